What follows belongs to an exercise in optimizing a design on an open flow for small area and a short achievable clock period; a production flow would make more cautious choices. In this exercise RTL edits were held to simulation tests only and were not proved equivalent to the original. Runs are listed by start time; runs that overlapped did not see each other's results, and the first one shown may already differ from the original design. Not every run is shown, and edits may drop behaviour that the tests do not exercise.

## flow/design.v

```verilog
`timescale 1ns / 1ps
module Cordic_stage
#(parameter M=32,N=5)
(input signed [M-1:0] x_in,
 input signed [M-1:0] y_in,
 input signed [M-1:0] z_in,
 input [1:0] mode,
 input rst,
 input signed [M-1:0] atanj,
 input [31:0] j,
 input clk,
 output reg signed [M-1:0] x_out,
 output reg signed [M-1:0] y_out,
 output reg signed [M-1:0] z_out);
 always @(posedge clk)
 begin
     if(rst)
         begin
             x_out <= 32'b0;
             y_out <= 32'b0;
             z_out <= 32'b0;
         end
     else
         begin
             case(mode)
                2'b00:
                 begin
                     if(z_in[M-1])
                         begin
                             x_out <= x_in + (y_in >>>j);
                             y_out <= y_in - (x_in >>>j);
                             z_out <= z_in + atanj;
                         end
                     else
                         begin
                             x_out <= x_in - (y_in >>>j);
                             y_out <= y_in + (x_in >>>j);
                             z_out <= z_in - atanj;
                         end
                 end
                2'b01:
                 begin
                     if(y_in[M-1])
                         begin
                             x_out <= x_in - (y_in >>>j);
                             y_out <= y_in + (x_in >>>j);
                             z_out <= z_in - atanj;
                         end
                     else
                         begin
                             x_out <= x_in + (y_in >>>j);
                             y_out <= y_in - (x_in >>>j);
                             z_out <= z_in + atanj;
                         end
                 end
                 2'b10:
                 begin
                     if(z_in[M-1])
                         begin
                             x_out <= x_in - (y_in >>>(j+1));
                             y_out <= y_in - (x_in >>>(j+1));
                             z_out <= z_in + atanj;
                         end
                     else
                         begin
                             x_out <= x_in + (y_in >>>(j+1));
                             y_out <= y_in + (x_in >>>(j+1));
                             z_out <= z_in - atanj;
                         end
                 end
                2'b11:
                 begin
                     if(y_in[M-1])
                         begin
                             x_out <= x_in + (y_in >>>(j+1));
                             y_out <= y_in + (x_in >>>(j+1));
                             z_out <= z_in - atanj;
                         end
                     else
                         begin
                             x_out <= x_in - (y_in >>>(j+1));
                             y_out <= y_in - (x_in >>>(j+1));
                             z_out <= z_in + atanj;
                         end
                 end
             endcase    
         end
 end
endmodule
`timescale 1ns / 1ps
module pre_stage
#(parameter M=32,N=5)
(input signed [M-1:0] x_in,
 input signed [M-1:0] y_in,
 input signed [M-1:0] z_in,
 input [1:0] mode,
 input clk,
 output reg signed [M-1:0] x_0,
 output reg signed [M-1:0] y_0,
 output reg signed [M-1:0] z_0);
 localparam signed [M-1:0] pi_2       = 32'b00110010010000111111011010101001;
 localparam signed [M-1:0] minus_pi_2 = 32'b11001101101111000000100101010111;
 localparam signed [M-1:0] pi         = 32'b01100100100001111110110101010001;
 always @(posedge clk)
 begin
     case(mode)
        2'b00:
                begin
                x_0 <= (z_in>pi_2)?-y_in:(z_in<minus_pi_2)?y_in:x_in;
                y_0 <= (z_in>pi_2)?x_in:(z_in<minus_pi_2)?-x_in:y_in;
                z_0 <= (z_in>pi_2)?(z_in-pi_2):(z_in<minus_pi_2)?(z_in+pi_2):z_in;
                end
        2'b01:
                begin
                x_0 <= (x_in[M-1])? -x_in: x_in;
                y_0 <= (x_in[M-1])? -y_in: y_in;
                z_0 <= (x_in[M-1])? ((y_in[M-1])?(z_in-pi):(z_in+pi)): z_in;
                end
        2'b10:
                begin
                x_0 <= x_in;
                y_0 <= y_in;
                z_0 <= z_in;
                end
        2'b11:
                begin
                x_0 <= x_in;
                y_0 <= y_in;
                z_0 <= z_in;
                end               
     endcase
 end
endmodule
`timescale 1ns / 1ps
module ROT_Cordic
#(parameter M=32,N=5)
(input signed [M-1:0] x_in,
 input signed [M-1:0] y_in,
 input signed [M-1:0] z_in,
 input [1:0] mode,
 input clk,
 input rst,
 output signed [M-1:0] xf,
 output signed [M-1:0] yf,
 output signed [M-1:0] zf);
 genvar j;
 wire signed [M-1:0] x [0:M];
 wire signed [M-1:0] y [0:M];
 wire signed [M-1:0] z [0:M];
 wire signed [31:0] atanj [0:M-1];
assign atanj[0]  = (mode[1]) ? 32'b00010001100100111110101001111011 : 32'b00011001000111111011010101000100;
assign atanj[1]  = (mode[1]) ? 32'b00001000001011000101011101111101 : 32'b00001110110101100011100101111001;
assign atanj[2]  = (mode[1]) ? 32'b00000100000001010110001001000111 : 32'b00000111110101101101101110110011;
assign atanj[3]  = (mode[1]) ? 32'b00000010000000001010101100010001 : 32'b00000011111101011010111110011100;
assign atanj[4]  = (mode[1]) ? 32'b00000001000000000001010101011001 : 32'b00000001111111101010111001010010;
assign atanj[5]  = (mode[1]) ? 32'b00000000100000000000001010101011 : 32'b00000000111111111101010111011000;
assign atanj[6]  = (mode[1]) ? 32'b00000000010000000000000001010101 : 32'b00000000011111111111101010111011;
assign atanj[7]  = (mode[1]) ? 32'b00000000001000000000000000001011 : 32'b00000000001111111111111101010111;
assign atanj[8]  = (mode[1]) ? 32'b00000000000100000000000000000001 : 32'b00000000000111111111111111101011;
assign atanj[9]  = (mode[1]) ? 32'b00000000000010000000000000000000 : 32'b00000000000011111111111111111101;
assign atanj[10] = (mode[1]) ? 32'b00000000000001000000000000000000 : 32'b00000000000001111111111111111111;
assign atanj[11] = (mode[1]) ? 32'b00000000000000100000000000000000 : 32'b00000000000000111111111111111111;
assign atanj[12] = (mode[1]) ? 32'b00000000000000010000000000000000 : 32'b00000000000000011111111111111111;
assign atanj[13] = (mode[1]) ? 32'b00000000000000001000000000000000 : 32'b00000000000000001111111111111111;
assign atanj[14] = (mode[1]) ? 32'b00000000000000000100000000000000 : 32'b00000000000000000111111111111111;
assign atanj[15] = (mode[1]) ? 32'b00000000000000000010000000000000 : 32'b00000000000000000011111111111111;
assign atanj[16] = (mode[1]) ? 32'b00000000000000000001000000000000 : 32'b00000000000000000001111111111111;
assign atanj[17] = (mode[1]) ? 32'b00000000000000000000100000000000 : 32'b00000000000000000000111111111111;
assign atanj[18] = (mode[1]) ? 32'b00000000000000000000010000000000 : 32'b00000000000000000000011111111111;
assign atanj[19] = (mode[1]) ? 32'b00000000000000000000001000000000 : 32'b00000000000000000000001111111111;
assign atanj[20] = (mode[1]) ? 32'b00000000000000000000000100000000 : 32'b00000000000000000000000111111111;
assign atanj[21] = (mode[1]) ? 32'b00000000000000000000000010000000 : 32'b00000000000000000000000011111111;
assign atanj[22] = (mode[1]) ? 32'b00000000000000000000000001000000 : 32'b00000000000000000000000001111111;
assign atanj[23] = (mode[1]) ? 32'b00000000000000000000000000100000 : 32'b00000000000000000000000000111111;
assign atanj[24] = (mode[1]) ? 32'b00000000000000000000000000010000 : 32'b00000000000000000000000000011111;
assign atanj[25] = (mode[1]) ? 32'b00000000000000000000000000001000 : 32'b00000000000000000000000000001111;
assign atanj[26] = (mode[1]) ? 32'b00000000000000000000000000000100 : 32'b00000000000000000000000000000111;
assign atanj[27] = (mode[1]) ? 32'b00000000000000000000000000000010 : 32'b00000000000000000000000000000011;
assign atanj[28] = (mode[1]) ? 32'b00000000000000000000000000000001 : 32'b00000000000000000000000000000001;
assign atanj[29] = (mode[1]) ? 32'b00000000000000000000000000000000 : 32'b00000000000000000000000000000000;
assign atanj[30] = (mode[1]) ? 32'b00000000000000000000000000000000 : 32'b00000000000000000000000000000000;
assign atanj[31] = (mode[1]) ? 32'b00000000000000000000000000000000 : 32'b00000000000000000000000000000000;
pre_stage m1(x_in,y_in,z_in,mode,clk,x[0],y[0],z[0]);
assign xf = x[M];
assign yf = y[M];
assign zf = z[M];
 generate
 for( j=0; j<M; j=j+1)
 begin
 Cordic_stage c1 (x[j],y[j],z[j],mode,rst,atanj[j],j,clk,x[j+1],y[j+1],z[j+1]);
 end 
 endgenerate
endmodule
```

## flow/run.sh

```bash
#!/bin/bash
# synth_recipe.tcl (not shown) runs the flow's synth.tcl, then flattens the netlist and writes it again
# the make line also repeats each setting of config.mk as NAME=value (left out here)
make -C /OpenROAD-flow-scripts/flow DESIGN_CONFIG=/design/flow/config.mk WORK_HOME=/design/flow/orfs CLKGATE_MAP_FILE= SYNTH_SCRIPT=/design/flow/synth_recipe.tcl finish
```

## flow/config.mk

```make
export PLATFORM = sky130hd
export DESIGN_NAME = ROT_Cordic
export DESIGN_NICKNAME = ROT_Cordic
export VERILOG_FILES = /design/flow/design.v
export SDC_FILE = /design/flow/constraint.sdc
export NUM_CORES = 8
export LEC_CHECK = 0
export CAP_MARGIN = 20
export CORE_MARGIN = 2
export CORE_UTILIZATION = 40
export SLEW_MARGIN = 20
```

## flow/constraint.sdc

```tcl
create_clock -name core_clock -period 5.5 [get_ports {clk}]
set_input_delay 1.1000 -clock core_clock [delete_from_list [all_inputs] [get_ports {clk}]]
set_output_delay 1.1000 -clock core_clock [all_outputs]
set_load 0.01 [all_outputs]
```

==> results of run 1 <==
-- critical path, cell delays in order (launching register included) --
cell and delay (ns):
dfxtp_1 0.51, inv_1 0.11, ha_1 0.39, o21bai_1 0.09, a21oi_1 0.25, o21ai_0 0.19, a2111oi_0 0.69, o31ai_1 0.27
a41o_1 0.32, a2111oi_0 0.42, a2111oi_0 0.14, buf_4 0.18, a211oi_1 0.38, o31ai_1 0.12, a21o_1 0.20, xor2_1 0.13
a2111oi_0 0.45
-- cell type report --
| cell class | instances | area (um2) |
|---|---|---|
| Antenna cell | 55 | 138 |
| Clock buffer | 528 | 11700 |
| Clock inverter | 259 | 3230 |
| Fill cell | 126000 | 682000 |
| Inverter | 4454 | 16800 |
| Multi-Input combinational cell | 56800 | 391000 |
| Sequential cell | 3168 | 63400 |
| Tap cell | 16000 | 20000 |
| Timing Repair Buffer | 1690 | 15300 |
-- cells by family (layout without fill, tap and decap cells) --
| family | after synthesis | in the layout |
|---|---|---|
| fa+ha+maj | 7003 | 7003 |
| compound gates | 24400 | 24400 |
| flops | 3168 | 3168 |
| other cells | 0 | 55 |
| buf+inv | 7890 | 6931 |
| simple gates | 20300 | 20300 |
| mux | 986 | 986 |
| xor+xnor | 4196 | 4196 |
-- registers in the layout (all words and copies together) (netlist names) --
| name | flops |
|---|---|
| m1.y_0 | 32 |
| m1.x_0 | 32 |
| m1.z_0 | 32 |
| genblk1.c1.y_out | 1024 |
| genblk1.c1.z_out | 1024 |
| genblk1.c1.x_out | 1024 |
-- per-stage QoR --
step | util [%] | instances
after global placement | 42.1 | 82100
after floorplan | - | 67900
after CTS | 43.4 | 82900
final | 43.4 | 83000
after detailed placement | 42.1 | 82100
after global routing | 43.4 | 82900
-- cell usage after synthesis, drive strengths merged, types with 313 or more instances --
cell type,instances
a211oi,1564
a21o,1324
ha,6707
mux2i,477
a31oi,952
a21oi,8007
inv,4345
a21boi,313
or2,331
xnor2,3225
buf,491
and3,423
o31ai,867
dfxtp,3168
o21ai,4806
a221oi,317
nor2,8218
o211ai,608
nand4,627
nor3,1931
o22ai,314
or3,639
nor4,784
xor2,971
o21bai,1645
nand2,3787
o21a,681
clkbuf,2945
nand3,1009
nand2b,767
and2,372
mux4,402
nor2b,831
-- layer usage --
| layer | track usage [%] | wire length [um] | vias up |
|---|---|---|---|
| met5 | 0 | 253 | - |
| met4 | 20.0 | 152000 | 40 |
| met3 | 3.97 | 146000 | 4499 |
| met2 | 50.6 | 897000 | 22000 |
| met1 | 41.1 | 859000 | 243000 |
| li1 | - | - | 243000 |
-- cells in the final DEF, fill, tap and decap left out, types with 431 or more instances in the layout --
cell	count
dfxtp_1	3145
xnor2_1	3223
o31ai_1	866
a21o_1	1304
mux2i_1	473
nor4_1	781
nand4_1	627
xor2_1	971
o21bai_1	1645
a211oi_1	1554
inv_1	4329
nand3_1	1008
nor3_1	1925
o21ai_0	4758
nor2_1	8207
o21a_1	679
nand2b_1	767
nand2_1	3776
clkbuf_16	431
a21oi_1	7965
o211ai_1	608
nor2b_1	830
ha_1	6686
buf_4	1326
or3_1	636
a31oi_1	952
-- final timing paths --
path	depth (start not counted)	end	start
worst min-delay path	3	genblk1[7].c1.x_out[1]	mode[0]
worst max-delay path	16	genblk1[10].c1.y_out[30]	genblk1[9].c1.x_out[13]
worst min register to register	1	genblk1[31].c1.z_out[0]	genblk1[30].c1.z_out[0]
worst max register to register	16	genblk1[10].c1.y_out[30]	genblk1[9].c1.x_out[13]
==> reports/qor.yml, run 1 <==
status:
  status: "complete, no violations"
clock_network:
  cts_setup_buffers: 0
  cts.sinks: 3168
  root_buffer: "clkbuf_16"
  hold_buffers: 0
  cts_inserted_buffers: 427
  clkSlewWorstSetupHoldPaths_ns: 0.06
  clk_path_buf_depth: 5
  postCtsResizedCells: 0
  insertion_delay_ns: 1.25
  htree_levels: 5
  cts_tree: "yes"
timing:
  maxSlewViolCount: 0
  fin_crit_ns: 5.00
  fmax_mhz: 200
  post-route-period-util_pct: 90.9
  setup_ws_ns: 0.501
  setup_viol: 0
  finClkSkew_ns: 0.123
  hold_ws_ns: 0.426
  rsz0062_at_grt: "false"
  hold_viol: 0
  tns_ns: 0
  relSlewSlack_pct: 11.2
  tightest_slew_ns: 1.32
synth:
  synth_compound_area_share_pct: 31.9
  synth_adder_area_share_pct: 18.6
  synth.top_cell.area_share_pct: 17.4
  synth-seq-cells: 3168
  synth_xor_area_share_pct: 7.61
  synth_area_leaders: "ha_1, dfxtp_1, a21oi_1"
  syn_inst: 67900
  yosys_warnings: 3
  synth_edf_count: 0
  yosysTopAreaCell: "ha_1"
  synth_cell_types: 95
  synth-simple-area-share_pct: 19.5
  avgSynthCellArea_um2: 7.11
  synth_top_family_by_area: "compound AO/OA/AOI/OAI gates"
  muxShareOfSynthArea_pct: 3.11
  ys.flop_type: "dfxtp_1"
  ys_seq_area_share_pct: 13.1
  synth_nets: 75000
  netlist_area_um2: 483000
  synthArstFlopShare_pct: 0
die:
  io_pins: 196
  die_h_um: 1100
  initial_core_util_pct: 40.1
  die_x_um: 1100
  coreArea_um2: 1200000
  dieArea_um2: 1220000
  core.rowCount: 403
layout:
  fin_nets: 73700
  stdcell_area_um2: 522000
  drive_gt1_share_pct: 5.44
  syn_to_final_growth_pct: 8.11
min_path:
  hold_class: "input pin to flop"
placed_design:
  io_buffers: 195
  place_congestion: 1.02
  placed_cell_area_um2: 507000
  hpwl_um: 1630000
  place_ws_ns: -0.0136
setup_path:
  rrSetupSlack_ns: 0.50
  arrival_ns: 6.00
  cp_max_fo: 7
  crit_path_end_kind: "flop"
  path_class: "flop to flop"
  required_ns: 6.51
  critPathLaunchType: "flop"
grt:
  grt_pass1_vias: 478000
  antenna_found_initial: 84
  grt_pass1_wl_um: 3050000
  grt_use_total_pct: 31.9
  grt_max_degree: 204
  grt_overflow: 0
drt:
  firstDrtPassIters: 8
  drtIter0Drc: 52200
  routed_wl_um: 2060000
  drc: 0
  detail_route.wl_per_cell_um: 24.8
  vias: 513000
  viasPerCell: 6.18
  ant_nets: 0
job:
  drv_cap: 0
Power of run 1 is not shown: the default activity estimate is doubtful for this run.
==> run 2, diff against run 1 <==
==> flow/design.v (replaced) <==
`timescale 1ns / 1ps
module Cordic_stage
#(parameter J=0, parameter [31:0] AC=32'd0, parameter [31:0] AH=32'd0)
(input clk,
 input rst,
 input [1:0] mode,
 input f_in,
 input [31:0] x_in,
 input [31:0] y_in,
 input [31:0] z_in,
 output reg f_out,
 output reg [31:0] x_out,
 output reg [31:0] y_out,
 output reg [31:0] z_out);
 wire zadd = mode[0] ? ~y_in[31] : z_in[31];    
 wire xsub = ~(zadd ^ mode[1]);                 
 wire ysub = zadd;                              
 wire zsub = ~zadd;
 wire [63:0] yx = {{32{y_in[31]}}, y_in};
 wire [63:0] xx = {{32{x_in[31]}}, x_in};
 wire [31:0] ys = mode[1] ? yx[J+1 +: 32] : yx[J +: 32];
 wire [31:0] xs = mode[1] ? xx[J+1 +: 32] : xx[J +: 32];
 wire [31:0] a  = mode[1] ? AH : AC;
 wire [31:0] xn = x_in + (ys ^ {32{xsub}}) + {31'd0, xsub};
 wire [31:0] yn = y_in + (xs ^ {32{ysub}}) + {31'd0, ysub};
 wire [31:0] zn = z_in + (a  ^ {32{zsub}}) + {31'd0, zsub};
 wire kill = rst | f_in;
 always @(posedge clk) begin
   f_out <= kill;
   x_out <= xn;
   y_out <= {yn[31] & ~kill, yn[30:0]};
   z_out <= rst ? 32'd0 : zn;
 end
endmodule
`timescale 1ns / 1ps
module pre_stage
#(parameter M=32,N=5)
(input signed [M-1:0] x_in,
 input signed [M-1:0] y_in,
 input signed [M-1:0] z_in,
 input [1:0] mode,
 input clk,
 output reg signed [M-1:0] x_0,
 output reg signed [M-1:0] y_0,
 output reg signed [M-1:0] z_0);
 localparam signed [M-1:0] pi_2       = 32'b00110010010000111111011010101001;
 localparam signed [M-1:0] minus_pi_2 = 32'b11001101101111000000100101010111;
 localparam signed [M-1:0] pi         = 32'b01100100100001111110110101010001;
 always @(posedge clk)
 begin
     case(mode)
        2'b00:
                begin
                x_0 <= (z_in>pi_2)?-y_in:(z_in<minus_pi_2)?y_in:x_in;
                y_0 <= (z_in>pi_2)?x_in:(z_in<minus_pi_2)?-x_in:y_in;
                z_0 <= (z_in>pi_2)?(z_in-pi_2):(z_in<minus_pi_2)?(z_in+pi_2):z_in;
                end
        2'b01:
                begin
                x_0 <= (x_in[M-1])? -x_in: x_in;
                y_0 <= (x_in[M-1])? -y_in: y_in;
                z_0 <= (x_in[M-1])? ((y_in[M-1])?(z_in-pi):(z_in+pi)): z_in;
                end
        2'b10:
                begin
                x_0 <= x_in;
                y_0 <= y_in;
                z_0 <= z_in;
                end
        2'b11:
                begin
                x_0 <= x_in;
                y_0 <= y_in;
                z_0 <= z_in;
                end               
     endcase
 end
endmodule
`timescale 1ns / 1ps
module ROT_Cordic
#(parameter M=32,N=5)
(input signed [M-1:0] x_in,
 input signed [M-1:0] y_in,
 input signed [M-1:0] z_in,
 input [1:0] mode,
 input clk,
 input rst,
 output signed [M-1:0] xf,
 output signed [M-1:0] yf,
 output signed [M-1:0] zf);
 localparam [32*32-1:0] ATC = {
  32'h00000000, 32'h00000000, 32'h00000000, 32'h00000001,
  32'h00000003, 32'h00000007, 32'h0000000F, 32'h0000001F,
  32'h0000003F, 32'h0000007F, 32'h000000FF, 32'h000001FF,
  32'h000003FF, 32'h000007FF, 32'h00000FFF, 32'h00001FFF,
  32'h00003FFF, 32'h00007FFF, 32'h0000FFFF, 32'h0001FFFF,
  32'h0003FFFF, 32'h0007FFFF, 32'h000FFFFD, 32'h001FFFEB,
  32'h003FFF57, 32'h007FFABB, 32'h00FFD5D8, 32'h01FEAE52,
  32'h03F5AF9C, 32'h07D6DBB3, 32'h0ED63979, 32'h191FB544};
 localparam [32*32-1:0] ATH = {
  32'h00000000, 32'h00000000, 32'h00000000, 32'h00000001,
  32'h00000002, 32'h00000004, 32'h00000008, 32'h00000010,
  32'h00000020, 32'h00000040, 32'h00000080, 32'h00000100,
  32'h00000200, 32'h00000400, 32'h00000800, 32'h00001000,
  32'h00002000, 32'h00004000, 32'h00008000, 32'h00010000,
  32'h00020000, 32'h00040000, 32'h00080000, 32'h00100001,
  32'h0020000B, 32'h00400055, 32'h008002AB, 32'h01001559,
  32'h0200AB11, 32'h04056247, 32'h082C577D, 32'h1193EA7B};
 wire [31:0] x [0:M];
 wire [31:0] y [0:M];
 wire [31:0] z [0:M];
 wire f [0:M];
 pre_stage m1(x_in,y_in,z_in,mode,clk,x[0],y[0],z[0]);
 assign f[0] = 1'b0;
 genvar j;
 generate
 for (j=0; j<M; j=j+1) begin : st
   Cordic_stage #(.J(j), .AC(ATC[32*j +: 32]), .AH(ATH[32*j +: 32])) c1
     (clk, rst, mode, f[j], x[j], y[j], z[j], f[j+1], x[j+1], y[j+1], z[j+1]);
 end
 endgenerate
 assign xf = x[M] & {M{~f[M]}};
 assign yf = y[M] & {M{~f[M]}};
 assign zf = z[M];
endmodule
==> run 2 against run 1 <==
- still clean
- final cell count shrank 52%
- setup slack lost 0.21 ns
- worst hold slack lost 0.0018 ns
- maximum frequency shrank 4.0%
- global-route usage shrank 8.6 points
- register-to-register slack lost 0.06 ns
- critical path type is now input pin to flop
- largest cell class unchanged
==> reports/qor.yml, run 2 <==
placed_design:
  placed_cell_area_um2: 277000  # -45%
  dp_cells: 39500  # -52%
  io_buffers: 195  # unchanged
  place_congestion: 0.940  # -7.6%
  hpwl_um: 591000  # -64%
timing:
  post-route-period-util_pct: 94.7  # +3.8 points
  tightest_slew_ns: 1.01  # -0.312 ns
  fin_crit_ns: 5.21  # +0.208 ns
  hold_ws_ns: 0.424  # -0.00175 ns
  fmax_mhz: 192  # -4.0%
  rsz0062_at_grt: "false"
  hold_viol: 0  # unchanged
  setup_viol: 0  # unchanged
  maxSlewViolCount: 0  # unchanged
  finClkSkew_ns: 0.0944  # -0.0288 ns
  relSlewSlack_pct: 32.2  # +21 points
drt:
  drc: 0  # unchanged
  drtIter0Drc: 13000  # -75%
  routed_wl_um: 729000  # -65%
  vias: 215000  # -58%
  detail_route.wl_per_cell_um: 18.1  # -27%
  viasPerCell: 5.35  # -14%
  ant_nets: 0  # unchanged
  firstDrtPassIters: 9  # +1
clock_network:
  htree_levels: 5  # unchanged
  cts_setup_buffers: 0  # unchanged
  clk_path_buf_depth: 4  # -1
  postCtsResizedCells: 0  # unchanged
  clkSlewWorstSetupHoldPaths_ns: 0.06  # about the same
  hold_buffers: 0  # unchanged
  cts_tree: "yes"
  insertion_delay_ns: 1.04  # -0.21 ns
  cts.sinks: 3200  # +1.0%
  cts_inserted_buffers: 382  # -11%
  root_buffer: "clkbuf_16"
grt:
  grt_overflow: 0  # unchanged
  grt_use_total_pct: 23.3  # -8.6 points
  grt_pass1_vias: 210000  # -56%
  grt_max_degree: 171  # -16%
  antenna_found_initial: 37  # -56%
  met3_usage_pct: 2.27  # -1.7 points
  gr-usage-met2_pct: 41.3  # -9.3 points
  grt.busiest_layer: "met2"
  grt_pass1_wl_um: 1150000  # -62%
  met1_usage_pct: 29.1  # -12 points
setup_path:
  rrSetupSlack_ns: 0.44  # -0.06 ns
  arrival_ns: 6.11  # +0.11 ns
  reg2regPathDepth: 18  # +2
  max_stage_delay_ns: 0.43  # -0.26 ns
  critPathLaunchType: "input pin"
  worstReg2RegEnd: "st[3].c1.y_out[30]"
  crit_path_end_kind: "flop"
  slowest_stage: "a211oi_1"
  r2r-start: "st[2].c1.y_out[31]"
  cp_max_fo: 18  # +11
  crit_chain: "buf_8, buf_4, nand2b_1, nand2_2, inv_1, xnor2_1, inv_1, fa_1, nor2b_1, o21ai_0, a21boi_0, o21ai_0, a211oi_1, buf_4, o211ai_1, o211ai_1, nand4_1, a21oi_1, o41ai_1, o21bai_1, a21oi_1, xnor2_1"
  path_class: "input pin to flop"
  required_ns: 6.40  # -0.11 ns
die:
  die_h_um: 775  # -30%
  coreArea_um2: 593000  # -51%
  dieArea_um2: 601000  # -51%
  initial_core_util_pct: 40.1  # about the same
  die_x_um: 775  # -30%
  core.rowCount: 283  # -30%
  io_pins: 196  # unchanged
synth:
  synth_nets: 31400  # -58%
  synth.top_cell.area_share_pct: 26.9  # +9.6 points
  synthArstFlopShare_pct: 0  # unchanged
  yosysMostFrequentCell: "dfxtp_1"
  syn_inst: 28600  # -58%
  avgSynthCellArea_um2: 8.31  # +17%
  yosys_warnings: 34  # +31
  synth_edf_count: 0  # unchanged
  synth-seq-cells: 3200  # +1.0%
  ys.flop_type: "dfxtp_1"
  ys_seq_area_share_pct: 26.9  # +14 points
  synth_area_leaders: "dfxtp_1, ha_1, xnor2_1"
  ys_top_cells_by_count: "dfxtp_1, xnor2_1, nor2_1, ha_1, a21oi_1"
  synth_cell_types: 112  # +18%
  yosysTopAreaCell: "dfxtp_1"
  netlist_area_um2: 238000  # -51%
min_path:
  holdPathEnd: "st[5].c1.f_out"
  hp-start: "st[4].c1.f_out"
  min_delay_path_depth: 1  # -2
  hold_class: "flop to flop"
status:
  status: "complete, no violations"
layout:
  stdcell_count: 40200  # -52%
  fill_cells: 56800  # -55%
  final_common_cell: "buf_4"
  final_cell_mix: "buf_4, dfxtp_1, xnor2_1, nor2_1, ha_1"
  syn_to_final_growth_pct: 22.3
  multi_input_area_um2: 169000  # -57%
  drive_gt1_share_pct: 15.4  # +10 points
  ff_latch_area_um2: 64100  # +0.97%
  fin_nets: 34800  # -53%
  top_regs: "st.c1.x_out x1024, st.c1.y_out x1024, st.c1.z_out x1024"
  stdcell_area_um2: 291000  # -44%
job:
  drv_cap: 0  # unchanged
==> run 2: changes by cell type after synthesis, sizes merged, moves of 677 or more <==
cell | before | now
a21oi | 8007 | 2533
nor2 | 8218 | 2944
ha | 6707 | 2612
o21ai | 4806 | 1421
inv | 4345 | 999
clkbuf | 2945 | 673
nand2 | 3787 | 1592
a211oi | 1564 | 181
o21bai | 1645 | 308
nor3 | 1931 | 618
o31ai | 867 | 152
nor4 | 784 | 107
==> run 2: metal layers <==
metal	vias to the layer above	wire length (um)
met3	1231	27300
li1	109000	-
met2	4282	349000
met4	4	30100
met5	-	27
met1	100000	322000
==> run 2: final cells by class <==
cell class                      instances  area share (%)
Timing Repair Buffer                 3938            10.6
Inverter                             1003            1.30
Clock buffer                          482            3.64
Multi-Input combinational cell      23500            58.0
Clock inverter                        225           0.994
Antenna cell                           24          0.0206
Tap cell                             7837            3.37
Sequential cell                      3200            22.0
==> run 2: stage by stage <==
step,setup TNS [ns],setup WS [ns],utilization [%]
2_1_floorplan,-8.98,-0.276,-
3_3_place_gp,-24.12,-0.458,46.8
3_5_place_dp,-35.52,-0.601,46.8
4_1_cts,0,0.346,49.0
5_1_grt,0,0.00421,49.0
6_report,0,0.293,49.0
==> run 2: worst max-delay path: cells and delay by family <==
kind                       cells  cell delay [ns]
buffers and inverters          5             1.12
AOI/OAI and AO/OA             10             2.17
xor gates and xnor gates       2             0.50
and+or+nand+nor                4             0.76
adders and majority gates      1             0.41
==> run 2: worst max-delay path by stage <==
| stage | from | slack, ns | endpoint | depth (start not counted) |
|---|---|---|---|---|
| 3_5_place_dp | mode[0] | -0.60 | st[7].c1.x_out[30] | 22 |
| 6_report | mode[0] | 0.29 | st[7].c1.x_out[30] | 22 |
| 4_1_cts | st[2].c1.y_out[31] | 0.35 | st[3].c1.y_out[30] | 18 |
| 5_1_grt | st[2].c1.y_out[31] | 0.004 | st[3].c1.y_out[30] | 18 |
| 3_3_place_gp | mode[0] | -0.46 | st[7].c1.x_out[30] | 22 |
| 2_1_floorplan | mode[1] | -0.28 | st[26].c1.x_out[31] | 26 |
==> run 2: cells by family (layout without fill, tap and decap cells) <==
kind of cell	Yosys count	in the layout	synth area share [%]
compound gates	7901	7901	21.3
xor+xnor	3961	3961	14.6
fa+ha+maj	2729	2729	14.6
buf+inv	1909	5648	3.06
flops	3200	3200	26.9
mux	785	785	3.31
other cells	0	24	0
simple gates	8129	8129	16.2
Power of run 2 is left out: the tool's default activity adds up to more than one toggle a clock period on the data nets, which glitch-free logic cannot reach.
==> run 3, diff against run 2 <==
--- a/flow/design.v
+++ b/flow/design.v
@@ -21,9 +21,10 @@
  wire [31:0] ys = mode[1] ? yx[J+1 +: 32] : yx[J +: 32];
  wire [31:0] xs = mode[1] ? xx[J+1 +: 32] : xx[J +: 32];
  wire [31:0] a  = mode[1] ? AH : AC;
- wire [31:0] xn = x_in + (ys ^ {32{xsub}}) + {31'd0, xsub};
- wire [31:0] yn = y_in + (xs ^ {32{ysub}}) + {31'd0, ysub};
- wire [31:0] zn = z_in + (a  ^ {32{zsub}}) + {31'd0, zsub};
+ wire [31:0] xn, yn, zn;
+ add32_sk ax (x_in, ys ^ {32{xsub}}, xsub, xn);
+ add32_sk ay (y_in, xs ^ {32{ysub}}, ysub, yn);
+ add32_sk az (z_in, a  ^ {32{zsub}}, zsub, zn);
  wire kill = rst | f_in;
  always @(posedge clk) begin
    f_out <= kill;
@@ -31,6 +32,173 @@
    y_out <= {yn[31] & ~kill, yn[30:0]};
    z_out <= rst ? 32'd0 : zn;
  end
+endmodule
+module add32_sk (input [31:0] a, input [31:0] b, input ci, output [31:0] s);
+ wire [31:0] p0 = a ^ b;
+ wire [31:0] g0 = a & b;
+ wire gc0 = g0[0] | (p0[0] & ci);
+ wire g1_1 = g0[1] | (p0[1] & gc0);
+ wire p1_1 = p0[1] & p0[0];
+ wire g1_3 = g0[3] | (p0[3] & g0[2]);
+ wire p1_3 = p0[3] & p0[2];
+ wire g1_5 = g0[5] | (p0[5] & g0[4]);
+ wire p1_5 = p0[5] & p0[4];
+ wire g1_7 = g0[7] | (p0[7] & g0[6]);
+ wire p1_7 = p0[7] & p0[6];
+ wire g1_9 = g0[9] | (p0[9] & g0[8]);
+ wire p1_9 = p0[9] & p0[8];
+ wire g1_11 = g0[11] | (p0[11] & g0[10]);
+ wire p1_11 = p0[11] & p0[10];
+ wire g1_13 = g0[13] | (p0[13] & g0[12]);
+ wire p1_13 = p0[13] & p0[12];
+ wire g1_15 = g0[15] | (p0[15] & g0[14]);
+ wire p1_15 = p0[15] & p0[14];
+ wire g1_17 = g0[17] | (p0[17] & g0[16]);
+ wire p1_17 = p0[17] & p0[16];
+ wire g1_19 = g0[19] | (p0[19] & g0[18]);
+ wire p1_19 = p0[19] & p0[18];
+ wire g1_21 = g0[21] | (p0[21] & g0[20]);
+ wire p1_21 = p0[21] & p0[20];
+ wire g1_23 = g0[23] | (p0[23] & g0[22]);
+ wire p1_23 = p0[23] & p0[22];
+ wire g1_25 = g0[25] | (p0[25] & g0[24]);
+ wire p1_25 = p0[25] & p0[24];
+ wire g1_27 = g0[27] | (p0[27] & g0[26]);
+ wire p1_27 = p0[27] & p0[26];
+ wire g1_29 = g0[29] | (p0[29] & g0[28]);
+ wire p1_29 = p0[29] & p0[28];
+ wire g1_31 = g0[31] | (p0[31] & g0[30]);
+ wire p1_31 = p0[31] & p0[30];
+ wire g2_2 = g0[2] | (p0[2] & g1_1);
+ wire p2_2 = p0[2] & p1_1;
+ wire g2_3 = g1_3 | (p1_3 & g1_1);
+ wire p2_3 = p1_3 & p1_1;
+ wire g2_6 = g0[6] | (p0[6] & g1_5);
+ wire p2_6 = p0[6] & p1_5;
+ wire g2_7 = g1_7 | (p1_7 & g1_5);
+ wire p2_7 = p1_7 & p1_5;
+ wire g2_10 = g0[10] | (p0[10] & g1_9);
+ wire p2_10 = p0[10] & p1_9;
+ wire g2_11 = g1_11 | (p1_11 & g1_9);
+ wire p2_11 = p1_11 & p1_9;
+ wire g2_14 = g0[14] | (p0[14] & g1_13);
+ wire p2_14 = p0[14] & p1_13;
+ wire g2_15 = g1_15 | (p1_15 & g1_13);
+ wire p2_15 = p1_15 & p1_13;
+ wire g2_18 = g0[18] | (p0[18] & g1_17);
+ wire p2_18 = p0[18] & p1_17;
+ wire g2_19 = g1_19 | (p1_19 & g1_17);
+ wire p2_19 = p1_19 & p1_17;
+ wire g2_22 = g0[22] | (p0[22] & g1_21);
+ wire p2_22 = p0[22] & p1_21;
+ wire g2_23 = g1_23 | (p1_23 & g1_21);
+ wire p2_23 = p1_23 & p1_21;
+ wire g2_26 = g0[26] | (p0[26] & g1_25);
+ wire p2_26 = p0[26] & p1_25;
+ wire g2_27 = g1_27 | (p1_27 & g1_25);
+ wire p2_27 = p1_27 & p1_25;
+ wire g2_30 = g0[30] | (p0[30] & g1_29);
+ wire p2_30 = p0[30] & p1_29;
+ wire g2_31 = g1_31 | (p1_31 & g1_29);
+ wire p2_31 = p1_31 & p1_29;
+ wire g3_4 = g0[4] | (p0[4] & g2_3);
+ wire p3_4 = p0[4] & p2_3;
+ wire g3_5 = g1_5 | (p1_5 & g2_3);
+ wire p3_5 = p1_5 & p2_3;
+ wire g3_6 = g2_6 | (p2_6 & g2_3);
+ wire p3_6 = p2_6 & p2_3;
+ wire g3_7 = g2_7 | (p2_7 & g2_3);
+ wire p3_7 = p2_7 & p2_3;
+ wire g3_12 = g0[12] | (p0[12] & g2_11);
+ wire p3_12 = p0[12] & p2_11;
+ wire g3_13 = g1_13 | (p1_13 & g2_11);
+ wire p3_13 = p1_13 & p2_11;
+ wire g3_14 = g2_14 | (p2_14 & g2_11);
+ wire p3_14 = p2_14 & p2_11;
+ wire g3_15 = g2_15 | (p2_15 & g2_11);
+ wire p3_15 = p2_15 & p2_11;
+ wire g3_20 = g0[20] | (p0[20] & g2_19);
+ wire p3_20 = p0[20] & p2_19;
+ wire g3_21 = g1_21 | (p1_21 & g2_19);
+ wire p3_21 = p1_21 & p2_19;
+ wire g3_22 = g2_22 | (p2_22 & g2_19);
+ wire p3_22 = p2_22 & p2_19;
+ wire g3_23 = g2_23 | (p2_23 & g2_19);
+ wire p3_23 = p2_23 & p2_19;
+ wire g3_28 = g0[28] | (p0[28] & g2_27);
+ wire p3_28 = p0[28] & p2_27;
+ wire g3_29 = g1_29 | (p1_29 & g2_27);
+ wire p3_29 = p1_29 & p2_27;
+ wire g3_30 = g2_30 | (p2_30 & g2_27);
+ wire p3_30 = p2_30 & p2_27;
+ wire g3_31 = g2_31 | (p2_31 & g2_27);
+ wire p3_31 = p2_31 & p2_27;
+ wire g4_8 = g0[8] | (p0[8] & g3_7);
+ wire p4_8 = p0[8] & p3_7;
+ wire g4_9 = g1_9 | (p1_9 & g3_7);
+ wire p4_9 = p1_9 & p3_7;
+ wire g4_10 = g2_10 | (p2_10 & g3_7);
+ wire p4_10 = p2_10 & p3_7;
+ wire g4_11 = g2_11 | (p2_11 & g3_7);
+ wire p4_11 = p2_11 & p3_7;
+ wire g4_12 = g3_12 | (p3_12 & g3_7);
+ wire p4_12 = p3_12 & p3_7;
+ wire g4_13 = g3_13 | (p3_13 & g3_7);
+ wire p4_13 = p3_13 & p3_7;
+ wire g4_14 = g3_14 | (p3_14 & g3_7);
+ wire p4_14 = p3_14 & p3_7;
+ wire g4_15 = g3_15 | (p3_15 & g3_7);
+ wire p4_15 = p3_15 & p3_7;
+ wire g4_24 = g0[24] | (p0[24] & g3_23);
+ wire p4_24 = p0[24] & p3_23;
+ wire g4_25 = g1_25 | (p1_25 & g3_23);
+ wire p4_25 = p1_25 & p3_23;
+ wire g4_26 = g2_26 | (p2_26 & g3_23);
+ wire p4_26 = p2_26 & p3_23;
+ wire g4_27 = g2_27 | (p2_27 & g3_23);
+ wire p4_27 = p2_27 & p3_23;
+ wire g4_28 = g3_28 | (p3_28 & g3_23);
+ wire p4_28 = p3_28 & p3_23;
+ wire g4_29 = g3_29 | (p3_29 & g3_23);
+ wire p4_29 = p3_29 & p3_23;
+ wire g4_30 = g3_30 | (p3_30 & g3_23);
+ wire p4_30 = p3_30 & p3_23;
+ wire g4_31 = g3_31 | (p3_31 & g3_23);
+ wire p4_31 = p3_31 & p3_23;
+ wire g5_16 = g0[16] | (p0[16] & g4_15);
+ wire p5_16 = p0[16] & p4_15;
+ wire g5_17 = g1_17 | (p1_17 & g4_15);
+ wire p5_17 = p1_17 & p4_15;
+ wire g5_18 = g2_18 | (p2_18 & g4_15);
+ wire p5_18 = p2_18 & p4_15;
+ wire g5_19 = g2_19 | (p2_19 & g4_15);
+ wire p5_19 = p2_19 & p4_15;
+ wire g5_20 = g3_20 | (p3_20 & g4_15);
+ wire p5_20 = p3_20 & p4_15;
+ wire g5_21 = g3_21 | (p3_21 & g4_15);
+ wire p5_21 = p3_21 & p4_15;
+ wire g5_22 = g3_22 | (p3_22 & g4_15);
+ wire p5_22 = p3_22 & p4_15;
+ wire g5_23 = g3_23 | (p3_23 & g4_15);
+ wire p5_23 = p3_23 & p4_15;
+ wire g5_24 = g4_24 | (p4_24 & g4_15);
+ wire p5_24 = p4_24 & p4_15;
+ wire g5_25 = g4_25 | (p4_25 & g4_15);
+ wire p5_25 = p4_25 & p4_15;
+ wire g5_26 = g4_26 | (p4_26 & g4_15);
+ wire p5_26 = p4_26 & p4_15;
+ wire g5_27 = g4_27 | (p4_27 & g4_15);
+ wire p5_27 = p4_27 & p4_15;
+ wire g5_28 = g4_28 | (p4_28 & g4_15);
+ wire p5_28 = p4_28 & p4_15;
+ wire g5_29 = g4_29 | (p4_29 & g4_15);
+ wire p5_29 = p4_29 & p4_15;
+ wire g5_30 = g4_30 | (p4_30 & g4_15);
+ wire p5_30 = p4_30 & p4_15;
+ wire g5_31 = g4_31 | (p4_31 & g4_15);
+ wire p5_31 = p4_31 & p4_15;
+ wire [31:0] c = {g5_30, g5_29, g5_28, g5_27, g5_26, g5_25, g5_24, g5_23, g5_22, g5_21, g5_20, g5_19, g5_18, g5_17, g5_16, g4_15, g4_14, g4_13, g4_12, g4_11, g4_10, g4_9, g4_8, g3_7, g3_6, g3_5, g3_4, g2_3, g2_2, g1_1, gc0, ci};
+ assign s = p0 ^ c;
 endmodule
 `timescale 1ns / 1ps
 module pre_stage
--- a/flow/config.mk
+++ b/flow/config.mk
@@ -7,5 +7,6 @@
 export LEC_CHECK = 0
 export CAP_MARGIN = 20
 export CORE_MARGIN = 2
-export CORE_UTILIZATION = 40
+export CORE_UTILIZATION = 60
+export SETUP_SLACK_MARGIN = 1.5
 export SLEW_MARGIN = 20
==> run 3 against run 2 <==
- still clean on timing, DRC and antenna
- synthesized cell count decreased by 16%
- clock-buffer cell count decreased by 16
- wire length decreased by 22%
- final cell count decreased by 24%
- setup slack improved by 0.99 ns
- non-clock buffer count decreased by 1783
- largest cell class unchanged
- highest routed layer unchanged
==> reports/qor.yml, run 3 <==
setup_path:
  critPathBufInv: 3  # -2
  critPathLaunchType: "input pin"
  r2r-start: "st[14].c1.y_out[31]"
  arrival_ns: 5.05  # -1.06 ns
  crit_path_end_kind: "flop"
  cp_top_family: "compound AO/OA/AOI/OAI gates"
  slowest_stage: "or4b_1"
  cp.depth: 20  # -9.1%
  rrSetupSlack_ns: 1.36  # +0.92 ns
  reg2regPathDepth: 17  # -1
  crit_chain: "buf_16, buf_16, nand2b_4, buf_6, nand2_4, nor2_4, a21oi_4, fa_2, nand2b_1, a211o_1, a211o_1, a41oi_2, o221ai_2, or4b_1, a31o_2, o31a_1, or4_4, nor2_2, a211oi_1, a221oi_1"
  crit_path_start: "mode[0]"
  cp_max_fo: 7  # -11
  required_ns: 6.34  # -0.06 ns
  worstReg2RegEnd: "st[15].c1.z_out[31]"
  path_class: "input pin to flop"
  cp-endpoint: "st[15].c1.z_out[31]"
  max_stage_delay_ns: 0.49  # +0.06 ns
layout:
  final_common_cell: "dfxtp_1"
  fin_nets: 28400  # -18%
  drive_gt1_share_pct: 17.1  # +1.6 points
  syn_to_final_growth_pct: 21.6
  fill_cells: 26600  # -53%
  final_cell_mix: "dfxtp_1, xnor2_1, nor2_1, ha_1, buf_4"
  top_regs: "st.c1.x_out x1024, st.c1.y_out x1024, st.c1.z_out x1024"
  stdcell_area_um2: 257000  # -12%
synth:
  avgSynthCellArea_um2: 8.80  # +5.9%
  synthArstFlopShare_pct: 0  # unchanged
  ys_top_cells_by_count: "dfxtp_1, xnor2_1, nor2_1, ha_1, a21oi_1"
  synth_nets: 26700  # -15%
  yosys_warnings: 34  # unchanged
  synth_area_leaders: "dfxtp_1, ha_1, xnor2_1"
  netlist_area_um2: 211000  # -11%
  ys_seq_area_share_pct: 30.3  # +3.4 points
  yosysTopAreaCell: "dfxtp_1"
  ys.flop_type: "dfxtp_1"
  syn_inst: 24000  # -16%
  yosysMostFrequentCell: "dfxtp_1"
  synth_cell_types: 105  # -6.3%
  synth-seq-cells: 3200  # unchanged
  synth_edf_count: 0  # unchanged
  synth.top_cell.area_share_pct: 30.3  # +3.4 points
clock_network:
  htree_levels: 5  # unchanged
  cts_tree: "yes"
  cts.sinks: 3200  # unchanged
  insertion_delay_ns: 0.95  # -0.09 ns
  clk_path_buf_depth: 4  # unchanged
  cts_inserted_buffers: 354  # -7.3%
  root_buffer: "clkbuf_16"
  clkSlewWorstSetupHoldPaths_ns: 0.06  # about the same
timing:
  tns_ns: 0  # unchanged
  fin_crit_ns: 4.21  # -0.993 ns
  rsz0062_at_grt: "true"
  hold_viol: 0  # unchanged
  setup_viol: 0  # unchanged
  hold_ws_ns: 0.429  # +0.00483 ns
  fmax_mhz: 237  # +24%
  post-route-period-util_pct: 76.6  # -18 points
  finClkSkew_ns: 0.0445  # -0.0498 ns
  tightest_slew_ns: 0.960  # -0.0496 ns
  setup_ws_ns: 1.29  # +0.993 ns
  maxSlewViolCount: 0  # unchanged
  relSlewSlack_pct: 36.0  # +3.8 points
drt:
  viasPerCell: 5.75  # +7.4%
  ant_nets: 0  # unchanged
  drc: 0  # unchanged
  routed_wl_um: 572000  # -22%
  detail_route.wl_per_cell_um: 18.7  # +3.0%
  vias: 176000  # -18%
  firstDrtPassIters: 8  # -1
  drtIter0Drc: 10800  # -17%
job:
  drv_cap: 0  # unchanged
grt:
  grt_pass1_vias: 167000  # -21%
  grt_overflow: 0  # unchanged
  grt_max_degree: 214  # +25%
  antenna_found_initial: 13  # -65%
  grt_use_total_pct: 29.9  # +6.7 points
  grt_pass1_wl_um: 881000  # -23%
placed_design:
  hpwl_um: 415000  # -30%
  place_ws_ns: -0.181  # +0.420 ns
  place_congestion: 0.915  # -2.7%
  placed_cell_area_um2: 227000  # -18%
  io_buffers: 195  # unchanged
die:
  initial_core_util_pct: 60.4  # +20 points
  dieArea_um2: 357000  # -41%
  io_pins: 196  # unchanged
  core.rowCount: 217  # -23%
  die_x_um: 597  # -23%
  coreArea_um2: 350000  # -41%
  die_h_um: 597  # -23%
status:
  status: "complete, no violations"
min_path:
  hold_class: "flop to flop"
[run 3: changes by cell type after synthesis, sizes merged, moves of 381 or more]
cell,before,now
a21o,1166,585
a21oi,2533,1616
ha,2612,2207
nand2,1592,1112
nor2,2944,2525
o21ai,1421,1000
xnor2,3086,2705
[run 3: kinds of logic after synthesis]
logic type                 after synthesis  share of synthesized area, %
AOI/OAI and AO/OA                     5123                          15.4
xor gates and xnor gates              3573                          14.8
adders and majority gates             2638                          16.8
buffers and inverters                 2010                          3.61
DFF                                   3200                          30.3
muxes                                  902                          4.28
and+or+nand+nor                       6572                          14.8
[run 3: repair_timing]
item,4_1_cts,5_1_grt
cloned,21,28
buffers inserted,167,480
hold buffers,0,0
pin swaps,231,820
setup endpoints to repair,1158,1155
gates resized for setup,648,1918
[run 3: worst min path at each step]
stage                                  from                end  slack (ns)  cells past startpoint
after global placement      st[28].c1.f_out    st[29].c1.f_out        0.42                      1
after floorplan           st[0].c1.z_out[0]  st[1].c1.z_out[0]        0.39                      1
after CTS                   st[26].c1.f_out    st[27].c1.f_out        0.43                      1
final                       st[26].c1.f_out    st[27].c1.f_out        0.43                      1
after detailed placement    st[28].c1.f_out    st[29].c1.f_out        0.42                      1
after global routing        st[26].c1.f_out    st[27].c1.f_out        0.44                      1
[run 3: worst reg2reg max path, delay by kind of cell (launching register included)]
family / cells / cell delay, ns
buffers and inverters: 1 / 0.08
DFF: 1 / 0.40
adders and majority gates: 1 / 0.21
AOI/OAI and AO/OA: 9 / 1.94
and+or+nand+nor: 6 / 1.41
[run 3: per-stage QoR]
stage               utilization, %  cells
floorplan                        -  24000
global placement              65.0  29300
detailed placement            65.0  29300
CTS                           69.8  30100
global route                  73.4  30600
finish                        73.4  30600
[run 3: layer usage]
metal	global-route usage, %	routed length, um	up-vias
met2	49.6	266000	3839
li1	-	-	87500
met4	7.26	14100	10
met1	41.8	267000	83900
met5	0	62	-
met3	2.79	25100	832
[run 3: area by class of cell]
type	instances	area [um2]	share of cell area (%)
multi-input cells	18800	150000	58.3
flip-flops and latches	3200	64100	25.0
repair buffers	2155	20200	7.87
clock buffers	466	9910	3.86
well taps	4599	5750	2.24
inverters	1232	4750	1.85
clock inverters	176	2360	0.917
repair inverters	1	30.0	0.0117
diodes	2	5.00	0.00195
Power of run 3 is not shown: the default activity estimate is doubtful for this run.
==> run 4, diff against run 3 <==
--- a/flow/config.mk
+++ b/flow/config.mk
@@ -7,6 +7,6 @@
 export LEC_CHECK = 0
 export CAP_MARGIN = 20
 export CORE_MARGIN = 2
-export CORE_UTILIZATION = 60
+export CORE_UTILIZATION = 70
 export SETUP_SLACK_MARGIN = 1.5
 export SLEW_MARGIN = 20
==> run 4 against run 3 <==
- via count up 6.9%
- worst hold slack about the same
- die area down 14%
- final cell count down 2.3%
- setup slack worse by 0.32 ns
- non-clock buffer count down 56
- wire length up 12%
- register-to-register slack worse by 0.14 ns
- flip-flop and latch count unchanged
==> reports/qor.yml, run 4 <==
drt:
  drc: 0  # unchanged
  firstDrtPassIters: 9  # +1
  ant_nets: 0  # unchanged
  drtIter0Drc: 16700  # +55%
  routed_wl_um: 639000  # +12%
  viasPerCell: 6.29  # +9.5%
  vias: 188000  # +6.9%
  detail_route.wl_per_cell_um: 21.4  # +14%
setup_path:
  cp_max_fo: 7  # unchanged
  required_ns: 6.35  # about the same
  cp_top_family: "compound AO/OA/AOI/OAI gates"
  crit_path_end_kind: "flop"
  critPathBufInv: 10  # +7
  max_stage_delay_ns: 0.37  # -0.12 ns
  path_class: "input pin to flop"
  critPathLaunchType: "input pin"
  slowest_stage: "a221o_1"
  arrival_ns: 5.38  # +0.33 ns
  cp_common_cell: "buf_6"
timing:
  relSlewSlack_pct: 29.0  # -7.0 points
  finClkSkew_ns: 0.0441  # -0.000403 ns
  maxSlewViolCount: 0  # unchanged
  rsz0062_at_grt: "true"
  hold_ws_ns: 0.429  # +0.000206 ns
  tightest_slew_ns: 1.07  # +0.105 ns
  fin_crit_ns: 4.53  # +0.319 ns
  setup_viol: 0  # unchanged
  fmax_mhz: 221  # -7.0%
  hold_viol: 0  # unchanged
  post-route-period-util_pct: 82.4  # +5.8 points
job:
  drv_cap: 0  # unchanged
layout:
  fin_util_pct: 86.6  # +13 points
  fin_nets: 28400  # -0.22%
  top_regs: "st.c1.x_out x1024, st.c1.y_out x1024, st.c1.z_out x1024"
  drive_gt1_share_pct: 18.4  # +1.4 points
  final_common_cell: "dfxtp_1"
  final_cell_mix: "dfxtp_1, xnor2_1, nor2_1, ha_1, buf_4"
  syn_to_final_growth_pct: 22.9
clock_network:
  hold_buffers: 0  # unchanged
  insertion_delay_ns: 0.96  # about the same
  clkSlewWorstSetupHoldPaths_ns: 0.06  # about the same
  root_buffer: "clkbuf_16"
  cts.sinks: 3200  # unchanged
  cts_tree: "yes"
  cts_inserted_buffers: 347  # -2.0%
  clk_path_buf_depth: 4  # unchanged
  htree_levels: 5  # unchanged
synth:
  synth_nets: 26700  # unchanged
  yosysTopAreaCell: "dfxtp_1"
  synth.top_cell.area_share_pct: 30.3  # unchanged
  yosys_warnings: 34  # unchanged
  avgSynthCellArea_um2: 8.80  # unchanged
  ys_top_cells_by_count: "dfxtp_1, xnor2_1, nor2_1, ha_1, a21oi_1"
  syn_inst: 24000  # unchanged
  yosysMostFrequentCell: "dfxtp_1"
  netlist_area_um2: 211000  # unchanged
  ys_seq_area_share_pct: 30.3  # unchanged
  synth_cell_types: 105  # unchanged
  synthArstFlopShare_pct: 0  # unchanged
  ys.flop_type: "dfxtp_1"
  synth-seq-cells: 3200  # unchanged
  synth_edf_count: 0  # unchanged
  synth_area_leaders: "dfxtp_1, ha_1, xnor2_1"
die:
  coreArea_um2: 300000  # -14%
  die_x_um: 553  # -7.4%
  initial_core_util_pct: 70.4  # +10 points
  dieArea_um2: 306000  # -14%
  io_pins: 196  # unchanged
  core.rowCount: 201  # -7.4%
  die_h_um: 553  # -7.4%
grt:
  antenna_found_initial: 7  # -6
  grt_pass1_vias: 171000  # +2.4%
  grt_pass1_wl_um: 884000  # +0.35%
  grt_overflow: 0  # unchanged
  grt_max_degree: 208  # -2.8%
  grt_use_total_pct: 34.7  # +4.7 points
placed_design:
  place_congestion: 0.937  # +2.5%
  hpwl_um: 400000  # -3.7%
  io_buffers: 195  # unchanged
min_path:
  hold_class: "flop to flop"
status:
  status: "complete, no violations"
==> run 4: repair_timing <==
action,in CTS,in global routing
pin swaps,278,1198
buffers inserted,215,802
endpoints found under the setup margin,1163,1189
gates cloned,25,49
resized for setup,819,2495
==> run 4: cell families after synthesis <==
group                      count (synthesis)  share of synthesized area (%)
and+or+nand+nor                         6572                           14.8
AOI/OAI and AO/OA                       5123                           15.4
xor gates and xnor gates                3573                           14.8
DFF                                     3200                           30.3
adders and majority gates               2638                           16.8
buffers and inverters                   2010                           3.61
muxes                                    902                           4.28
==> run 4: metrics by stage <==
stage	instance area, um2	cells	setup TNS, ns	worst slack (ns)
after floorplan	213000	24000	-1.88	-0.102
after global placement	223000	28200	-0.838	-0.146
after detailed placement	223000	28200	-3.10	-0.193
after CTS	241000	29100	0	1.26
after global routing	260000	29900	0	0.909
final	260000	29900	0	0.968
==> run 4: final cells by class <==
class | instances | area (um2)
Antenna cell | 4 | 10.0
Clock buffer | 467 | 9930
Clock inverter | 165 | 2240
Fill cell | 15800 | 40200
Inverter | 1232 | 4770
Multi-Input combinational cell | 18800 | 153000
Sequential cell | 3200 | 64100
Tap cell | 3958 | 4950
Timing Repair Buffer | 2099 | 20800
Timing Repair inverter | 2 | 41.3
==> run 4: final timing paths <==
path	startpoint	endpoint	slack, ns	cells after the start
setup / recovery	mode[0]	st[11].c1.x_out[31]	0.97	26
hold / removal	st[1].c1.z_out[0]	st[2].c1.z_out[0]	0.43	1
setup reg to reg	st[2].c1.y_out[31]	st[3].c1.x_out[29]	1.22	20
hold reg to reg	st[1].c1.z_out[0]	st[2].c1.z_out[0]	0.43	1
==> run 4: routing by layer <==
| metal | track usage [%] | routed length (um) | share of wire (%) |
|---|---|---|---|
| met1 | 46.4 | 260000 | 41 |
| met2 | 58.7 | 305000 | 48 |
| met3 | 3.43 | 45000 | 7.0 |
| met4 | 10.9 | 29300 | 4.6 |
| met5 | 0 | 22 | 0.0034 |
==> run 4: worst reg2reg max path: cells and delay by family (launching register included) <==
kind                     cells  cell delay, ns
AO/OA/AOI/OAI               11            2.20
flip-flops                   1            0.57
AND/OR/NAND/NOR              3            0.48
buffers and inverters        4            0.43
adder cells (fa/ha/maj)      1            0.42
XOR/XNOR                     1            0.13
Power of run 4 is not shown: the default activity estimate is doubtful for this run.
==> run 5, diff against run 4 <==
==> flow/flow/run.sh (new file) <==
#!/bin/bash
# Own layout flow: the standard ORFS flow (standard.sh) with two
# synthesis changes: no full/half-adder cell extraction (ADDER_MAP_FILE
# empty) and ABC run with a delay-driven mapping script (abc_map.script).
# Everything after synthesis is the standard flow.
set -euo pipefail
W=$PWD
export FLOW_WORK=$W
export FLOW_ABC_SCRIPT=$W/flow/abc_map.script
bash standard.sh SYNTH_SCRIPT=$W/flow/synth.tcl ADDER_MAP_FILE= finish > $W/flow_make.log 2>&1
==> flow/flow/abc_map.script (new file) <==
strash
dch -f
map -D 2000
topo
stime -c
buffer -c
upsize -c -D 2000
dnsize -c -D 2000
==> flow/flow/synth.tcl (new file) <==
proc abc {args} {
  set i [lsearch -exact $args -script]
  if {$i >= 0} {
    lset args [expr {$i + 1}] $::env(FLOW_ABC_SCRIPT)
  }
  puts "flow abc: $args"
  yosys abc {*}$args
}
source $::env(FLOW_WORK)/synth_recipe.tcl
==> flow/standard.sh (new file) <==
#!/bin/bash
# synth_recipe.tcl (not shown) runs the flow's synth.tcl, then flattens the netlist and writes it again
# the make line also repeats each setting of config.mk as NAME=value (left out here)
make -C /OpenROAD-flow-scripts/flow DESIGN_CONFIG=/design/flow/config.mk WORK_HOME=/design/flow/orfs CLKGATE_MAP_FILE= SYNTH_SCRIPT=/design/flow/synth_recipe.tcl "${@:-finish}"
--- a/flow/config.mk
+++ b/flow/config.mk
@@ -7,6 +7,6 @@
 export LEC_CHECK = 0
 export CAP_MARGIN = 20
 export CORE_MARGIN = 2
-export CORE_UTILIZATION = 70
+export CORE_UTILIZATION = 60
 export SETUP_SLACK_MARGIN = 1.5
 export SLEW_MARGIN = 20
removed: flow/run.sh
==> run 5 against run 4 <==
- global-route usage is 1.6 points lower
- non-clock buffer count decreased by 1404
- register-to-register slack gained 0.50 ns
- critical path depth down 8
- flip-flop and latch count is the same
- wire length about the same
- core utilization shrank 20 points
- clock-buffer cell count fell by 7
- sequential share of layout area increased by 2.1 points
- clock skew about the same
- final area decreased by 7.8%
- synthesized cell count increased by 39%
==> reports/qor.yml, run 5 <==
grt:
  grt_pass1_vias: 190000  # +11%
  grt_max_degree: 170  # -18%
  grt_use_total_pct: 33.1  # -1.6 points
  grt_overflow: 0  # unchanged
  grt_pass1_wl_um: 993000  # +12%
  antenna_found_initial: 19  # +12
synth:
  ys_top_cells_by_count: "nor2_1, nand2_1, inv_1, dfxtp_1, xor2_1"
  synth_cell_types: 106  # +0.95%
  synth_nets: 33400  # +25%
  yosys_warnings: 34  # unchanged
  ys.flop_type: "dfxtp_1"
  avgSynthCellArea_um2: 6.55  # -26%
  synth-seq-cells: 3200  # unchanged
  yosysMostFrequentCell: "nor2_1"
  netlist_area_um2: 218000  # +3.3%
  synth_area_leaders: "dfxtp_1, nor2_1, xor2_1"
  syn_inst: 33300  # +39%
  synth_edf_count: 0  # unchanged
  ys_seq_area_share_pct: 29.4  # -0.96 points
  yosysTopAreaCell: "dfxtp_1"
  synthArstFlopShare_pct: 0  # unchanged
  synth.top_cell.area_share_pct: 29.4  # -0.96 points
drt:
  firstDrtPassIters: 9  # unchanged
  detail_route.wl_per_cell_um: 16.6  # -22%
  vias: 207000  # +10%
  ant_nets: 0  # unchanged
  drc: 0  # unchanged
  routed_wl_um: 640000  # about the same
  viasPerCell: 5.38  # -14%
  drtIter0Drc: 15000  # -9.8%
setup_path:
  path_class: "input pin to flop"
  worstReg2RegEnd: "st[9].c1.y_out[26]"
  critPathLaunchType: "input pin"
  required_ns: 6.38  # +0.03 ns
  arrival_ns: 4.90  # -0.48 ns
  crit_path_end_kind: "flop"
  reg2regPathDepth: 14  # -30%
  rrSetupSlack_ns: 1.72  # +0.50 ns
  r2r-start: "st[8].c1.z_out[31]"
  cp_max_fo: 26  # +19
job:
  drv_cap: 0  # unchanged
timing:
  hold_viol: 0  # unchanged
  fmax_mhz: 249  # +13%
  setup_viol: 0  # unchanged
  hold_ws_ns: 0.399  # -0.0297 ns
  finClkSkew_ns: 0.0444  # +0.000330 ns
  tightest_slew_ns: 1.03  # -0.0397 ns
  post-route-period-util_pct: 73.1  # -9.3 points
  rsz0062_at_grt: "true"
  maxSlewViolCount: 0  # unchanged
  tns_ns: 0  # unchanged
  relSlewSlack_pct: 31.2  # +2.2 points
  fin_crit_ns: 4.02  # -0.510 ns
placed_design:
  place_congestion: 0.964  # +2.9%
  placed_cell_area_um2: 224000  # +0.53%
  io_buffers: 195  # unchanged
  hpwl_um: 489000  # +22%
clock_network:
  htree_levels: 5  # unchanged
  cts.sinks: 3200  # unchanged
  insertion_delay_ns: 0.96  # about the same
  cts_tree: "yes"
  clk_path_buf_depth: 4  # unchanged
  hold_buffers: 0  # unchanged
  cts_inserted_buffers: 354  # +2.0%
  root_buffer: "clkbuf_16"
  clkSlewWorstSetupHoldPaths_ns: 0.05  # about the same
layout:
  fill_cells: 33000  # +110%
  final_common_cell: "nor2_1"
  stdcell_area_um2: 240000  # -7.8%
  syn_to_final_growth_pct: 9.76
  fin_util_pct: 66.1  # -20 points
  ff_latch_area_um2: 64100  # about the same
  fin_nets: 33500  # +18%
  final_cell_mix: "nor2_1, nand2_1, inv_1, dfxtp_1, xor2_1"
  drive_gt1_share_pct: 6.01  # -12 points
  top_regs: "st.c1.x_out x1024, st.c1.y_out x1024, st.c1.z_out x1024"
  multi_input_area_um2: 133000  # -13%
min_path:
  holdPathEnd: "st[31].c1.z_out[19]"
  hp-start: "st[30].c1.z_out[19]"
  min_delay_path_depth: 2  # +1
  hold_class: "flop to flop"
die:
  io_pins: 196  # unchanged
  dieArea_um2: 369000  # +20%
  initial_core_util_pct: 60.2  # -10 points
  coreArea_um2: 362000  # +21%
  die_h_um: 607  # +9.7%
  core.rowCount: 221  # +10%
  die_x_um: 607  # +9.7%
status:
  status: "complete, no violations"
## run 5: final cells by class
class	instances	share of cell area, %
Timing Repair inverter	2	0.00679
Tap cell	4794	2.50
Clock inverter	175	1.08
Inverter	4601	7.26
Timing Repair Buffer	695	2.85
Antenna cell	8	0.00836
Sequential cell	3200	26.7
Clock buffer	460	4.15
Multi-Input combinational cell	24600	55.4
## run 5: how the worst max path moves through the flow
stage                  from                   to  slack, ns  depth (start not counted)
finish              mode[1]   st[9].c1.z_out[18]       1.48                         18
global route        mode[1]  st[24].c1.x_out[23]       1.38                         21
CTS                 mode[0]  st[26].c1.z_out[31]       1.50                         19
detailed placement  mode[0]  st[26].c1.z_out[31]       0.08                         19
global placement    mode[0]  st[14].c1.x_out[30]       0.13                         22
floorplan           mode[0]   st[7].c1.x_out[28]       1.49                         16
## run 5: what timing repair did
action                                  4_1_cts  5_1_grt
pin swaps                                     7       26
gates resized for setup                      56      301
buffers inserted                             20       78
endpoints found under the setup margin      602     1108
cloned                                        1       15
## run 5: critical path, cell delays in order
cell and delay [ns]:
buf_16 0.31, clkinv_16 0.25, buf_12 0.25, xor2_4 0.19
buf_12 0.20, xor2_1 0.18, nor2_1 0.20, a21boi_1 0.16
o21ai_2 0.24, inv_1 0.08, o21ai_2 0.19, nand4_1 0.12
nand2_2 0.19, inv_2 0.14, o21ai_1 0.21, o21ai_0 0.12
a21oi_2 0.42, buf_4 0.19
## run 5: logic make-up after synthesis
logic type	Yosys count	share of synthesized area [%]
AOI/OAI and AO/OA	6719	17.9
xor gates and xnor gates	4122	16.6
adders and majority gates	49	0.225
buffers and inverters	5558	10.4
DFF	3200	29.4
muxes	26	0.134
and+or+nand+nor	13700	25.4
## run 5: routing by layer
metal / GRT usage, % / up-vias / share of wire, %
met5: 0 / - / 0.018
met4: 19.2 / 18 / 6.5
met3: 3.55 / 1613 / 5.1
met2: 56.6 / 5661 / 46
met1: 40.3 / 93700 / 42
li1: - / 106000 / -
## run 5: per-stage QoR
step | instances | setup slack [ns]
floorplan | 33300 | 1.49
global placement | 37800 | 0.129
detailed placement | 37800 | 0.0791
CTS | 38400 | 1.50
global route | 38500 | 1.38
finish | 38500 | 1.48
Power of run 5 is not shown: the default activity estimate is doubtful for this run.
==> run 6, diff against run 5 <==
--- a/flow/design.v
+++ b/flow/design.v
@@ -1,6 +1,7 @@
 `timescale 1ns / 1ps
 module Cordic_stage
-#(parameter J=0, parameter [31:0] AC=32'd0, parameter [31:0] AH=32'd0)
+#(parameter J=0, parameter [31:0] AC=32'd0, parameter [31:0] AH=32'd0,
+  parameter CLRXY=0)    
 (input clk,
  input rst,
  input [1:0] mode,
@@ -22,21 +23,27 @@
  wire [31:0] xs = mode[1] ? xx[J+1 +: 32] : xx[J +: 32];
  wire [31:0] a  = mode[1] ? AH : AC;
  wire [31:0] xn, yn, zn;
- add32_sk ax (x_in, ys ^ {32{xsub}}, xsub, xn);
- add32_sk ay (y_in, xs ^ {32{ysub}}, ysub, yn);
- add32_sk az (z_in, a  ^ {32{zsub}}, zsub, zn);
+ addsub32 ax (x_in, ys, xsub, xn);
+ addsub32 ay (y_in, xs, ysub, yn);
+ addsub32 az (z_in, a,  zsub, zn);
  wire kill = rst | f_in;
  always @(posedge clk) begin
    f_out <= kill;
-   x_out <= xn;
-   y_out <= {yn[31] & ~kill, yn[30:0]};
+   if (CLRXY) begin
+     x_out <= kill ? 32'd0 : xn;
+     y_out <= kill ? 32'd0 : yn;
+   end else begin
+     x_out <= xn;
+     y_out <= {yn[31] & ~kill, yn[30:0]};
+   end
    z_out <= rst ? 32'd0 : zn;
  end
 endmodule
-module add32_sk (input [31:0] a, input [31:0] b, input ci, output [31:0] s);
- wire [31:0] p0 = a ^ b;
- wire [31:0] g0 = a & b;
- wire gc0 = g0[0] | (p0[0] & ci);
+module addsub32 (input [31:0] a, input [31:0] b, input sub, output [31:0] s);
+ wire [31:0] bb = b ^ {32{sub}};
+ wire [31:0] p0 = a ^ bb;
+ wire [31:0] g0 = a & bb;
+ wire gc0 = g0[0] | (p0[0] & sub);
  wire g1_1 = g0[1] | (p0[1] & gc0);
  wire p1_1 = p0[1] & p0[0];
  wire g1_3 = g0[3] | (p0[3] & g0[2]);
@@ -197,7 +204,7 @@
  wire p5_30 = p4_30 & p4_15;
  wire g5_31 = g4_31 | (p4_31 & g4_15);
  wire p5_31 = p4_31 & p4_15;
- wire [31:0] c = {g5_30, g5_29, g5_28, g5_27, g5_26, g5_25, g5_24, g5_23, g5_22, g5_21, g5_20, g5_19, g5_18, g5_17, g5_16, g4_15, g4_14, g4_13, g4_12, g4_11, g4_10, g4_9, g4_8, g3_7, g3_6, g3_5, g3_4, g2_3, g2_2, g1_1, gc0, ci};
+ wire [31:0] c = {g5_30, g5_29, g5_28, g5_27, g5_26, g5_25, g5_24, g5_23, g5_22, g5_21, g5_20, g5_19, g5_18, g5_17, g5_16, g4_15, g4_14, g4_13, g4_12, g4_11, g4_10, g4_9, g4_8, g3_7, g3_6, g3_5, g3_4, g2_3, g2_2, g1_1, gc0, sub};
  assign s = p0 ^ c;
 endmodule
 `timescale 1ns / 1ps
@@ -283,11 +290,11 @@
  genvar j;
  generate
  for (j=0; j<M; j=j+1) begin : st
-   Cordic_stage #(.J(j), .AC(ATC[32*j +: 32]), .AH(ATH[32*j +: 32])) c1
+   Cordic_stage #(.J(j), .AC(ATC[32*j +: 32]), .AH(ATH[32*j +: 32]), .CLRXY(j == M-1)) c1
      (clk, rst, mode, f[j], x[j], y[j], z[j], f[j+1], x[j+1], y[j+1], z[j+1]);
  end
  endgenerate
- assign xf = x[M] & {M{~f[M]}};
- assign yf = y[M] & {M{~f[M]}};
+ assign xf = x[M];
+ assign yf = y[M];
  assign zf = z[M];
 endmodule
--- a/flow/config.mk
+++ b/flow/config.mk
@@ -8,5 +8,6 @@
 export CAP_MARGIN = 20
 export CORE_MARGIN = 2
 export CORE_UTILIZATION = 60
-export SETUP_SLACK_MARGIN = 1.5
+export SETUP_SLACK_MARGIN = 2.5
 export SLEW_MARGIN = 20
+export TNS_END_PERCENT = 0
==> run 6 against run 5 <==
- still clean
- register-to-register slack better by 0.14 ns
- final cell count down 0.89%
- core utilization grew 0.74 points
- via count down 0.36%
- wire length is 0.45% lower
==> reports/qor.yml, run 6 <==
status:
  status: "complete, no violations"
synth:
  syn_inst: 32900  # -1.3%
  yosysTopAreaCell: "dfxtp_1"
  synth-seq-cells: 3199  # -0.031%
  synth_area_leaders: "dfxtp_1, nor2_1, xor2_1"
  synthArstFlopShare_pct: 0  # unchanged
  yosys_warnings: 34  # unchanged
  netlist_area_um2: 217000  # -0.58%
  yosysMostFrequentCell: "nor2_1"
  synth_edf_count: 0  # unchanged
  synth.top_cell.area_share_pct: 29.5  # +0.16 points
  synth_nets: 33000  # -1.3%
  avgSynthCellArea_um2: 6.60  # +0.74%
  ys_seq_area_share_pct: 29.5  # +0.16 points
  ys.flop_type: "dfxtp_1"
  synth_cell_types: 114  # +7.5%
  ys_top_cells_by_count: "nor2_1, nand2_1, inv_1, dfxtp_1, xor2_1"
grt:
  grt_max_degree: 142  # -16%
  antenna_found_initial: 10  # -9
  grt_use_total_pct: 33.6  # +0.54 points
  grt_pass1_wl_um: 1000000  # +1.1%
  grt_pass1_vias: 192000  # +1.2%
  grt_overflow: 0  # unchanged
setup_path:
  path_class: "input pin to flop"
  rrSetupSlack_ns: 1.86  # +0.14 ns
  cp_common_cell: "nand2_1"
  crit_chain: "buf_16, buf_16, buf_16, buf_4, bufbuf_16, o21ai_0, xnor2_1, nand2_1, nand2_1, nand2_1, o22ai_1, nand2_1, o211ai_1, nor2_4, nor4_4, o21ai_0, xnor2_1"
  required_ns: 6.32  # -0.06 ns
  critPathLaunchType: "input pin"
  arrival_ns: 4.59  # -0.31 ns
  crit_path_end_kind: "flop"
  cp_max_fo: 29  # +12%
  slowest_stage: "o21ai_0"
  max_stage_delay_ns: 0.49  # +0.07 ns
layout:
  top_regs: "st.c1.x_out x1024, st.c1.y_out x1024, st.c1.z_out x1024"
  stdcell_area_um2: 240000  # +0.36%
  multi_input_area_um2: 133000  # about the same
  ff_latch_area_um2: 64100  # about the same
  drive_gt1_share_pct: 6.80  # +0.79 points
  fill_cells: 32400  # -1.9%
  final_common_cell: "nor2_1"
  fin_nets: 33200  # -0.99%
  syn_to_final_growth_pct: 10.8
  final_cell_mix: "nor2_1, nand2_1, inv_1, dfxtp_1, xor2_1"
timing:
  hold_viol: 0  # unchanged
  rsz0062_at_grt: "true"
  fin_crit_ns: 3.77  # -0.251 ns
  fmax_mhz: 265  # +6.6%
  setup_viol: 0  # unchanged
  tightest_slew_ns: 1.02  # -0.00540 ns
  post-route-period-util_pct: 68.6  # -4.6 points
  hold_ws_ns: 0.400  # +0.000295 ns
  finClkSkew_ns: 0.0546  # +0.0102 ns
  relSlewSlack_pct: 32.0  # +0.85 points
  tns_ns: 0  # unchanged
  maxSlewViolCount: 0  # unchanged
drt:
  vias: 206000  # -0.36%
  ant_nets: 0  # unchanged
  detail_route.wl_per_cell_um: 16.7  # +0.45%
  routed_wl_um: 637000  # -0.45%
  firstDrtPassIters: 7  # -2
  viasPerCell: 5.41  # +0.54%
  drtIter0Drc: 16100  # +7.0%
  drc: 0  # unchanged
clock_network:
  clk_path_buf_depth: 4  # unchanged
  htree_levels: 5  # unchanged
  root_buffer: "clkbuf_16"
  insertion_delay_ns: 0.97  # about the same
  hold_buffers: 0  # unchanged
  clkSlewWorstSetupHoldPaths_ns: 0.06  # about the same
  cts_inserted_buffers: 355  # +0.28%
  cts_tree: "yes"
  cts.sinks: 3199  # -0.031%
die:
  die_x_um: 605  # -0.29%
  dieArea_um2: 366000  # -0.57%
  die_h_um: 605  # -0.29%
  core.rowCount: 220  # -0.45%
  io_pins: 196  # unchanged
  initial_core_util_pct: 60.4  # +0.11 points
  coreArea_um2: 359000  # -0.76%
placed_design:
  hpwl_um: 485000  # -0.68%
  io_buffers: 195  # unchanged
  place_congestion: 0.980  # +1.6%
  placed_cell_area_um2: 223000  # -0.44%
job:
  drv_cap: 0  # unchanged
min_path:
  hold_class: "flop to flop"
[run 6: cell count changes after synthesis, sizes merged, moves of 37 or more]
cell | before | now
nor2 | 6955 | 6740
inv | 4585 | 4462
xor2 | 2765 | 2858
and2 | 208 | 150
xnor2 | 1357 | 1312
or2 | 351 | 310
a211oi | 136 | 99
[run 6: metal layers]
metal | part of all wire (%) | GRT usage (%)
met2 | 47 | 58.1
met1 | 42 | 41.6
met3 | 5.5 | 3.74
met4 | 5.3 | 16.3
met5 | 0.0093 | 0
[run 6: layout make-up]
class | count | area share (%)
well taps | 4773 | 2.48
flip-flops and latches | 3199 | 26.7
multi-input cells | 24300 | 55.2
diodes | 6 | 0.00625
repair buffers | 770 | 3.49
clock buffers | 452 | 4.10
repair inverters | 5 | 0.0135
clock inverters | 196 | 1.03
inverters | 4475 | 7.04
[run 6: final timing paths]
path / end / depth (start not counted) / from
max: st[3].c1.y_out[30] / 17 / mode[1]
min: st[31].c1.z_out[19] / 2 / st[30].c1.z_out[19]
max reg2reg: st[14].c1.z_out[31] / 21 / st[13].c1.y_out[31]
min reg2reg: st[31].c1.z_out[19] / 2 / st[30].c1.z_out[19]
[run 6: kinds of logic (layout without fill, tap and decap cells)]
group	count (synthesis)	in the layout	synth area share (%)
fa+ha+maj	69	69	0.324
other cells	0	6	0
mux	25	25	0.129
simple gates	13400	13400	25.0
flops	3199	3199	29.5
buf+inv	5412	5898	10.2
xor+xnor	4170	4170	17.0
compound gates	6634	6634	17.8
[run 6: stage by stage]
stage               worst slack [ns]  instances  util [%]
floorplan                       1.60      32900         -
global placement               0.230      37300      62.1
detailed placement             0.148      37300      62.1
CTS                             1.93      38100      66.6
global route                    1.57      38200      66.9
finish                          1.73      38200      66.9
[run 6: worst max-delay path, delay by kind of cell]
| family | cells | cell delay [ns] |
|---|---|---|
| AOI/OAI and AO/OA | 4 | 1.11 |
| xor gates and xnor gates | 2 | 0.52 |
| buffers and inverters | 5 | 1.02 |
| and+or+nand+nor | 6 | 0.77 |
[run 6: timing repair]
item	CTS	global route
gates cloned	33	5
endpoints found under the setup margin	2567	2486
gates resized for setup	461	137
pin swaps	65	36
hold endpoints to repair	0	0
buffers inserted	120	34
Power of run 6 is not shown: the default activity estimate is doubtful for this run.
==> run 7, diff against run 6 <==
==> flow/design.v (replaced) <==
`timescale 1ns / 1ps
module Cordic_stage
#(parameter J=0, parameter [31:0] AC=32'd0, parameter [31:0] AH=32'd0,
  parameter CLRXY=0)    
(input clk,
 input rst,
 input [1:0] mode,
 input f_in,
 input [31:0] x_in,
 input [31:0] y_in,
 input [31:0] z_in,
 output reg f_out,
 output reg [31:0] x_out,
 output reg [31:0] y_out,
 output reg [31:0] z_out);
 wire zadd = mode[0] ? ~y_in[31] : z_in[31];
 wire [63:0] yx = {{32{y_in[31]}}, y_in};
 wire [63:0] xx = {{32{x_in[31]}}, x_in};
 wire [31:0] ysel = mode[1] ? ~yx[J+1 +: 32] : yx[J +: 32];
 wire [31:0] xs   = mode[1] ?  xx[J+1 +: 32] : xx[J +: 32];
 wire [31:0] a    = mode[1] ? AH : AC;
 wire [31:0] xn, yn, zn;
 addc32 ax (x_in, ysel ^ {32{~zadd}}, ~(zadd ^ mode[1]), xn);
 addc32 ay (y_in, xs   ^ {32{zadd}},  zadd,              yn);
 addc32 az (z_in, a    ^ {32{~zadd}}, ~zadd,             zn);
 wire kill = rst | f_in;
 always @(posedge clk) begin
   f_out <= kill;
   if (CLRXY) begin
     x_out <= kill ? 32'd0 : xn;
     y_out <= kill ? 32'd0 : yn;
   end else begin
     x_out <= xn;
     y_out <= {yn[31] & ~kill, yn[30:0]};
   end
   z_out <= rst ? 32'd0 : zn;
 end
endmodule
module addc32 (input [31:0] a, input [31:0] b, input sub, output [31:0] s);
 wire [31:0] bb = b;
 wire [31:0] p0 = a ^ bb;
 wire [31:0] g0 = a & bb;
 wire gc0 = g0[0] | (p0[0] & sub);
 wire g1_1 = g0[1] | (p0[1] & gc0);
 wire p1_1 = p0[1] & p0[0];
 wire g1_3 = g0[3] | (p0[3] & g0[2]);
 wire p1_3 = p0[3] & p0[2];
 wire g1_5 = g0[5] | (p0[5] & g0[4]);
 wire p1_5 = p0[5] & p0[4];
 wire g1_7 = g0[7] | (p0[7] & g0[6]);
 wire p1_7 = p0[7] & p0[6];
 wire g1_9 = g0[9] | (p0[9] & g0[8]);
 wire p1_9 = p0[9] & p0[8];
 wire g1_11 = g0[11] | (p0[11] & g0[10]);
 wire p1_11 = p0[11] & p0[10];
 wire g1_13 = g0[13] | (p0[13] & g0[12]);
 wire p1_13 = p0[13] & p0[12];
 wire g1_15 = g0[15] | (p0[15] & g0[14]);
 wire p1_15 = p0[15] & p0[14];
 wire g1_17 = g0[17] | (p0[17] & g0[16]);
 wire p1_17 = p0[17] & p0[16];
 wire g1_19 = g0[19] | (p0[19] & g0[18]);
 wire p1_19 = p0[19] & p0[18];
 wire g1_21 = g0[21] | (p0[21] & g0[20]);
 wire p1_21 = p0[21] & p0[20];
 wire g1_23 = g0[23] | (p0[23] & g0[22]);
 wire p1_23 = p0[23] & p0[22];
 wire g1_25 = g0[25] | (p0[25] & g0[24]);
 wire p1_25 = p0[25] & p0[24];
 wire g1_27 = g0[27] | (p0[27] & g0[26]);
 wire p1_27 = p0[27] & p0[26];
 wire g1_29 = g0[29] | (p0[29] & g0[28]);
 wire p1_29 = p0[29] & p0[28];
 wire g1_31 = g0[31] | (p0[31] & g0[30]);
 wire p1_31 = p0[31] & p0[30];
 wire g2_3 = g1_3 | (p1_3 & g1_1);
 wire p2_3 = p1_3 & p1_1;
 wire g2_7 = g1_7 | (p1_7 & g1_5);
 wire p2_7 = p1_7 & p1_5;
 wire g2_11 = g1_11 | (p1_11 & g1_9);
 wire p2_11 = p1_11 & p1_9;
 wire g2_15 = g1_15 | (p1_15 & g1_13);
 wire p2_15 = p1_15 & p1_13;
 wire g2_19 = g1_19 | (p1_19 & g1_17);
 wire p2_19 = p1_19 & p1_17;
 wire g2_23 = g1_23 | (p1_23 & g1_21);
 wire p2_23 = p1_23 & p1_21;
 wire g2_27 = g1_27 | (p1_27 & g1_25);
 wire p2_27 = p1_27 & p1_25;
 wire g2_31 = g1_31 | (p1_31 & g1_29);
 wire p2_31 = p1_31 & p1_29;
 wire g3_7 = g2_7 | (p2_7 & g2_3);
 wire p3_7 = p2_7 & p2_3;
 wire g3_15 = g2_15 | (p2_15 & g2_11);
 wire p3_15 = p2_15 & p2_11;
 wire g3_23 = g2_23 | (p2_23 & g2_19);
 wire p3_23 = p2_23 & p2_19;
 wire g3_31 = g2_31 | (p2_31 & g2_27);
 wire p3_31 = p2_31 & p2_27;
 wire g4_15 = g3_15 | (p3_15 & g3_7);
 wire p4_15 = p3_15 & p3_7;
 wire g4_31 = g3_31 | (p3_31 & g3_23);
 wire p4_31 = p3_31 & p3_23;
 wire g5_31 = g4_31 | (p4_31 & g4_15);
 wire p5_31 = p4_31 & p4_15;
 wire g6_23 = g3_23 | (p3_23 & g4_15);
 wire p6_23 = p3_23 & p4_15;
 wire g7_11 = g2_11 | (p2_11 & g3_7);
 wire p7_11 = p2_11 & p3_7;
 wire g7_19 = g2_19 | (p2_19 & g4_15);
 wire p7_19 = p2_19 & p4_15;
 wire g7_27 = g2_27 | (p2_27 & g6_23);
 wire p7_27 = p2_27 & p6_23;
 wire g8_5 = g1_5 | (p1_5 & g2_3);
 wire p8_5 = p1_5 & p2_3;
 wire g8_9 = g1_9 | (p1_9 & g3_7);
 wire p8_9 = p1_9 & p3_7;
 wire g8_13 = g1_13 | (p1_13 & g7_11);
 wire p8_13 = p1_13 & p7_11;
 wire g8_17 = g1_17 | (p1_17 & g4_15);
 wire p8_17 = p1_17 & p4_15;
 wire g8_21 = g1_21 | (p1_21 & g7_19);
 wire p8_21 = p1_21 & p7_19;
 wire g8_25 = g1_25 | (p1_25 & g6_23);
 wire p8_25 = p1_25 & p6_23;
 wire g8_29 = g1_29 | (p1_29 & g7_27);
 wire p8_29 = p1_29 & p7_27;
 wire g9_2 = g0[2] | (p0[2] & g1_1);
 wire p9_2 = p0[2] & p1_1;
 wire g9_4 = g0[4] | (p0[4] & g2_3);
 wire p9_4 = p0[4] & p2_3;
 wire g9_6 = g0[6] | (p0[6] & g8_5);
 wire p9_6 = p0[6] & p8_5;
 wire g9_8 = g0[8] | (p0[8] & g3_7);
 wire p9_8 = p0[8] & p3_7;
 wire g9_10 = g0[10] | (p0[10] & g8_9);
 wire p9_10 = p0[10] & p8_9;
 wire g9_12 = g0[12] | (p0[12] & g7_11);
 wire p9_12 = p0[12] & p7_11;
 wire g9_14 = g0[14] | (p0[14] & g8_13);
 wire p9_14 = p0[14] & p8_13;
 wire g9_16 = g0[16] | (p0[16] & g4_15);
 wire p9_16 = p0[16] & p4_15;
 wire g9_18 = g0[18] | (p0[18] & g8_17);
 wire p9_18 = p0[18] & p8_17;
 wire g9_20 = g0[20] | (p0[20] & g7_19);
 wire p9_20 = p0[20] & p7_19;
 wire g9_22 = g0[22] | (p0[22] & g8_21);
 wire p9_22 = p0[22] & p8_21;
 wire g9_24 = g0[24] | (p0[24] & g6_23);
 wire p9_24 = p0[24] & p6_23;
 wire g9_26 = g0[26] | (p0[26] & g8_25);
 wire p9_26 = p0[26] & p8_25;
 wire g9_28 = g0[28] | (p0[28] & g7_27);
 wire p9_28 = p0[28] & p7_27;
 wire g9_30 = g0[30] | (p0[30] & g8_29);
 wire p9_30 = p0[30] & p8_29;
 wire [31:0] c = {g9_30, g8_29, g9_28, g7_27, g9_26, g8_25, g9_24, g6_23, g9_22, g8_21, g9_20, g7_19, g9_18, g8_17, g9_16, g4_15, g9_14, g8_13, g9_12, g7_11, g9_10, g8_9, g9_8, g3_7, g9_6, g8_5, g9_4, g2_3, g9_2, g1_1, gc0, sub};
 assign s = p0 ^ c;
endmodule
`timescale 1ns / 1ps
module pre_stage
#(parameter M=32,N=5)
(input signed [M-1:0] x_in,
 input signed [M-1:0] y_in,
 input signed [M-1:0] z_in,
 input [1:0] mode,
 input clk,
 output reg signed [M-1:0] x_0,
 output reg signed [M-1:0] y_0,
 output reg signed [M-1:0] z_0);
 localparam [M-1:0] pi_2       = 32'b00110010010000111111011010101001;
 localparam [M-1:0] minus_pi_2 = 32'b11001101101111000000100101010111;
 localparam [M-1:0] pi         = 32'b01100100100001111110110101010001;
 wire gt = ~z_in[M-1] & (z_in[M-2:0] > pi_2[M-2:0]);
 wire lt =  z_in[M-1] & (z_in[M-2:0] < minus_pi_2[M-2:0]);
 wire m00 = (mode == 2'b00);
 wire m01 = (mode == 2'b01);
 wire up  = m00 & gt;           
 wire dn  = m00 & lt;           
 wire flp = m01 & x_in[M-1];    
 wire sw = up | dn;
 wire nx = up | flp;
 wire ny = dn | flp;
 wire [M-1:0] xs = sw ? y_in : x_in;
 wire [M-1:0] ys = sw ? x_in : y_in;
 wire [M-1:0] k = up  ? minus_pi_2 :
                  dn  ? pi_2 :
                  flp ? (y_in[M-1] ? -pi : pi) : {M{1'b0}};
 always @(posedge clk) begin
   x_0 <= (xs ^ {M{nx}}) + {{(M-1){1'b0}}, nx};
   y_0 <= (ys ^ {M{ny}}) + {{(M-1){1'b0}}, ny};
   z_0 <= z_in + k;
 end
endmodule
`timescale 1ns / 1ps
module ROT_Cordic
#(parameter M=32,N=5)
(input signed [M-1:0] x_in,
 input signed [M-1:0] y_in,
 input signed [M-1:0] z_in,
 input [1:0] mode,
 input clk,
 input rst,
 output signed [M-1:0] xf,
 output signed [M-1:0] yf,
 output signed [M-1:0] zf);
 localparam [32*32-1:0] ATC = {
  32'h00000000, 32'h00000000, 32'h00000000, 32'h00000001,
  32'h00000003, 32'h00000007, 32'h0000000F, 32'h0000001F,
  32'h0000003F, 32'h0000007F, 32'h000000FF, 32'h000001FF,
  32'h000003FF, 32'h000007FF, 32'h00000FFF, 32'h00001FFF,
  32'h00003FFF, 32'h00007FFF, 32'h0000FFFF, 32'h0001FFFF,
  32'h0003FFFF, 32'h0007FFFF, 32'h000FFFFD, 32'h001FFFEB,
  32'h003FFF57, 32'h007FFABB, 32'h00FFD5D8, 32'h01FEAE52,
  32'h03F5AF9C, 32'h07D6DBB3, 32'h0ED63979, 32'h191FB544};
 localparam [32*32-1:0] ATH = {
  32'h00000000, 32'h00000000, 32'h00000000, 32'h00000001,
  32'h00000002, 32'h00000004, 32'h00000008, 32'h00000010,
  32'h00000020, 32'h00000040, 32'h00000080, 32'h00000100,
  32'h00000200, 32'h00000400, 32'h00000800, 32'h00001000,
  32'h00002000, 32'h00004000, 32'h00008000, 32'h00010000,
  32'h00020000, 32'h00040000, 32'h00080000, 32'h00100001,
  32'h0020000B, 32'h00400055, 32'h008002AB, 32'h01001559,
  32'h0200AB11, 32'h04056247, 32'h082C577D, 32'h1193EA7B};
 wire [31:0] x [0:M];
 wire [31:0] y [0:M];
 wire [31:0] z [0:M];
 wire f [0:M];
 pre_stage m1(x_in,y_in,z_in,mode,clk,x[0],y[0],z[0]);
 assign f[0] = 1'b0;
 genvar j;
 generate
 for (j=0; j<M; j=j+1) begin : st
   Cordic_stage #(.J(j), .AC(ATC[32*j +: 32]), .AH(ATH[32*j +: 32]), .CLRXY(j == M-1)) c1
     (clk, rst, mode, f[j], x[j], y[j], z[j], f[j+1], x[j+1], y[j+1], z[j+1]);
 end
 endgenerate
 assign xf = x[M];
 assign yf = y[M];
 assign zf = z[M];
endmodule
==> run 7 against run 6 <==
- core utilization is 1.4 points higher
- non-clock buffer count up 245
- register-to-register slack better by 0.09 ns
- clock skew decreased by 0.016 ns
- final area fell by 0.93%
==> reports/qor.yml, run 7 <==
clock_network:
  clkSlewWorstSetupHoldPaths_ns: 0.06  # about the same
  cts_inserted_buffers: 353  # -0.56%
  htree_levels: 5  # unchanged
  cts_tree: "yes"
  cts.sinks: 3199  # unchanged
  root_buffer: "clkbuf_16"
  insertion_delay_ns: 0.95  # -0.02 ns
  clk_path_buf_depth: 4  # unchanged
  hold_buffers: 0  # unchanged
setup_path:
  crit_path_end_kind: "flop"
  required_ns: 6.32  # about the same
  critPathLaunchType: "input pin"
  path_class: "input pin to flop"
  arrival_ns: 4.44  # -0.15 ns
  cp_max_fo: 9  # -69%
placed_design:
  io_buffers: 195  # unchanged
  place_ws_ns: 0.0813  # -0.0663 ns
  place_congestion: 0.932  # -4.8%
  placed_cell_area_um2: 216000  # -3.3%
  hpwl_um: 436000  # -10%
status:
  status: "complete, no violations"
timing:
  hold_viol: 0  # unchanged
  maxSlewViolCount: 0  # unchanged
  setup_ws_ns: 1.88  # +0.148 ns
  fin_crit_ns: 3.62  # -0.148 ns
  finClkSkew_ns: 0.0387  # -0.0159 ns
  relSlewSlack_pct: 34.5  # +2.5 points
  post-route-period-util_pct: 65.9  # -2.7 points
  tightest_slew_ns: 0.983  # -0.0371 ns
  setup_viol: 0  # unchanged
  rsz0062_at_grt: "true"
  fmax_mhz: 276  # +4.1%
  tns_ns: 0  # unchanged
drt:
  viasPerCell: 5.26  # -2.7%
  met3_length_um: 26700  # -23%
  dr_wl_met2_um: 280000  # -5.8%
  vias: 192000  # -6.8%
  drtIter0Drc: 12200  # -24%
  wl_met1_um: 248000  # -8.1%
  drc: 0  # unchanged
  routed_wl_um: 583000  # -8.4%
  firstDrtPassIters: 6  # -1
  detail_route.wl_per_cell_um: 16.0  # -4.4%
  highest_layer: "met5"
  ant_nets: 0  # unchanged
synth:
  yosys_warnings: 34  # unchanged
  synth.top_cell.area_share_pct: 30.6  # +1.0 points
  synth_area_leaders: "dfxtp_1, nor2_1, xor2_1"
  synth_cell_types: 108  # -5.3%
  synthArstFlopShare_pct: 0  # unchanged
  synth-seq-cells: 3199  # unchanged
  yosysMostFrequentCell: "nor2_1"
  avgSynthCellArea_um2: 6.73  # +2.0%
  syn_inst: 31200  # -5.3%
  yosysTopAreaCell: "dfxtp_1"
  ys_top_cells_by_count: "nor2_1, nand2_1, inv_1, dfxtp_1, xor2_1"
  ys_seq_area_share_pct: 30.6  # +1.0 points
  synth_nets: 31300  # -5.3%
  ys.flop_type: "dfxtp_1"
  netlist_area_um2: 210000  # -3.4%
  synth_edf_count: 0  # unchanged
die:
  dieArea_um2: 354000  # -3.4%
  io_pins: 196  # unchanged
  coreArea_um2: 349000  # -3.0%
  die_x_um: 595  # -1.7%
  die_h_um: 595  # -1.7%
  initial_core_util_pct: 60.1  # -0.23 points
  core.rowCount: 217  # -1.4%
job:
  drv_cap: 0  # unchanged
grt:
  antenna_found_initial: 17  # +7
  grt_max_degree: 124  # -13%
  grt_pass1_wl_um: 909000  # -9.5%
  grt_overflow: 0  # unchanged
  grt_pass1_vias: 178000  # -7.6%
  grt_use_total_pct: 31.2  # -2.5 points
layout:
  fill_cells: 30400  # -6.2%
  fin_nets: 31800  # -4.3%
  final_cell_mix: "nor2_1, nand2_1, inv_1, dfxtp_1, xor2_1"
  stdcell_area_um2: 238000  # -0.93%
  final_common_cell: "nor2_1"
  multi_input_area_um2: 130000  # -2.2%
  syn_to_final_growth_pct: 13.6
  drive_gt1_share_pct: 9.48  # +2.7 points
  ff_latch_area_um2: 64100  # about the same
  top_regs: "st.c1.x_out x1024, st.c1.y_out x1024, st.c1.z_out x1024"
min_path:
  hold_class: "flop to flop"
==> run 7: cell types whose count changed after synthesis, moves of 91 or more <==
| cell | before | now |
|---|---|---|
| a21oi_1 | 2167 | 1492 |
| a31oi_1 | 301 | 142 |
| and2_1 | 147 | 306 |
| buf_2 | 323 | 232 |
| inv_1 | 4387 | 3873 |
| nand3_1 | 535 | 339 |
| nor2_1 | 6679 | 6549 |
| nor3_1 | 538 | 433 |
| o21ai_0 | 2629 | 1937 |
| o21ai_1 | 191 | 602 |
| o21ai_2 | 13 | 114 |
| o221ai_1 | 154 | 23 |
| o31ai_1 | 154 | 61 |
| o41ai_1 | 96 | 203 |
==> run 7: repair_timing <==
| item | in CTS | in global routing |
|---|---|---|
| setup buffers | 166 | 148 |
| setup endpoints to repair | 2477 | 2308 |
| pin swaps | 100 | 174 |
| gates resized for setup | 541 | 668 |
| cloned | 35 | 27 |
==> run 7: critical path, stage by stage <==
cell and delay, ns:
buf_16 0.15, buf_16 0.20, buf_4 0.16, o21ai_0 0.39, nand2_1 0.10, o21ai_1 0.16, maj3_1 0.25, o21ai_0 0.13
a21o_2 0.28, a211oi_4 0.39, o221ai_4 0.23, a21boi_4 0.28, o21ai_2 0.11, maj3_2 0.32, xor2_1 0.14
==> run 7: final timing paths <==
check	startpoint	end	slack, ns	cells after the start
setup reg to reg	st[17].c1.y_out[31]	st[18].c1.x_out[27]	1.95	14
hold reg to reg	st[29].c1.z_out[17]	st[30].c1.z_out[17]	0.40	2
setup / recovery	mode[1]	st[4].c1.y_out[27]	1.88	15
hold / removal	st[29].c1.z_out[17]	st[30].c1.z_out[17]	0.40	2
==> run 7: logic make-up (layout without fill, tap and decap cells) <==
kind of cell | after synthesis | after routing | share of synthesized area [%]
mux | 1 | 1 | 0.00478
other cells | 0 | 6 | 0
fa+ha+maj | 83 | 83 | 0.410
flops | 3199 | 3199 | 30.6
compound gates | 5665 | 5665 | 16.2
buf+inv | 4787 | 5593 | 9.74
xor+xnor | 4081 | 4081 | 17.2
simple gates | 13300 | 13300 | 25.9
==> run 7: layout make-up <==
type / instances / share of cell area, %
Sequential cell: 3199 / 26.9
Multi-Input combinational cell: 23200 / 54.4
Antenna cell: 6 / 0.00630
Timing Repair Buffer: 1015 / 4.72
Inverter: 3933 / 6.24
Clock inverter: 174 / 1.05
Tap cell: 4599 / 2.42
Clock buffer: 471 / 4.21
==> run 7: through the flow <==
stage	cells	hold slack, ns	utilization (%)
finish	36600	0.398	68.3
global route	36600	0.409	68.3
CTS	36400	0.399	66.9
detailed placement	35500	0.392	62.0
global placement	35500	0.390	62.0
floorplan	31200	0.388	-
==> run 7: per-layer routing <==
metal  GRT usage, %  vias to the layer above
met5              0                        -
met2           55.7                     4332
met1           37.8                    87400
li1               -                    99500
met4           13.8                       10
met3           3.06                     1177
Power of run 7 is not shown: the default activity estimate is doubtful for this run.
==> run 8, diff against run 7 <==
--- a/flow/config.mk
+++ b/flow/config.mk
@@ -8,6 +8,9 @@
 export CAP_MARGIN = 20
 export CORE_MARGIN = 2
 export CORE_UTILIZATION = 60
+export CTS_CLUSTER_DIAMETER = 100
+export CTS_CLUSTER_SIZE = 30
+export PLACE_DENSITY = 0.8
 export SETUP_SLACK_MARGIN = 2.5
 export SLEW_MARGIN = 20
 export TNS_END_PERCENT = 0
==> run 8 against run 7 <==
- clock skew grew 0.015 ns
- highest routed layer unchanged
- flip-flop and latch count is the same
- synthesized area is the same
- global-route usage shrank 1.1 points
- largest cell class unchanged
==> reports/qor.yml, run 8 <==
status:
  status: "complete, no violations"
min_path:
  hp-start: "st[28].c1.z_out[29]"
  holdPathEnd: "st[29].c1.z_out[29]"
  hold_class: "flop to flop"
  min_delay_path_depth: 2  # unchanged
layout:
  drive_gt1_share_pct: 10.2  # +0.72 points
  final_common_cell: "nor2_1"
  top_regs: "st.c1.x_out x1024, st.c1.y_out x1024, st.c1.z_out x1024"
  fill_cells: 29600  # -2.5%
  fin_nets: 31800  # +0.17%
  syn_to_final_growth_pct: 12.0
  final_cell_mix: "nor2_1, nand2_1, inv_1, dfxtp_1, xor2_1"
  fin_util_pct: 67.3  # -0.99 points
setup_path:
  reg2regPathDepth: 20  # +6
  cp_common_cell: "buf_16"
  crit_path_end_kind: "flop"
  r2r-start: "st[13].c1.y_out[31]"
  max_stage_delay_ns: 0.46  # +0.07 ns
  crit_chain: "buf_16, buf_16, buf_12, o21ai_4, buf_12, buf_16, buf_16, xor2_4, and2_1, nor2_1, a21oi_2, o221ai_2, a2111oi_1, a21boi_4, o21ai_4, nand2_2, a21boi_2, o21a_1, nor3_1"
  worstReg2RegEnd: "st[14].c1.x_out[31]"
  cp_max_fo: 12  # +3
  critPathLaunchType: "input pin"
  required_ns: 6.32  # about the same
  arrival_ns: 4.38  # -0.06 ns
  slowest_stage: "a2111oi_1"
  rrSetupSlack_ns: 2.04  # +0.09 ns
  path_class: "input pin to flop"
grt:
  grt_use_total_pct: 30.0  # -1.1 points
  antenna_found_initial: 8  # -9
  grt_max_degree: 178  # +44%
  grt_pass1_wl_um: 885000  # -2.6%
  grt_overflow: 0  # unchanged
  grt_pass1_vias: 180000  # +1.2%
job:
  drv_cap: 0  # unchanged
clock_network:
  cts_tree: "yes"
  insertion_delay_ns: 0.94  # about the same
  htree_levels: 4  # -1
  cts_inserted_buffers: 142  # -60%
  cts.sinks: 3199  # unchanged
  clkSlewWorstSetupHoldPaths_ns: 0.11  # +0.05 ns
  clk_path_buf_depth: 4  # unchanged
  hold_buffers: 0  # unchanged
  root_buffer: "clkbuf_16"
timing:
  relSlewSlack_pct: 32.7  # -1.7 points
  fmax_mhz: 282  # +2.0%
  hold_viol: 0  # unchanged
  rsz0062_at_grt: "true"
  setup_viol: 0  # unchanged
  tightest_slew_ns: 1.01  # +0.0261 ns
  tns_ns: 0  # unchanged
  post-route-period-util_pct: 64.6  # -1.3 points
  finClkSkew_ns: 0.0541  # +0.0154 ns
  maxSlewViolCount: 0  # unchanged
  fin_crit_ns: 3.55  # -0.0713 ns
synth:
  syn_inst: 31200  # unchanged
  synth_area_leaders: "dfxtp_1, nor2_1, xor2_1"
  synth_nets: 31300  # unchanged
  yosysMostFrequentCell: "nor2_1"
  synth_cell_types: 108  # unchanged
  yosysTopAreaCell: "dfxtp_1"
  netlist_area_um2: 210000  # unchanged
  avgSynthCellArea_um2: 6.73  # unchanged
  ys_seq_area_share_pct: 30.6  # unchanged
  synth.top_cell.area_share_pct: 30.6  # unchanged
  yosys_warnings: 34  # unchanged
  ys_top_cells_by_count: "nor2_1, nand2_1, inv_1, dfxtp_1, xor2_1"
  synthArstFlopShare_pct: 0  # unchanged
  synth-seq-cells: 3199  # unchanged
  synth_edf_count: 0  # unchanged
  ys.flop_type: "dfxtp_1"
die:
  dieArea_um2: 354000  # unchanged
  die_x_um: 595  # unchanged
  coreArea_um2: 349000  # unchanged
  core.rowCount: 217  # unchanged
  die_h_um: 595  # unchanged
  io_pins: 196  # unchanged
  initial_core_util_pct: 60.1  # unchanged
drt:
  drtIter0Drc: 13400  # +10%
  drc: 0  # unchanged
  routed_wl_um: 571000  # -2.1%
  viasPerCell: 5.34  # +1.5%
  ant_nets: 0  # unchanged
  firstDrtPassIters: 6  # unchanged
  vias: 194000  # +1.0%
  detail_route.wl_per_cell_um: 15.7  # -1.7%
placed_design:
  place_congestion: 0.954  # +2.4%
  io_buffers: 195  # unchanged
  hpwl_um: 413000  # -5.3%
[run 8: area by class of cell]
type | instances | area, um2 | area share (%)
tap | 4599 | 5750 | 2.45
antenna | 5 | 12.5 | 0.00533
timing repair buffer | 1268 | 13700 | 5.83
inverter | 3933 | 14900 | 6.33
clock inverter | 54 | 744 | 0.317
timing repair inverter | 1 | 11.3 | 0.00480
sequential | 3199 | 64100 | 27.3
clock buffer | 159 | 3810 | 1.63
multi-input combinational | 23200 | 132000 | 56.1
[run 8: kinds of logic (layout without fill, tap and decap cells)]
logic type                 count (synthesis)  count (layout)  share of synthesized area, %
DFF                                     3199            3199                          30.6
adders and majority gates                 83              83                         0.410
and+or+nand+nor                        13300           13300                          25.9
AOI/OAI and AO/OA                       5665            5670                          16.2
xor gates and xnor gates                4081            4082                          17.2
buffers and inverters                   4787            5415                          9.74
other                                      0               5                             0
muxes                                      1               1                       0.00478
[run 8: how the worst max path moves through the flow]
| stage | cells past startpoint | end | start |
|---|---|---|---|
| after global placement | 16 | m1.x_0[31] | z_in[5] |
| after global routing | 23 | st[8].c1.x_out[27] | mode[0] |
| after floorplan | 18 | st[4].c1.y_out[27] | mode[0] |
| after detailed placement | 16 | m1.x_0[21] | z_in[5] |
| final | 19 | st[5].c1.y_out[31] | mode[0] |
| after CTS | 19 | st[4].c1.y_out[27] | mode[0] |
[run 8: layer usage]
metal,global-route usage (%),wire [um]
met5,0,13
met4,14.7,32300
met3,3.28,30300
met2,54.5,277000
met1,35.0,231000
[run 8: through the flow]
step / instance area, um2 / hold WS, ns / setup slack, ns / cells
floorplan: 210000 / 0.388 / 1.53 / 31200
global placement: 216000 / 0.391 / 0.226 / 35600
detailed placement: 216000 / 0.392 / 0.201 / 35600
CTS: 227000 / 0.404 / 2.06 / 36100
global route: 235000 / 0.416 / 1.80 / 36400
finish: 235000 / 0.404 / 1.95 / 36400
[run 8: critical path: cells and delay by family]
family / cells / cell delay [ns]
and+or+nand+nor: 4 / 0.50
xor gates and xnor gates: 1 / 0.16
AOI/OAI and AO/OA: 8 / 1.62
buffers and inverters: 6 / 0.97
[run 8: repair_timing]
action,4_1_cts,5_1_grt
endpoints found under the setup margin,2528,2196
pin swaps,166,387
cloned,49,35
resized for setup,751,1069
setup buffers,257,285
Power of run 8 is not shown: the default activity estimate is doubtful for this run.
==> run 9, diff against run 8 <==
--- a/flow/config.mk
+++ b/flow/config.mk
@@ -8,8 +8,8 @@
 export CAP_MARGIN = 20
 export CORE_MARGIN = 2
 export CORE_UTILIZATION = 60
-export CTS_CLUSTER_DIAMETER = 100
-export CTS_CLUSTER_SIZE = 30
+export CTS_CLUSTER_DIAMETER = 90
+export CTS_CLUSTER_SIZE = 24
 export PLACE_DENSITY = 0.8
 export SETUP_SLACK_MARGIN = 2.5
 export SLEW_MARGIN = 20
==> run 9 against run 8 <==
- global-route usage grew 0.38 points
- clock skew increased by 0.015 ns
- final area grew 0.42%
- non-clock buffer count increased by 26
==> reports/qor.yml, run 9 <==
layout:
  fin_util_pct: 67.6  # +0.28 points
  fin_nets: 31900  # +0.18%
  final_cell_mix: "nor2_1, nand2_1, inv_1, dfxtp_1, xor2_1"
  fill_cells: 29500  # -0.59%
  ff_latch_area_um2: 64100  # about the same
  stdcell_area_um2: 236000  # +0.42%
  drive_gt1_share_pct: 10.2  # +0.031 points
  top_regs: "st.c1.x_out x1024, st.c1.y_out x1024, st.c1.z_out x1024"
  syn_to_final_growth_pct: 12.4
  multi_input_area_um2: 132000  # about the same
  final_common_cell: "nor2_1"
synth:
  synthArstFlopShare_pct: 0  # unchanged
  ys_top_cells_by_count: "nor2_1, nand2_1, inv_1, dfxtp_1, xor2_1"
  synth.top_cell.area_share_pct: 30.6  # unchanged
  ys_seq_area_share_pct: 30.6  # unchanged
  avgSynthCellArea_um2: 6.73  # unchanged
  synth-seq-cells: 3199  # unchanged
  synth_area_leaders: "dfxtp_1, nor2_1, xor2_1"
  synth_nets: 31300  # unchanged
  syn_inst: 31200  # unchanged
  yosysTopAreaCell: "dfxtp_1"
  ys.flop_type: "dfxtp_1"
  yosysMostFrequentCell: "nor2_1"
  netlist_area_um2: 210000  # unchanged
  yosys_warnings: 34  # unchanged
  synth_edf_count: 0  # unchanged
  synth_cell_types: 108  # unchanged
setup_path:
  reg2regPathDepth: 18  # -10%
  critPathLaunchType: "input pin"
  worstReg2RegEnd: "st[17].c1.x_out[31]"
  r2r-start: "st[16].c1.y_out[31]"
  path_class: "input pin to flop"
  cp_max_fo: 6  # -6
  rrSetupSlack_ns: 2.01  # -0.03 ns
  crit_path_end_kind: "flop"
  required_ns: 6.38  # +0.06 ns
  arrival_ns: 4.43  # +0.05 ns
drt:
  drc: 0  # unchanged
  firstDrtPassIters: 7  # +1
  ant_nets: 0  # unchanged
  vias: 195000  # +0.21%
  drtIter0Drc: 13500  # +0.81%
  viasPerCell: 5.34  # about the same
  routed_wl_um: 572000  # +0.19%
  detail_route.wl_per_cell_um: 15.7  # about the same
clock_network:
  cts_tree: "yes"
  cts_inserted_buffers: 174  # +23%
  htree_levels: 4  # unchanged
  clkSlewWorstSetupHoldPaths_ns: 0.09  # -0.02 ns
  cts.sinks: 3199  # unchanged
  root_buffer: "clkbuf_16"
  insertion_delay_ns: 0.96  # +0.02 ns
  clk_path_buf_depth: 4  # unchanged
min_path:
  holdPathEnd: "st[29].c1.z_out[20]"
  hold_class: "flop to flop"
  min_delay_path_depth: 2  # unchanged
  hp-start: "st[28].c1.z_out[20]"
status:
  status: "complete, no violations"
timing:
  setup_ws_ns: 1.95  # +0.00353 ns
  relSlewSlack_pct: 31.4  # -1.3 points
  tightest_slew_ns: 1.03  # +0.0200 ns
  tns_ns: 0  # unchanged
  fmax_mhz: 282  # about the same
  fin_crit_ns: 3.55  # -0.00353 ns
  maxSlewViolCount: 0  # unchanged
  finClkSkew_ns: 0.0694  # +0.0152 ns
  rsz0062_at_grt: "true"
  post-route-period-util_pct: 64.5  # about the same
  setup_viol: 0  # unchanged
  hold_viol: 0  # unchanged
grt:
  grt_overflow: 0  # unchanged
  grt_pass1_vias: 181000  # +0.85%
  grt_use_total_pct: 30.4  # +0.38 points
  grt_max_degree: 178  # unchanged
  antenna_found_initial: 13  # +5
  grt_pass1_wl_um: 895000  # +1.2%
job:
  drv_cap: 0  # unchanged
placed_design:
  io_buffers: 195  # unchanged
  hpwl_um: 413000  # unchanged
  place_ws_ns: 0.201  # unchanged
  placed_cell_area_um2: 216000  # unchanged
  place_congestion: 0.954  # unchanged
die:
  initial_core_util_pct: 60.1  # unchanged
  die_h_um: 595  # unchanged
  die_x_um: 595  # unchanged
  coreArea_um2: 349000  # unchanged
  io_pins: 196  # unchanged
  dieArea_um2: 354000  # unchanged
  core.rowCount: 217  # unchanged
-- run 9: cell count changes in the layout (fill, tap and decap cells not counted), moves of 11 or more --
cell       change
a21oi_1       +11
buf_12        +13
buf_4         +27
clkbuf_16     +21
nand2_1       +19
nand2_2       -16
xnor2_2       -12
-- run 9: cell families after synthesis --
family / Yosys count / synth area share (%)
AND/OR/NAND/NOR: 13300 / 25.9
AO/OA/AOI/OAI: 5665 / 16.2
buffers and inverters: 4787 / 9.74
XOR/XNOR: 4081 / 17.2
flip-flops: 3199 / 30.6
adder cells (fa/ha/maj): 83 / 0.410
multiplexers: 1 / 0.00478
-- run 9: final cells by class --
class                   count  share of cell area [%]
diodes                      4                 0.00425
well taps                4599                    2.44
clock inverters            59                   0.327
multi-input cells       23200                    55.8
flip-flops and latches   3199                    27.2
repair buffers           1294                    5.92
clock buffers             191                    1.96
inverters                3933                    6.30
-- run 9: repair_timing --
item	4_1_cts	5_1_grt
setup buffers	313	259
pin swaps	224	331
cloned	58	20
resized for setup	948	844
hold buffers	0	0
endpoints found under the setup margin	2544	2162
-- run 9: how the worst max path moves through the flow --
stage / from / end / slack [ns] / cells past startpoint
6_report: mode[0] / st[17].c1.x_out[31] / 1.95 / 19
3_3_place_gp: z_in[5] / m1.x_0[31] / 0.23 / 16
2_1_floorplan: mode[0] / st[4].c1.y_out[27] / 1.53 / 18
5_1_grt: mode[0] / st[17].c1.x_out[31] / 1.79 / 19
4_1_cts: mode[0] / st[5].c1.y_out[23] / 2.11 / 23
3_5_place_dp: z_in[5] / m1.x_0[21] / 0.20 / 16
-- run 9: critical path, cell delays in order --
cell and delay [ns]:
clkbuf_16 0.17, buf_6 0.16, o21ai_4 0.25, buf_12 0.22
xor2_2 0.20, xor2_1 0.24, nand2_1 0.08, o21ai_0 0.14
nand2_1 0.16, o21ai_2 0.16, a31oi_4 0.17, o21ai_4 0.26
a31o_4 0.20, nand2_1 0.06, a21oi_1 0.22, o21bai_1 0.14
a21boi_1 0.27, o22ai_1 0.11, nand2_1 0.08
-- run 9: metal layers --
layer	vias up	part of all wire [%]	global-route usage, %	routed length, um
met5	-	0.0065	0	37
met4	6	5.9	15.8	33800
met3	1443	5.7	3.59	32300
met2	5133	48	54.6	275000
met1	88700	40	35.4	231000
li1	99600	-	-	-
-- run 9: through the flow --
step / cells / hold slack (ns)
after floorplan: 31200 / 0.388
after global placement: 35600 / 0.391
after detailed placement: 35600 / 0.392
after CTS: 36200 / 0.405
after global routing: 36500 / 0.415
final: 36500 / 0.404
Power of run 9 is not shown: the default activity estimate is doubtful for this run.
==> run 10, diff against run 9 <==
--- a/flow/design.v
+++ b/flow/design.v
@@ -20,9 +20,9 @@
  wire [31:0] xs   = mode[1] ?  xx[J+1 +: 32] : xx[J +: 32];
  wire [31:0] a    = mode[1] ? AH : AC;
  wire [31:0] xn, yn, zn;
- addc32 ax (x_in, ysel ^ {32{~zadd}}, ~(zadd ^ mode[1]), xn);
- addc32 ay (y_in, xs   ^ {32{zadd}},  zadd,              yn);
- addc32 az (z_in, a    ^ {32{~zadd}}, ~zadd,             zn);
+ addw32 ax (x_in, ysel, ~zadd, ~(zadd ^ mode[1]), xn);
+ addw32 ay (y_in, xs,    zadd,  zadd,              yn);
+ addw32 az (z_in, a,    ~zadd, ~zadd,              zn);
  wire kill = rst | f_in;
  always @(posedge clk) begin
    f_out <= kill;
@@ -36,9 +36,10 @@
    z_out <= rst ? 32'd0 : zn;
  end
 endmodule
-module addc32 (input [31:0] a, input [31:0] b, input sub, output [31:0] s);
- wire [31:0] bb = b;
- wire [31:0] p0 = a ^ bb;
+module addw32 (input [31:0] a, input [31:0] b, input w, input sub, output [31:0] s);
+ wire [31:0] bb = b ^ {32{w}};
+ wire [31:0] t0 = a ^ b;
+ wire [31:0] p0 = t0 ^ {32{w}};
  wire [31:0] g0 = a & bb;
  wire gc0 = g0[0] | (p0[0] & sub);
  wire g1_1 = g0[1] | (p0[1] & gc0);
--- a/flow/config.mk
+++ b/flow/config.mk
@@ -8,8 +8,8 @@
 export CAP_MARGIN = 20
 export CORE_MARGIN = 2
 export CORE_UTILIZATION = 60
-export CTS_CLUSTER_DIAMETER = 90
-export CTS_CLUSTER_SIZE = 24
+export CTS_CLUSTER_DIAMETER = 100
+export CTS_CLUSTER_SIZE = 30
 export PLACE_DENSITY = 0.8
 export SETUP_SLACK_MARGIN = 2.5
 export SLEW_MARGIN = 20
==> run 10 against run 9 <==
- maximum frequency down 5.1%
- non-clock buffer count decreased by 311
- critical path depth up 2
- core utilization is 1.4 points lower
==> reports/qor.yml, run 10 <==
setup_path:
  arrival_ns: 4.57  # +0.14 ns
  critPathLaunchType: "input pin"
  required_ns: 6.32  # -0.06 ns
  crit_path_end_kind: "flop"
  reg2regPathDepth: 19  # +1
  rrSetupSlack_ns: 1.80  # -0.21 ns
  path_class: "input pin to flop"
  cp_max_fo: 8  # +2
placed_design:
  place_congestion: 0.941  # -1.4%
  io_buffers: 195  # unchanged
  place_ws_ns: 0.152  # -0.0493 ns
  hpwl_um: 425000  # +3.0%
layout:
  final_cell_mix: "nor2_1, nand2_1, inv_1, dfxtp_1, xor2_1"
  syn_to_final_growth_pct: 9.57
  fin_nets: 31900  # +0.019%
  drive_gt1_share_pct: 7.23  # -3.0 points
  ff_latch_area_um2: 64100  # about the same
  multi_input_area_um2: 129000  # -2.3%
  fill_cells: 30600  # +3.8%
  final_common_cell: "nor2_1"
  top_regs: "st.c1.x_out x1024, st.c1.y_out x1024, st.c1.z_out x1024"
drt:
  drc: 0  # unchanged
  ant_nets: 0  # unchanged
  vias: 195000  # -0.089%
  routed_wl_um: 570000  # -0.33%
  detail_route.wl_per_cell_um: 15.6  # -0.29%
  firstDrtPassIters: 9  # +2
  drtIter0Drc: 14500  # +7.4%
  viasPerCell: 5.34  # about the same
timing:
  hold_viol: 0  # unchanged
  rsz0062_at_grt: "true"
  finClkSkew_ns: 0.0573  # -0.0121 ns
  tightest_slew_ns: 1.08  # +0.0547 ns
  fin_crit_ns: 3.74  # +0.192 ns
  maxSlewViolCount: 0  # unchanged
  relSlewSlack_pct: 27.8  # -3.6 points
  tns_ns: 0  # unchanged
  fmax_mhz: 267  # -5.1%
  setup_viol: 0  # unchanged
  setup_ws_ns: 1.76  # -0.192 ns
  hold_ws_ns: 0.403  # -0.00109 ns
  post-route-period-util_pct: 68.0  # +3.5 points
synth:
  syn_inst: 31500  # +1.1%
  avgSynthCellArea_um2: 6.64  # -1.3%
  yosysMostFrequentCell: "nor2_1"
  synth-seq-cells: 3199  # unchanged
  synth_nets: 31600  # +1.1%
  synthArstFlopShare_pct: 0  # unchanged
  ys_seq_area_share_pct: 30.6  # +0.060 points
  synth.top_cell.area_share_pct: 30.6  # +0.060 points
  synth_edf_count: 0  # unchanged
  yosysTopAreaCell: "dfxtp_1"
  synth_area_leaders: "dfxtp_1, nor2_1, xor2_1"
  yosys_warnings: 34  # unchanged
  synth_cell_types: 105  # -2.8%
  ys.flop_type: "dfxtp_1"
  netlist_area_um2: 209000  # -0.20%
  ys_top_cells_by_count: "nor2_1, nand2_1, inv_1, dfxtp_1, xor2_1"
die:
  dieArea_um2: 353000  # -0.19%
  io_pins: 196  # unchanged
  core.rowCount: 216  # -0.46%
  initial_core_util_pct: 60.4  # +0.25 points
  coreArea_um2: 346000  # -0.62%
  die_h_um: 594  # about the same
  die_x_um: 594  # about the same
clock_network:
  clkSlewWorstSetupHoldPaths_ns: 0.12  # +0.03 ns
  hold_buffers: 0  # unchanged
  clk_path_buf_depth: 4  # unchanged
  insertion_delay_ns: 0.90  # -0.06 ns
  cts_inserted_buffers: 145  # -17%
  cts.sinks: 3199  # unchanged
  root_buffer: "clkbuf_16"
  htree_levels: 4  # unchanged
  cts_tree: "yes"
min_path:
  hold_class: "flop to flop"
  min_delay_path_depth: 2  # unchanged
grt:
  grt_overflow: 0  # unchanged
  grt_max_degree: 180  # +1.1%
  grt_use_total_pct: 30.5  # +0.046 points
  grt_pass1_wl_um: 891000  # -0.45%
  antenna_found_initial: 11  # -2
  grt_pass1_vias: 178000  # -2.1%
job:
  drv_cap: 0  # unchanged
status:
  status: "complete, no violations"
run 10: cell types whose count changed after synthesis, sizes merged, moves of 73 or more:
| cell | previous run | this run |
|---|---|---|
| nor2 | 6575 | 7001 |
| nand2 | 4841 | 4552 |
| nor3 | 445 | 599 |
| inv | 3920 | 4066 |
| a21oi | 1561 | 1439 |
| o21a | 126 | 199 |
run 10: logic make-up (layout without fill, tap and decap cells):
| kind of cell | count (synthesis) | after routing | synth area share (%) |
|---|---|---|---|
| fa+ha+maj | 34 | 34 | 0.163 |
| buf+inv | 4932 | 5283 | 9.69 |
| compound gates | 5682 | 5686 | 16.1 |
| flops | 3199 | 3199 | 30.6 |
| mux | 33 | 33 | 0.158 |
| other cells | 0 | 5 | 0 |
| xor+xnor | 4034 | 4034 | 16.9 |
| simple gates | 13600 | 13600 | 26.4 |
run 10: through the flow:
| step | instances | utilization, % | cell area, um2 |
|---|---|---|---|
| after floorplan | 31500 | - | 209000 |
| after global placement | 35800 | 62.3 | 216000 |
| after detailed placement | 35800 | 62.3 | 216000 |
| after CTS | 36300 | 65.3 | 226000 |
| after global routing | 36400 | 66.2 | 229000 |
| final | 36400 | 66.2 | 229000 |
run 10: critical path, stage by stage:
cell      delay (ns)
buf_16          0.23
buf_16          0.18
nand2_1         0.09
o21ai_4         0.11
buf_12          0.19
buf_4           0.14
xor2_1          0.27
xor2_1          0.24
nand2_1         0.07
o21ai_0         0.14
nand2_1         0.17
a21oi_4         0.21
o21bai_1        0.15
a211oi_2        0.32
buf_4           0.16
o21ai_0         0.06
nand2_1         0.14
nand2_1         0.09
a21boi_1        0.17
nor2_1          0.07
xnor2_1         0.25
run 10: layer usage:
metal	global-route usage, %	routed length [um]	up-vias
met5	0	45	-
met4	12.8	26200	6
met3	2.91	29500	1189
met2	53.0	269000	4932
met1	38.4	245000	88700
li1	-	-	99800
run 10: path summary, 6_finish.rpt:
check / startpoint / endpoint
max: mode[0] / st[28].c1.x_out[23]
min: st[30].c1.z_out[20] / st[31].c1.z_out[20]
max reg2reg: st[27].c1.y_out[31] / st[28].c1.x_out[23]
min reg2reg: st[30].c1.z_out[20] / st[31].c1.z_out[20]
run 10: final cells by class:
class | count | share of cell area, %
inverter | 4076 | 6.73
tap | 4578 | 2.50
timing repair buffer | 983 | 4.64
multi-input combinational | 23400 | 56.1
timing repair inverter | 3 | 0.00819
antenna | 5 | 0.00546
sequential | 3199 | 27.9
clock buffer | 159 | 1.67
clock inverter | 62 | 0.391
run 10: timing repair:
action                                 4_1_cts  5_1_grt
cloned                                      49       11
resized for setup                          625      433
endpoints found under the hold margin        0        0
setup buffers                              213      105
pin swaps                                  148      116
setup endpoints to repair                 2504     2304
Power of run 10 is not shown: the default activity estimate is doubtful for this run.
==> run 11, diff against run 10 <==
--- a/flow/design.v
+++ b/flow/design.v
@@ -20,9 +20,9 @@
  wire [31:0] xs   = mode[1] ?  xx[J+1 +: 32] : xx[J +: 32];
  wire [31:0] a    = mode[1] ? AH : AC;
  wire [31:0] xn, yn, zn;
- addw32 ax (x_in, ysel, ~zadd, ~(zadd ^ mode[1]), xn);
- addw32 ay (y_in, xs,    zadd,  zadd,              yn);
- addw32 az (z_in, a,    ~zadd, ~zadd,              zn);
+ addc32 ax (x_in, ysel ^ {32{~zadd}}, ~(zadd ^ mode[1]), xn);
+ addc32 ay (y_in, xs   ^ {32{zadd}},  zadd,              yn);
+ addc32 az (z_in, a    ^ {32{~zadd}}, ~zadd,             zn);
  wire kill = rst | f_in;
  always @(posedge clk) begin
    f_out <= kill;
@@ -36,10 +36,9 @@
    z_out <= rst ? 32'd0 : zn;
  end
 endmodule
-module addw32 (input [31:0] a, input [31:0] b, input w, input sub, output [31:0] s);
- wire [31:0] bb = b ^ {32{w}};
- wire [31:0] t0 = a ^ b;
- wire [31:0] p0 = t0 ^ {32{w}};
+module addc32 (input [31:0] a, input [31:0] b, input sub, output [31:0] s);
+ wire [31:0] bb = b;
+ wire [31:0] p0 = a ^ bb;
  wire [31:0] g0 = a & bb;
  wire gc0 = g0[0] | (p0[0] & sub);
  wire g1_1 = g0[1] | (p0[1] & gc0);
--- a/flow/config.mk
+++ b/flow/config.mk
@@ -7,7 +7,7 @@
 export LEC_CHECK = 0
 export CAP_MARGIN = 20
 export CORE_MARGIN = 2
-export CORE_UTILIZATION = 60
+export CORE_UTILIZATION = 55
 export CTS_CLUSTER_DIAMETER = 100
 export CTS_CLUSTER_SIZE = 30
 export PLACE_DENSITY = 0.8
==> run 11 against run 10 <==
- synthesized area is 0.20% higher
- first-iteration DRC count is 9.3% lower
- critical path depth is 4 lower
- highest routed layer unchanged
- core utilization is 4.6 points lower
- clock skew is 0.0073 ns lower
- maximum frequency is 6.4% higher
- flip-flop and latch count stayed put
- global-route usage is 3.2 points lower
- setup slack better by 0.23 ns
- worst hold slack better by 0.0022 ns
- largest cell class unchanged
- non-clock buffer count is 189 higher
- register-to-register slack better by 0.27 ns
==> reports/qor.yml, run 11 <==
grt:
  grt_pass1_vias: 181000  # +1.7%
  grt_use_total_pct: 27.2  # -3.2 points
  grt_overflow: 0  # unchanged
  grt_pass1_wl_um: 879000  # -1.3%
  gr-usage-met2_pct: 50.1  # -2.9 points
  met1_usage_pct: 30.7  # -7.7 points
  antenna_found_initial: 8  # -3
  met3_usage_pct: 2.44  # -0.46 points
  grt_max_degree: 153  # -15%
  grt.busiest_layer: "met2"
timing:
  maxSlewViolCount: 0  # unchanged
  relSlewSlack_pct: 39.0  # +11 points
  fmax_mhz: 285  # +6.4%
  post-route-period-util_pct: 63.9  # -4.1 points
  setup_viol: 0  # unchanged
  finClkSkew_ns: 0.0499  # -0.00732 ns
  setup_ws_ns: 1.99  # +0.226 ns
  fin_crit_ns: 3.51  # -0.226 ns
  tns_ns: 0  # unchanged
  hold_viol: 0  # unchanged
  tightest_slew_ns: 0.908  # -0.175 ns
  rsz0062_at_grt: "true"
placed_design:
  place_ws_ns: 0.0284  # -0.124 ns
  io_buffers: 195  # unchanged
  hpwl_um: 416000  # -2.2%
  place_congestion: 0.946  # +0.53%
synth:
  muxShareOfSynthArea_pct: 0.00478  # -0.15 points
  synth_compound_area_share_pct: 16.2  # +0.13 points
  synth_adder_area_share_pct: 0.410  # +0.25 points
  synthArstFlopShare_pct: 0  # unchanged
  ys_seq_area_share_pct: 30.6  # -0.060 points
  syn_inst: 31200  # -1.1%
  synth_xor_area_share_pct: 17.2  # +0.24 points
  synth_cell_types: 108  # +2.9%
  yosys_warnings: 34  # unchanged
  netlist_area_um2: 210000  # +0.20%
  synth.top_cell.area_share_pct: 30.6  # -0.060 points
  synth_top_family_by_area: "simple AND/OR/NAND/NOR gates"
  synth-simple-area-share_pct: 25.9  # -0.46 points
  ys.flop_type: "dfxtp_1"
  ys_top_cells_by_count: "nor2_1, nand2_1, inv_1, dfxtp_1, xor2_1"
  synth-seq-cells: 3199  # unchanged
  synth_nets: 31300  # -1.1%
  avgSynthCellArea_um2: 6.73  # +1.3%
  yosysMostFrequentCell: "nor2_1"
  yosysTopAreaCell: "dfxtp_1"
  synth_area_leaders: "dfxtp_1, nor2_1, xor2_1"
  synth_edf_count: 0  # unchanged
die:
  coreArea_um2: 379000  # +9.4%
  initial_core_util_pct: 55.3  # -5.1 points
  io_pins: 196  # unchanged
  dieArea_um2: 386000  # +9.2%
  die_x_um: 621  # +4.5%
  die_h_um: 621  # +4.5%
  core.rowCount: 226  # +4.6%
clock_network:
  cts_tree: "yes"
  hold_buffers: 0  # unchanged
  clkSlewWorstSetupHoldPaths_ns: 0.10  # -0.02 ns
  cts_inserted_buffers: 143  # -1.4%
  cts.sinks: 3199  # unchanged
  htree_levels: 4  # unchanged
  clk_path_buf_depth: 4  # unchanged
  root_buffer: "clkbuf_16"
  insertion_delay_ns: 0.93  # +0.03 ns
layout:
  final_common_cell: "nor2_1"
  final_cell_mix: "nor2_1, nand2_1, inv_1, dfxtp_1, xor2_1"
  fin_nets: 31700  # -0.51%
  syn_to_final_growth_pct: 11.3
  top_regs: "st.c1.x_out x1024, st.c1.y_out x1024, st.c1.z_out x1024"
  drive_gt1_share_pct: 9.53  # +2.3 points
drt:
  ant_nets: 0  # unchanged
  vias: 194000  # -0.50%
  viasPerCell: 5.28  # -1.2%
  detail_route.wl_per_cell_um: 15.3  # -2.2%
  firstDrtPassIters: 6  # -3
  drtIter0Drc: 13200  # -9.3%
  routed_wl_um: 562000  # -1.5%
  drc: 0  # unchanged
setup_path:
  crit_path_end_kind: "flop"
  arrival_ns: 4.30  # -0.27 ns
  cp_max_fo: 12  # +4
  critPathLaunchType: "input pin"
  path_class: "input pin to flop"
  required_ns: 6.28  # -0.04 ns
job:
  drv_cap: 0  # unchanged
status:
  status: "complete, no violations"
min_path:
  hold_class: "flop to flop"
-- run 11: stage by stage --
step | hold slack [ns] | utilization, % | cell area (um2) | instances
2_1_floorplan | 0.388 | - | 210000 | 31200
3_3_place_gp | 0.389 | 57.1 | 217000 | 36000
3_5_place_dp | 0.392 | 57.1 | 217000 | 36000
4_1_cts | 0.408 | 60.0 | 227000 | 36500
5_1_grt | 0.425 | 61.5 | 233000 | 36700
6_report | 0.406 | 61.5 | 233000 | 36700
-- run 11: logic make-up after synthesis --
logic type / after synthesis
compound gates: 5665
xor+xnor: 4081
fa+ha+maj: 83
buf+inv: 4787
flops: 3199
mux: 1
simple gates: 13300
-- run 11: path summary, 6_finish.rpt --
check / to / startpoint / cells after the start / slack [ns]
worst min register to register: st[30].c1.z_out[9] / st[29].c1.z_out[9] / 2 / 0.41
worst min-delay path: st[30].c1.z_out[9] / st[29].c1.z_out[9] / 2 / 0.41
worst max-delay path: st[6].c1.x_out[22] / mode[0] / 17 / 1.99
worst max register to register: st[0].c1.y_out[31] / m1.y_0[31] / 15 / 2.07
-- run 11: worst max-delay path, cell delays in order --
cell and delay (ns):
buf_16 0.14, bufbuf_16 0.30, o21ai_4 0.28, buf_12 0.19
buf_8 0.17, xor2_1 0.19, and2_1 0.17, nor2_2 0.06
nand2_1 0.17, nor2_2 0.10, a221oi_2 0.31, o21ai_2 0.13
a31oi_4 0.28, o21bai_4 0.12, nand3_1 0.08, and2_1 0.19
xor2_1 0.26
-- run 11: final cells by class --
class,instances,area (um2)
tap,5016,6280
antenna,1,2.50
fill,33400,146000
multi-input combinational,23200,131000
sequential,3199,64100
timing repair buffer,1172,12400
clock buffer,166,3880
clock inverter,53,756
inverter,3933,14900
-- run 11: routing by layer --
| metal | wire length, um | part of all wire, % |
|---|---|---|
| met5 | 46 | 0.0082 |
| met4 | 36700 | 6.5 |
| met3 | 24200 | 4.3 |
| met2 | 276000 | 49 |
| met1 | 225000 | 40 |
-- run 11: timing repair --
item	in CTS	in global routing
endpoints found under the setup margin	2527	2217
resized for setup	726	894
pin swaps	154	289
setup buffers	232	220
gates cloned	43	22
Power of run 11 is not shown: the default activity estimate is doubtful for this run.

-- afterwards: timing with drivers on the ports --
How much do the figures lean on ideal ports? The routed layouts below were timed once more, with nothing changed but the port constraints.
Step 1 assumes that a clkbuf_16 drives the clock port and a buf_2 every other input.
Step 2, shift: input delay + t, output delay - t, t = (earliest + latest rising clock arrival at the registers) / 2. This alone moves slack from input paths to output paths.
Three values: ideal, step 1, step 2; two values: the first two.
run | t, ns | setup WS [ns] | worst setup path at the end | slew at the worst register clock pin (ns) | worst data-port slew with drivers (ns)
run 1 | 1.379 | 0.501 / 0.501 / -0.360 | input to register | 0.09 / 0.09 | 0.26
run 2 | 1.110 | 0.293 / 0.360 / -0.750 | input to register | 0.07 / 0.07 | 0.20
run 3 | 1.050 | 1.287 / 1.054 / 0.005 | input to register | 0.07 / 0.07 | 0.45
run 4 | 1.051 | 0.968 / 0.805 / -0.246 | input to register | 0.07 / 0.07 | 0.42
run 5 | 1.073 | 1.478 / 1.189 / 0.117 | input to register | 0.07 / 0.07 | 0.48
run 6 | 1.067 | 1.729 / 1.542 / 0.475 | input to register | 0.07 / 0.07 | 0.44
run 7 | 1.052 | 1.877 / 1.601 / 0.549 | input to register | 0.07 / 0.07 | 0.48
run 8 | 1.018 | 1.948 / 1.521 / 0.503 | input to register | 0.12 / 0.12 | 0.64
run 9 | 1.030 | 1.951 / 1.607 / 0.577 | input to register | 0.11 / 0.11 | 0.61
run 10 | 1.000 | 1.759 / 1.455 / 0.455 | input to register | 0.12 / 0.12 | 0.53
run 11 | 1.006 | 1.986 / 1.578 / 0.572 | input to register | 0.12 / 0.12 | 0.58
With both steps, setup timing fails in run 1, run 2 and run 4, where it was met with ideal ports. The setup slack of run 8, which loses most, moves by -0.427 ns with the drivers and by -1.445 ns with both steps.
